From an optimization exercise on the open Yosys and OpenROAD flow, aimed at small area, a short achievable clock period and few clock cycles; shortcuts taken in it are not production practice. Only simulation tests tie the RTL to the original design; equivalence was not proved. The runs stand in the order in which they began. Some may have run side by side, so a run need not build on the results above it, and the first need not be the original design. The series may have gaps, and a smaller design here may also do less where the tests do not look. Power and IR drop assume default switching activity.

==> flow/design.v <==
`timescale 1ns / 1ps
module Fetch_Unit (
    input clk,
    input rstn,
    output reg [32-1:0] o_mem_pc,
    input [32-1:0] i_mem_inst,
    input [32-1:0] i_mem_addr,
    output reg [32-1:0] o_du_inst,
    output reg [32-1:0] o_du_addr,
    output reg o_du_branch_taken,
    input i_du_stall,
    input i_exec_flush,
    input [32-1:0] i_exec_pc,
    output reg o_exec_sig_align_error
);
  reg flush_flag;
  reg [32-1:0] pc;
  reg [32-1:0] pc_add_4;
  reg [32-1:0] branch_pc;
  reg [32-1:0] inst_buf[1:0];
  reg [32-1:0] addr_buf[1:0];
  reg branch_taken_buf;
  always @(*) begin
    o_mem_pc = i_du_stall ? pc - 4 : pc;
    o_du_inst = inst_buf[1];
    o_du_addr = addr_buf[1];
    pc_add_4 = pc + 32'd4;
    o_du_branch_taken = branch_taken_buf;
  end
  reg [32-1:0] imm_JAL;
  reg is_JAL;
  reg [32-1:0] imm_B;
  reg is_Branch;
  reg [6:0] opcode;
  reg branch_taken;
  always @(*) begin
    opcode = inst_buf[0][6:0];
    imm_JAL = {
      {(32 - 20) {inst_buf[0][31]}},
      inst_buf[0][19:12],
      inst_buf[0][20],
      inst_buf[0][30:21],
      1'b0
    };
    is_JAL = opcode == 7'b1101111;
    imm_B = {
      {(32 - 12) {inst_buf[0][31]}}, inst_buf[0][7], inst_buf[0][30:25], inst_buf[0][11:8], 1'b0
    };
    is_Branch = opcode == 7'b1100011;
    branch_taken = is_JAL | (is_Branch & imm_B[31]);
    branch_pc = is_JAL ? addr_buf[0] + imm_JAL : is_Branch ? addr_buf[0] + imm_B : 0;
  end
  always @(posedge clk or negedge rstn) begin
    if (!rstn) begin
      pc <= 32'b0;
      addr_buf[0] <= -32'd1;
      addr_buf[1] <= -32'd1;
      o_exec_sig_align_error <= 0;
      flush_flag <= 1;
    end else begin
      if (i_exec_flush) begin
        addr_buf[0] <= -32'd1;
        addr_buf[1] <= -32'd1;
        flush_flag  <= 1;
        if (i_exec_pc[1:0] != 2'b0) begin
          pc <= 32'h0;
          o_exec_sig_align_error <= 1;
        end else begin
          pc <= i_exec_pc;
          o_exec_sig_align_error <= 0;
        end
      end else if (i_du_stall) begin
        pc <= pc;
        addr_buf[0] <= addr_buf[0];
        addr_buf[1] <= addr_buf[1];
      end else if (branch_taken) begin
        pc <= branch_pc;
        addr_buf[1] <= addr_buf[0];
        addr_buf[0] <= -32'd1;
        flush_flag <= 1;
      end else if (flush_flag) begin
        pc <= pc_add_4;
        addr_buf[1] <= addr_buf[0];
        addr_buf[0] <= -32'd1;
        flush_flag <= 0;
      end else begin
        pc <= pc_add_4;
        addr_buf[1] <= addr_buf[0];
        addr_buf[0] <= i_mem_addr;
      end
    end
  end
  always @(posedge clk or negedge rstn) begin
    if (!rstn) begin
      inst_buf[0] <= 32'h00000013;
      inst_buf[1] <= 32'h00000013;
    end else begin
      if (i_exec_flush) begin
        inst_buf[0] <= 32'h00000013;
        inst_buf[1] <= 32'h00000013;
      end else if (i_du_stall) begin
        inst_buf[0] <= inst_buf[0];
        inst_buf[1] <= inst_buf[1];
      end else if (branch_taken) begin
        inst_buf[1] <= inst_buf[0];
        inst_buf[0] <= 32'h00000013;
      end else if (flush_flag) begin
        inst_buf[1] <= inst_buf[0];
        inst_buf[0] <= 32'h00000013;
      end else begin
        inst_buf[1] <= inst_buf[0];
        inst_buf[0] <= i_mem_inst;
      end
    end
  end
  always @(posedge clk or negedge rstn) begin
    if (!rstn) begin
      branch_taken_buf <= 0;
    end else begin
      if (i_exec_flush) begin
        branch_taken_buf <= 0;
      end else if (i_du_stall) begin
        branch_taken_buf <= branch_taken_buf;
      end else begin
        branch_taken_buf <= branch_taken;
      end
    end
  end
endmodule
`timescale 1ns / 1ps
module Decode_Unit (
    input clk,
    input rstn,
    input [32-1:0] i_fu_inst,
    input [32-1:0] i_fu_addr,
    input i_fu_branch_taken,
    output reg o_fu_stall,
    output reg [4:0] o_reg_rs1,
    output reg [4:0] o_reg_rs2,
    input i_exec_stall,
    input i_exec_flush,
    output reg o_exec_branch_taken,
    output reg [4:0] o_exec_rs1,
    output reg [4:0] o_exec_rs2,
    output reg [4:0] o_exec_rd,
    output reg [1:0] o_exec_src2_type,
    output reg [4:0] o_exec_opcode,
    output reg [32-1:0] o_exec_pc,
    output reg [32-1:0] o_exec_imm,
    output reg o_exec_is_load
);
  parameter src_imm = 0, src_reg = 1, src_pc = 2, src_zero = 3;
  parameter op_add = 0, op_sub = 1,   
  op_and = 2, op_or = 3, op_xor = 4,   
  op_slt = 5, op_sltu = 6,   
  op_sll = 7, op_srl = 8, op_sra = 9,   
  op_jal = 10, op_jalr = 11,   
  op_beq = 12, op_bne = 13, op_blt = 14, op_bge = 15, op_bltu = 16, op_bgeu = 17,   
  op_lui = 18, op_auipc = 19,   
  op_lb = 20, op_lh = 21, op_lw = 22, op_lbu = 23, op_lhu = 24,   
  op_sb = 25, op_sh = 26, op_sw = 27,   
  op_nop = 31;
  reg [32-1:0] inst_buf;
  reg [32-1:0] addr_buf;
  reg branch_taken_buf;
  always @(posedge clk or negedge rstn) begin
    if (!rstn) begin
      inst_buf <= 32'h00000013;
      addr_buf <= -32'd1;
      branch_taken_buf <= 0;
    end else begin
      if (i_exec_flush) begin
        inst_buf <= 32'h00000013;
        addr_buf <= -32'd1;
        branch_taken_buf <= 0;
      end else if (i_exec_stall) begin
        inst_buf <= inst_buf;
        addr_buf <= addr_buf;
        branch_taken_buf <= branch_taken_buf;
      end else begin
        inst_buf <= i_fu_inst;
        addr_buf <= i_fu_addr;
        branch_taken_buf <= i_fu_branch_taken;
      end
    end
  end
  wire [6:0] funct7;
  wire [4:0] rs2;
  wire [4:0] rs1;
  wire [2:0] funct3;
  wire [4:0] rd;
  wire [6:0] opcode;
  assign funct7 = inst_buf[31:25];
  assign rs2 = inst_buf[24:20];
  assign rs1 = inst_buf[19:15];
  assign funct3 = inst_buf[14:12];
  assign rd = inst_buf[11:7];
  assign opcode = inst_buf[6:0];
  reg [31:0] imm_I, imm_S, imm_B, imm_U, imm_J;
  always @(*) begin
    imm_I = {{21{inst_buf[31]}}, inst_buf[30:20]};
    imm_S = {{21{inst_buf[31]}}, inst_buf[30:25], inst_buf[11:7]};
    imm_B = {{20{inst_buf[31]}}, inst_buf[7], inst_buf[30:25], inst_buf[11:8], 1'b0};
    imm_U = {inst_buf[31:12], 12'b0};
    imm_J = {{12{inst_buf[31]}}, inst_buf[19:12], inst_buf[20], inst_buf[30:21], 1'b0};
  end
  reg is_R_type, is_I_type, is_S_type, is_B_type, is_U_type, is_J_type;
  always @(*) begin
    is_R_type = opcode == 7'b0110011;
    is_I_type = opcode == 7'b0010011 | opcode == 7'b1100111 | opcode == 7'b0000011;
    is_S_type = opcode == 7'b0100011;
    is_B_type = opcode == 7'b1100011;
    is_U_type = opcode == 7'b0110111 | opcode == 7'b0010111;
    is_J_type = opcode == 7'b1101111;
  end
  always @(*) begin
    o_fu_stall = i_exec_stall;
    o_reg_rs1 = rs1;
    o_reg_rs2 = rs2;
    o_exec_branch_taken = branch_taken_buf;
    o_exec_rs1 = rs1;
    o_exec_rs2 = rs2;
    o_exec_rd = (is_B_type | is_S_type) ? 0 : rd;
    o_exec_pc = addr_buf;
    o_exec_imm = is_I_type ? imm_I : is_S_type ? imm_S : is_B_type ? imm_B : is_U_type ? imm_U : is_J_type ? imm_J : 32'b0;
    o_exec_is_load = opcode == 7'b0000011;
  end
  always @(*) begin
    if (is_R_type) begin
      o_exec_src2_type = src_reg;
    end else if (is_I_type) begin
      o_exec_src2_type = src_imm;
    end else if (is_S_type) begin
      o_exec_src2_type = src_reg;
    end else if (is_B_type) begin
      o_exec_src2_type = src_reg;
    end else if (is_U_type) begin
      o_exec_src2_type = src_imm;
    end else if (is_J_type) begin
      o_exec_src2_type = src_imm;
    end else begin   
      o_exec_src2_type = src_imm;
    end
  end
  always @(*) begin
    if (opcode == 7'b0110111) begin   
      o_exec_opcode = op_lui;
    end else if (opcode == 7'b0010111) begin   
      o_exec_opcode = op_auipc;
    end else if (opcode == 7'b1101111) begin   
      o_exec_opcode = op_jal;
    end else if (opcode == 7'b1100111) begin   
      o_exec_opcode = op_jalr;
    end else if (opcode == 7'b1100011) begin   
      case (funct3)
        3'b000:  o_exec_opcode = op_beq;
        3'b001:  o_exec_opcode = op_bne;
        3'b100:  o_exec_opcode = op_blt;
        3'b101:  o_exec_opcode = op_bge;
        3'b110:  o_exec_opcode = op_bltu;
        3'b111:  o_exec_opcode = op_bgeu;
        default: o_exec_opcode = op_nop;
      endcase
    end else if (opcode == 7'b0000011) begin   
      case (funct3)
        3'b000:  o_exec_opcode = op_lb;
        3'b001:  o_exec_opcode = op_lh;
        3'b010:  o_exec_opcode = op_lw;
        3'b100:  o_exec_opcode = op_lbu;
        3'b101:  o_exec_opcode = op_lhu;
        default: o_exec_opcode = op_nop;
      endcase
    end else if (opcode == 7'b0100011) begin   
      case (funct3)
        3'b000:  o_exec_opcode = op_sb;
        3'b001:  o_exec_opcode = op_sh;
        3'b010:  o_exec_opcode = op_sw;
        default: o_exec_opcode = op_nop;
      endcase
    end else if (opcode == 7'b0010011 | opcode == 7'b0110011) begin   
      case (funct3)
        3'b000:
        if (opcode == 7'b0110011 & funct7[5] == 1) o_exec_opcode = op_sub;
        else o_exec_opcode = op_add;
        3'b010: o_exec_opcode = op_slt;
        3'b011: o_exec_opcode = op_sltu;
        3'b100: o_exec_opcode = op_xor;
        3'b110: o_exec_opcode = op_or;
        3'b111: o_exec_opcode = op_and;
        3'b001: o_exec_opcode = op_sll;
        3'b101:
        case (funct7[5])
          0: o_exec_opcode = op_srl;
          1: o_exec_opcode = op_sra;
        endcase
      endcase
    end else begin
      o_exec_opcode = op_nop;
    end
  end
endmodule
`timescale 1ns / 1ps
module Execute_Unit (
    input clk,
    input rstn,
    input [4:0] i_du_rs1,   
    input [4:0] i_du_rs2,   
    input [4:0] i_du_rd,   
    input [1:0] i_du_src2_type,
    input [4:0] i_du_opcode,
    input [32-1:0] i_du_pc,
    input [32-1:0] i_du_imm,
    input i_du_branch_taken,
    output o_du_stall,
    output o_du_flush,
    input i_du_is_load,
    input [32-1:0] i_reg_data1,
    input [32-1:0] i_reg_data2,
    output o_fu_flush,
    output reg [32-1:0] o_fu_pc,
    input i_fu_sig_align_error,
    output reg [32-1:0] o_mau_addr_r,
    output reg [1:0] o_mau_len_r,
    output reg o_mau_is_signed,
    output o_mau_read_en,
    output reg [32-1:0] o_mau_addr_w,
    output reg [32-1:0] o_mau_data_w,
    output reg [1:0] o_mau_len_w,
    output o_mau_write_en,
    output [4:0] o_mau_rd,
    output [32-1:0] o_mau_res,
    input [4:0] i_mau_bypass_reg,
    input [32-1:0] i_mau_bypass_data,
    input [4:0] i_wb_bypass_reg,
    input [32-1:0] i_wb_bypass_data
);
  parameter src_imm = 0, src_reg = 1, src_pc = 2, src_zero = 3;
  parameter op_add = 0, op_sub = 1,   
  op_and = 2, op_or = 3, op_xor = 4,   
  op_slt = 5, op_sltu = 6,   
  op_sll = 7, op_srl = 8, op_sra = 9,   
  op_jal = 10, op_jalr = 11,   
  op_beq = 12, op_bne = 13, op_blt = 14, op_bge = 15, op_bltu = 16, op_bgeu = 17,   
  op_lui = 18, op_auipc = 19,   
  op_lb = 20, op_lh = 21, op_lw = 22, op_lbu = 23, op_lhu = 24,   
  op_sb = 25, op_sh = 26, op_sw = 27,   
  op_nop = 31;
  reg [32-1:0] rs1_data_buffer, rs2_data_buffer, pc_buffer, imm_buffer;   
  reg [4:0] rd_buffer, rs1_buffer, rs2_buffer, opcode_buffer;
  reg [1:0] src2_type;
  reg branch_taken, should_branch, flush_flag, load_flag;
  reg [32-1:0] res;
  always @(posedge clk or negedge rstn) begin
    if (!rstn) begin
      rs1_buffer <= 0;
      rs1_data_buffer <= 0;
      rs2_buffer <= 0;
      rs2_data_buffer <= 0;
      pc_buffer <= 0;
      imm_buffer <= 0;
      rd_buffer <= 0;
      branch_taken <= 0;
      load_flag <= 0;
      src2_type <= src_zero;
      opcode_buffer <= op_nop;
    end else begin
      if (flush_flag) begin   
        rs1_buffer <= 0;
        rs1_data_buffer <= 0;
        rs2_buffer <= 0;
        rs2_data_buffer <= 0;
        pc_buffer <= 0;
        imm_buffer <= 0;
        rd_buffer <= 0;
        branch_taken <= 0;
        load_flag <= 0;
        src2_type <= src_zero;
        opcode_buffer <= op_nop;
      end else begin
        rs1_data_buffer <= (i_du_rs1 == 0 | o_du_stall) ? 0 : (i_du_rs1 == rd_buffer) ? res : (i_du_rs1 == i_mau_bypass_reg) ? i_mau_bypass_data : (i_du_rs1 == i_wb_bypass_reg) ? i_wb_bypass_data : i_reg_data1;
        rs2_data_buffer <= (i_du_rs2 == 0 | o_du_stall) ? 0 : (i_du_rs2 == rd_buffer) ? res : (i_du_rs2 == i_mau_bypass_reg) ? i_mau_bypass_data : (i_du_rs2 == i_wb_bypass_reg) ? i_wb_bypass_data : i_reg_data2;
        rs1_buffer <= o_du_stall ? 0 : i_du_rs1;
        rs2_buffer <= o_du_stall ? 0 : i_du_rs2;
        pc_buffer <= o_du_stall ? 0 : i_du_pc;
        imm_buffer <= o_du_stall ? 0 : i_du_imm;
        rd_buffer <= o_du_stall ? 0 : i_du_rd;
        opcode_buffer <= o_du_stall ? op_nop : i_du_opcode;
        src2_type <= o_du_stall ? src_zero : i_du_src2_type;
        branch_taken <= o_du_stall ? 0 : i_du_branch_taken;
        load_flag <= o_du_stall ? 0 : i_du_is_load;
      end
    end
  end
  always @(*) begin
    res = 0;
    flush_flag = 0;
    should_branch = 0;
    o_fu_pc = 0;
    o_mau_addr_r = 0;
    o_mau_len_r = 0;
    o_mau_is_signed = 0;
    o_mau_addr_w = 0;
    o_mau_data_w = 0;
    o_mau_len_w = 0;
    case (opcode_buffer)
      op_add:
      if (src2_type == src_reg) res = rs1_data_buffer + rs2_data_buffer;
      else res = rs1_data_buffer + imm_buffer;
      op_sub: res = rs1_data_buffer - rs2_data_buffer;
      op_and:
      if (src2_type == src_reg) res = rs1_data_buffer & rs2_data_buffer;
      else res = rs1_data_buffer & imm_buffer;
      op_or:
      if (src2_type == src_reg) res = rs1_data_buffer | rs2_data_buffer;
      else res = rs1_data_buffer | imm_buffer;
      op_xor:
      if (src2_type == src_reg) res = rs1_data_buffer ^ rs2_data_buffer;
      else res = rs1_data_buffer ^ imm_buffer;
      op_slt:
      if (src2_type == src_reg)
        res = $signed(rs1_data_buffer) < $signed(rs2_data_buffer) ? 32'b1 : 32'b0;
      else res = $signed(rs1_data_buffer) < $signed(imm_buffer) ? 32'b1 : 32'b0;
      op_sltu:
      if (src2_type == src_reg) res = rs1_data_buffer < rs2_data_buffer ? 32'b1 : 32'b0;
      else res = rs1_data_buffer < imm_buffer ? 32'b1 : 32'b0;
      op_sll:
      if (src2_type == src_reg) res = rs1_data_buffer << (rs2_data_buffer & 32'b11111);
      else res = rs1_data_buffer << (imm_buffer & 32'b11111);
      op_srl:
      if (src2_type == src_reg) res = rs1_data_buffer >> (rs2_data_buffer & 32'b11111);
      else res = rs1_data_buffer >> (imm_buffer & 32'b11111);
      op_sra:
      if (src2_type == src_reg) res = $signed(rs1_data_buffer) >>> (rs2_data_buffer & 32'b11111);
      else res = $signed(rs1_data_buffer) >>> (imm_buffer & 32'b11111);
      op_jal: res = pc_buffer + 4;   
      op_jalr: begin
        o_fu_pc = (rs1_data_buffer + imm_buffer) & (~32'b1);
        flush_flag = 1;
        res = pc_buffer + 4;
      end
      op_beq, op_bne, op_blt, op_bge, op_bltu, op_bgeu: begin
        case (opcode_buffer)
          op_beq:  should_branch = rs1_data_buffer == rs2_data_buffer;
          op_bne:  should_branch = rs1_data_buffer != rs2_data_buffer;
          op_blt:  should_branch = $signed(rs1_data_buffer) < $signed(rs2_data_buffer);
          op_bge:  should_branch = $signed(rs1_data_buffer) >= $signed(rs2_data_buffer);
          op_bltu: should_branch = rs1_data_buffer < rs2_data_buffer;
          op_bgeu: should_branch = rs1_data_buffer >= rs2_data_buffer;
        endcase
        if (should_branch & !branch_taken) begin
          o_fu_pc = pc_buffer + imm_buffer;
          flush_flag = 1;
        end else if (!should_branch & branch_taken) begin
          o_fu_pc = pc_buffer + 4;
          flush_flag = 1;
        end
      end
      op_lui: res = imm_buffer;
      op_auipc: res = pc_buffer + imm_buffer;
      op_lb, op_lh, op_lw, op_lbu, op_lhu: begin
        o_mau_addr_r = rs1_data_buffer + imm_buffer;
        o_mau_len_r = (opcode_buffer == op_lb | opcode_buffer == op_lbu) ? 0 : (opcode_buffer == op_lh | opcode_buffer == op_lhu)? 1 : 2;
        o_mau_is_signed = (opcode_buffer == op_lb | opcode_buffer == op_lh | opcode_buffer == op_lw) ? 1 : 0;
      end
      op_sb, op_sh, op_sw: begin
        o_mau_addr_w = rs1_data_buffer + imm_buffer;
        o_mau_data_w = rs2_data_buffer;
        o_mau_len_w  = opcode_buffer == op_sb ? 0 : opcode_buffer == op_sh ? 1 : 2;
      end
      default: begin
        res = 0;
        flush_flag = 0;
      end
    endcase
  end
  assign o_fu_flush = flush_flag;
  assign o_du_flush = flush_flag;
  assign o_mau_read_en = opcode_buffer == op_lb | opcode_buffer == op_lh | opcode_buffer == op_lw | opcode_buffer == op_lbu | opcode_buffer == op_lhu;
  assign o_mau_write_en = opcode_buffer == op_sb | opcode_buffer == op_sh | opcode_buffer == op_sw;
  assign o_mau_rd = rd_buffer;
  assign o_mau_res = res;
  assign o_du_stall = i_fu_sig_align_error | (load_flag & rd_buffer != 0 & (rd_buffer == i_du_rs1 | rd_buffer == i_du_rs2));
endmodule
`timescale 1ns / 1ps
module Mem_Access_Unit (
    input clk,
    input rstn,
    input [32-1:0] i_exec_addr_r,
    input [1:0] i_exec_len_r,
    input i_exec_is_signed,
    input i_exec_read_en,
    input [32-1:0] i_exec_addr_w,
    input [32-1:0] i_exec_data_w,
    input [1:0] i_exec_len_w,
    input i_exec_write_en,
    input [4:0] i_exec_rd,
    input [32-1:0] i_exec_res,
    output [4:0] o_exec_bypass_reg,
    output [32-1:0] o_exec_bypass_data,
    output o_mem_read_en,
    output [32-1:0] o_mem_addr_r,
    input  [32-1:0] i_mem_data_r,
    output [32-1:0] o_mem_addr_w,
    output [32-1:0] o_mem_data_w,
    output [1:0] o_mem_len_w,
    output o_mem_write_en,
    output reg [4:0] o_wb_rd,
    output reg [32-1:0] o_wb_res
);
  reg [4:0] rd_buffer;
  reg [32-1:0] res_buffer;
  reg [1:0] len_r_buffer;
  reg is_signed_buffer;
  reg read_en_buffer;
  reg write_en_buffer;
  always @(posedge clk or negedge rstn) begin
    if (!rstn) begin
      rd_buffer <= 0;
      res_buffer <= 0;
      len_r_buffer <= 0;
      is_signed_buffer <= 0;
      read_en_buffer <= 0;
      write_en_buffer <= 0;
    end else begin
      rd_buffer <= i_exec_rd;
      res_buffer <= i_exec_res;
      len_r_buffer <= i_exec_len_r;
      is_signed_buffer <= i_exec_is_signed;
      read_en_buffer <= i_exec_read_en;
      write_en_buffer <= i_exec_write_en;
    end
  end
  assign o_mem_read_en = i_exec_read_en;
  assign o_mem_addr_r = i_exec_addr_r;
  assign o_mem_addr_w = i_exec_addr_w;
  assign o_mem_data_w = i_exec_data_w;
  assign o_mem_len_w = i_exec_len_w;
  assign o_mem_write_en = i_exec_write_en;
  assign o_exec_bypass_reg = o_wb_rd;
  assign o_exec_bypass_data = o_wb_res;
  always @(*) begin
    if (read_en_buffer) begin
      o_wb_rd = rd_buffer;
      case (len_r_buffer)
        0:   
        case (is_signed_buffer)
          1: o_wb_res = {{24{i_mem_data_r[7]}}, i_mem_data_r[7:0]};
          0: o_wb_res = {24'b0, i_mem_data_r[7:0]};
        endcase
        1:   
        case (is_signed_buffer)
          1: o_wb_res = {{16{i_mem_data_r[15]}}, i_mem_data_r[15:0]};
          0: o_wb_res = {16'b0, i_mem_data_r[15:0]};
        endcase
        default:   
        o_wb_res = i_mem_data_r;
      endcase
    end else if (write_en_buffer) begin
      o_wb_rd  = 0;
      o_wb_res = 0;
    end else begin
      o_wb_rd  = rd_buffer;
      o_wb_res = res_buffer;
    end
  end
endmodule
`timescale 1ns / 1ps
module Write_Back_Unit (
    input clk,
    input rstn,
    input [4:0] i_mau_rd,
    input [32-1:0] i_mau_res,
    output o_reg_write_en,
    output [4:0] o_reg_addr,
    output [32-1:0] o_reg_data,
    output [32-1:0] o_exec_bypass_data,
    output [4:0] o_exec_bypass_reg
);
  reg [4:0] addr_buffer;
  reg [32-1:0] data_buffer;
  always @(posedge clk) begin
    if (!rstn) begin
      addr_buffer <= 0;
      data_buffer <= 0;
    end else begin
      addr_buffer <= i_mau_rd;
      data_buffer <= i_mau_res;
    end
  end
  assign o_reg_write_en = addr_buffer != 0;
  assign o_reg_addr = addr_buffer;
  assign o_reg_data = data_buffer;
  assign o_exec_bypass_reg = addr_buffer;
  assign o_exec_bypass_data = data_buffer;
endmodule
`timescale 1ns / 1ps
module Register_File (
    input clk,
    input rstn,
    input [4:0] i_du_rs1,
    input [4:0] i_du_rs2,
    output [32-1:0] o_exec_data1,
    output [32-1:0] o_exec_data2,
    input i_wb_write_en,
    input [4:0] i_wb_rd,
    input [32-1:0] i_wb_data
);
  integer i;
  reg [32-1:0] GPRs[31:1];   
  assign o_exec_data1 = (i_du_rs1 == 0) ? 0 : GPRs[i_du_rs1];
  assign o_exec_data2 = (i_du_rs2 == 0) ? 0 : GPRs[i_du_rs2];
  always @(posedge clk or negedge rstn) begin
    if (!rstn) begin
      for (i = 1; i < 32; i = i + 1) begin
        GPRs[i] <= 32'b0;
      end
    end else begin
      if (i_wb_write_en) begin
        GPRs[i_wb_rd] <= i_wb_data;
      end
    end
  end
endmodule
`timescale 1ps / 1ps
module Cpu (
    input clk,
    input rstn,
    output [32-1:0] pc,
    input [32-1:0] inst,
    input [32-1:0] pc_copy,
    output read_en,
    output [32-1:0] read_addr,
    input [32-1:0] read_data,
    output write_en,
    output [32-1:0] write_addr,
    output [32-1:0] write_data,
    output [1:0] write_len
);
  wire [31:0] fu_du_inst, fu_du_addr, exec_fu_pc, du_exec_pc, du_exec_imm, reg_exec_data1, reg_exec_data2, exec_mau_addr_r, exec_mau_addr_w, exec_mau_data_w, exec_mau_res, mau_exec_bypass_data, wb_exec_res, mau_wb_res, wb_reg_data;
  wire [4:0] du_reg_rs1, du_reg_rs2, du_exec_rs1, du_exec_rs2, du_exec_rd, du_exec_opcode, exec_mau_rd, mau_exec_bypass_reg, wb_exec_bypass_reg, mau_wb_rd, wb_reg_rd;
  wire [1:0] du_exec_src2_type, exec_mau_len_r, exec_mau_len_w;
  wire fu_du_branch_taken,du_fu_stall,exec_fu_flush,fu_exec_align_error,exec_du_stall,exec_du_flush,du_exec_branch_taken,du_exec_is_load,exec_mau_is_signed,exec_mau_read_en,exec_mau_write_en,wb_reg_write_en;
  Fetch_Unit fetch_unit_inst (
      .clk(clk),
      .rstn(rstn),
      .o_mem_pc(pc),
      .i_mem_inst(inst),
      .i_mem_addr(pc_copy),
      .o_du_inst(fu_du_inst),
      .o_du_addr(fu_du_addr),
      .o_du_branch_taken(fu_du_branch_taken),
      .i_du_stall(du_fu_stall),
      .i_exec_flush(exec_fu_flush),
      .i_exec_pc(exec_fu_pc),
      .o_exec_sig_align_error(fu_exec_align_error)
  );
  Decode_Unit decode_unit_inst (
      .clk(clk),
      .rstn(rstn),
      .i_fu_inst(fu_du_inst),
      .i_fu_addr(fu_du_addr),
      .i_fu_branch_taken(fu_du_branch_taken),
      .o_fu_stall(du_fu_stall),
      .o_reg_rs1(du_reg_rs1),
      .o_reg_rs2(du_reg_rs2),
      .i_exec_stall(exec_du_stall),
      .i_exec_flush(exec_du_flush),
      .o_exec_branch_taken(du_exec_branch_taken),
      .o_exec_rs1(du_exec_rs1),
      .o_exec_rs2(du_exec_rs2),
      .o_exec_rd(du_exec_rd),
      .o_exec_src2_type(du_exec_src2_type),
      .o_exec_opcode(du_exec_opcode),
      .o_exec_pc(du_exec_pc),
      .o_exec_imm(du_exec_imm),
      .o_exec_is_load(du_exec_is_load)
  );
  Execute_Unit execute_unit_inst (
      .clk(clk),
      .rstn(rstn),
      .i_du_rs1(du_exec_rs1),
      .i_du_rs2(du_exec_rs2),
      .i_du_rd(du_exec_rd),
      .i_du_src2_type(du_exec_src2_type),
      .i_du_opcode(du_exec_opcode),
      .i_du_pc(du_exec_pc),
      .i_du_imm(du_exec_imm),
      .i_du_branch_taken(du_exec_branch_taken),
      .o_du_stall(exec_du_stall),
      .o_du_flush(exec_du_flush),
      .i_reg_data1(reg_exec_data1),
      .i_reg_data2(reg_exec_data2),
      .o_fu_flush(exec_fu_flush),
      .o_fu_pc(exec_fu_pc),
      .i_fu_sig_align_error(fu_exec_align_error),
      .o_mau_addr_r(exec_mau_addr_r),
      .o_mau_len_r(exec_mau_len_r),
      .o_mau_is_signed(exec_mau_is_signed),
      .o_mau_read_en(exec_mau_read_en),
      .o_mau_addr_w(exec_mau_addr_w),
      .o_mau_data_w(exec_mau_data_w),
      .o_mau_len_w(exec_mau_len_w),
      .o_mau_write_en(exec_mau_write_en),
      .o_mau_rd(exec_mau_rd),
      .o_mau_res(exec_mau_res),
      .i_mau_bypass_reg(mau_exec_bypass_reg),
      .i_mau_bypass_data(mau_exec_bypass_data),
      .i_wb_bypass_reg(wb_exec_bypass_reg),
      .i_wb_bypass_data(wb_exec_res),
      .i_du_is_load(du_exec_is_load)
  );
  Mem_Access_Unit mem_access_unit_inst (
      .clk(clk),
      .rstn(rstn),
      .i_exec_addr_r(exec_mau_addr_r),
      .i_exec_len_r(exec_mau_len_r),
      .i_exec_is_signed(exec_mau_is_signed),
      .i_exec_read_en(exec_mau_read_en),
      .i_exec_addr_w(exec_mau_addr_w),
      .i_exec_data_w(exec_mau_data_w),
      .i_exec_len_w(exec_mau_len_w),
      .i_exec_write_en(exec_mau_write_en),
      .i_exec_rd(exec_mau_rd),
      .i_exec_res(exec_mau_res),
      .o_exec_bypass_reg(mau_exec_bypass_reg),
      .o_exec_bypass_data(mau_exec_bypass_data),
      .o_mem_addr_r(read_addr),
      .i_mem_data_r(read_data),
      .o_mem_addr_w(write_addr),
      .o_mem_data_w(write_data),
      .o_mem_len_w(write_len),
      .o_mem_write_en(write_en),
      .o_wb_rd(mau_wb_rd),
      .o_wb_res(mau_wb_res),
      .o_mem_read_en(read_en)
  );
  Write_Back_Unit write_back_unit_inst (
      .clk(clk),
      .rstn(rstn),
      .i_mau_rd(mau_wb_rd),
      .i_mau_res(mau_wb_res),
      .o_reg_write_en(wb_reg_write_en),
      .o_reg_addr(wb_reg_rd),
      .o_reg_data(wb_reg_data),
      .o_exec_bypass_data(wb_exec_res),
      .o_exec_bypass_reg(wb_exec_bypass_reg)
  );
  Register_File register_file_inst (
      .clk(clk),
      .rstn(rstn),
      .i_du_rs1(du_reg_rs1),
      .i_du_rs2(du_reg_rs2),
      .o_exec_data1(reg_exec_data1),
      .o_exec_data2(reg_exec_data2),
      .i_wb_write_en(wb_reg_write_en),
      .i_wb_rd(wb_reg_rd),
      .i_wb_data(wb_reg_data)
  );
endmodule
==> flow/run.sh <==
#!/bin/bash
# synth_recipe.tcl (not shown) runs the flow's synth.tcl, then flattens the netlist and writes it again
# the make line also repeats each setting of config.mk as NAME=value (left out here)
make -C /OpenROAD-flow-scripts/flow DESIGN_CONFIG=/design/flow/config.mk WORK_HOME=/design/flow/orfs CLKGATE_MAP_FILE= SYNTH_SCRIPT=/design/flow/synth_recipe.tcl finish
==> flow/config.mk <==
export PLATFORM = sky130hd
export DESIGN_NAME = Cpu
export DESIGN_NICKNAME = Cpu
export VERILOG_FILES = /design/flow/design.v
export SDC_FILE = /design/flow/constraint.sdc
export NUM_CORES = 4
export LEC_CHECK = 0
export CAP_MARGIN = 20
export CORE_MARGIN = 2
export CORE_UTILIZATION = 40
export SLEW_MARGIN = 20
==> flow/constraint.sdc <==
create_clock -name core_clock -period 8.0 [get_ports {clk}]
set_input_delay 1.6000 -clock core_clock [delete_from_list [all_inputs] [get_ports {clk}]]
set_output_delay 1.6000 -clock core_clock [all_outputs]
set_load 0.01 [all_outputs]
==> results.tsv, run 1 <==
metric	value	unit
result_of_the_run	finished clean	
port-buffer-count	229	
leakagePower	44.9	nW
power.density	357	nW/um^2
endpoint_kind	primary output	
detailed_placement_hpwl	315000	um
finClkSkew	0.0884	ns
netlist-cell-type-count	99	
arrival	5.91	ns
setup-violations-final	0	
synth.avg_cell_area	9.51	sq um
cts-htree-levels	4	
crit_type	reg -> out	
startpoint_type	flip-flop	
power.ir.vdd_worst	0.000218	V
synth_async_sr_flop_share	97.4	%
pre_cts_slack	1.25	ns
ys_seq_area_share	40.9	%
ioPinCount	230	
drt_iter0_markers	17200	
post-route-cell-area	99700	sq um
first_pass_grt_wire_length	663000	um
synth-edff-count	0	
mostFrequentLayoutCells	1,291 x dfrtp_1, 1,010 x mux2_2, 886 x a22oi_1	
yosys_warnings	9	
worst-r2r-cell-count	25	
seq_power_share	30.6	%
holdCritPathClass	reg -> reg	
total_power	35.6	mW
rsz0062_at_grt	false	
dpl_cell_area	94000	sq um
die_area	224000	sq um
gpl.final_weighted_congestion	1.10	
fin_crit_sh	93.9	%
fp.coreArea	219000	sq um
cts.repair_timing.setup_buffer_count	0	
floorplan.initialDensity	40.2	%
detail_route.first_pass.iterations	14	
post_drt_wl_per_cell	39.7	um
post_route_cells_drive_above_1_share	20.4	%
layout.cells.most_common	dfrtp_1	
netlist_instances	9265	
power.share.clock	22.3	%
clock_insertion_delay_worst_skew	0.89	ns
cts_tree	yes	
r2r-start	execute_unit_inst.rs1_data_buffer[0]	
hold_buffers	0	
crit_path_start	execute_unit_inst.imm_buffer[0]	
timing_worst_slew_pin_value	1.28	ns
hold_violations	0	
cts.reportedPaths.clkPinSlew	0.07	ns
max-clock-path-buffers	3	
root_buffer	clkbuf_16	
cellInternalPower	18.1	mW
route.antenna.remaining_nets	0	
area_growth	13.2	%
chipWidth	473	um
number_of_buffers_added_by_the_clock_tree_synthesis_step	158	
regToRegEndpoint	fetch_unit_inst.pc[28]	
die_y	473	um
grt_max_degree	180	
worst-endpoint-required	6.40	ns
finalWirelength	483000	um
drv_cap	0	
max_clock_freq	133	MHz
grtUsageTotal	41.8	%
drcViolationCount	0	
power.share.combinational	47.1	%
rows	172	
syn-cell-area	88100	sq um
report.final.slew_viol_count	0	
yosys_most_used_dff	dfrtp_1	
worstSetupEndpoint	write_addr[28]	
net_switching_power	17.5	mW
ys_seq_elements	1441	
finalSetupTns	0	ns
route.vias.total	87800	
post_drt_via_cell_ratio	7.21	
grt_antenna_before_repair	38	
globalRouteOverflowTotal	0	
min_clock_period_post_route	7.51	ns
p_sw_share	49.1	%
clock_sinks	1441	
slew_headroom	13.8	%
worst-r2r-setup-slack	1.01	ns
worstPathMaxFanout	8	
num-nets-final	9533	
post_cts_resized	0	
via_count_of_the_first_global_routing_pass	82400	
nFillCells	20900	
final_critical_path_setup_slack	0.486	ns
through the flow:
stage | util (%) | cells | hold slack [ns]
2_1_floorplan | - | 9265 | 0.420
5_1_grt | 45.5 | 12200 | 0.492
4_1_cts | 45.4 | 12200 | 0.469
6_report | 45.5 | 12200 | 0.467
3_5_place_dp | 42.9 | 11900 | 0.450
3_3_place_gp | 42.8 | 11900 | 0.450
final cells by class:
type / count / area [sq um] / share of cell area (%)
multi-input combinational: 6803 / 49000 / 49.2
sequential: 1441 / 36000 / 36.1
timing repair buffer: 501 / 4510 / 4.52
clock buffer: 211 / 4500 / 4.52
tap: 2871 / 3590 / 3.60
clock inverter: 83 / 1100 / 1.10
inverter: 250 / 941 / 0.943
antenna: 19 / 47.5 / 0.0477
power groups by stage:
stage	clock (mW)	sequential [mW]	combinational, mW
after floorplan	0	9.64	9.16
after global placement	0	10.9	15.7
after detailed placement	0	10.9	15.7
after CTS	7.95	10.8	15.8
after global routing	8.27	10.9	17.1
final	7.93	10.9	16.8
worst min path at each step:
stage,cells after the start,to,slack (ns),start
after global routing,2,decode_unit_inst.addr_buf[6],0.49,decode_unit_inst.addr_buf[6]
after floorplan,0,mem_access_unit_inst.rd_buffer[4],0.42,execute_unit_inst.rd_buffer[4]
final,2,decode_unit_inst.addr_buf[10],0.47,fetch_unit_inst.addr_buf[1][10]
after global placement,0,mem_access_unit_inst.rd_buffer[1],0.45,execute_unit_inst.rd_buffer[1]
after CTS,2,decode_unit_inst.addr_buf[10],0.47,fetch_unit_inst.addr_buf[1][10]
after detailed placement,0,mem_access_unit_inst.rd_buffer[1],0.45,execute_unit_inst.rd_buffer[1]
registers in the layout, summed over array words and instances (netlist names), 2 cells and up:
signal,cells
mem_access_unit_inst.res_buffer,32
execute_unit_inst.pc_buffer,32
execute_unit_inst.src2_type,2
register_file_inst.GPRs,992
decode_unit_inst.inst_buf,32
mem_access_unit_inst.rd_buffer,5
execute_unit_inst.rs1_data_buffer,32
execute_unit_inst.imm_buffer,32
mem_access_unit_inst.len_r_buffer,2
decode_unit_inst.addr_buf,32
execute_unit_inst.rd_buffer,5
fetch_unit_inst.addr_buf,64
write_back_unit_inst.addr_buffer,5
fetch_unit_inst.inst_buf,64
execute_unit_inst.rs2_data_buffer,32
write_back_unit_inst.data_buffer,32
fetch_unit_inst.pc,32
execute_unit_inst.opcode_buffer,5
synth_stat cells, drive strengths merged (20+ instances only):
cell type | instances | area (sq um)
dfrtp | 1291 | 32300
mux2 | 1010 | 11400
a22oi | 886 | 6650
nand2 | 827 | 3100
clkbuf | 653 | 2450
nor2 | 629 | 2360
a21oi | 600 | 3040
o21ai | 362 | 1810
ha | 274 | 3430
nand3 | 257 | 1290
inv | 248 | 933
nor3 | 192 | 971
nand4 | 175 | 1090
xnor2 | 136 | 1190
buf | 118 | 513
dfstp | 113 | 2970
mux2i | 110 | 1110
o22ai | 93 | 582
and3 | 81 | 507
xor2 | 78 | 683
a211oi | 77 | 583
a21o | 74 | 556
o211ai | 71 | 538
a221oi | 61 | 541
nand2b | 59 | 372
a222oi | 55 | 551
and2 | 55 | 344
a31oi | 49 | 307
nor2b | 47 | 294
nor4 | 43 | 282
or3 | 39 | 249
dfxtp | 37 | 741
a22o | 36 | 315
o221ai | 31 | 272
o31ai | 26 | 195
o21bai | 25 | 188
mux4 | 23 | 518
a221o | 21 | 210
and4 | 21 | 184
or2 | 21 | 131
or4 | 20 | 150
critical path: stages, from the launching register on:
cell and delay (ns):
dfrtp_1 0.52, ha_1 0.34, fa_1 0.42, nor2b_1 0.17, o311a_1 0.32, o311a_1 0.40, a2111oi_4 0.49, o21ai_1 0.21
nand4_1 0.14, and4bb_2 0.39, mux2i_1 0.20, and2_1 0.21, nor2_1 0.56, clkdlybuf4s50_1 0.67
cells by family (layout without fill, tap and decap cells):
family                     Yosys count  after routing  share of synthesized area (%)
adders and majority gates          280            280                           4.03
AOI/OAI and AO/OA                 2641           2641                           20.3
muxes                             1143           1143                           14.8
buffers and inverters             1021           1045                           4.43
other                                0             19                              0
DFF                               1441           1441                           40.9
xor gates and xnor gates           214            214                           2.13
and+or+nand+nor                   2525           2525                           13.4
metal layers:
metal,wire (um),global-route usage (%)
met1,184000,54.4
met2,185000,55.5
met4,42100,28.4
met5,325,0.735
met3,71600,17.5
Testbench counts, summed over its fixed seeds: cycles 44,112.
==> inputs of run 2 (changes only) <==
==> flow/design.v (replaced) <==
`timescale 1ns / 1ps
module Register_File (
    input clk,
    input [4:0] i_rs1,
    input [4:0] i_rs2,
    output [32-1:0] o_data1,
    output [32-1:0] o_data2,
    input i_we,
    input [4:0] i_rd,
    input [32-1:0] i_wd
);
  reg [32-1:0] GPRs[31:1];
  assign o_data1 = (i_rs1 == 5'd0) ? 32'd0 : GPRs[i_rs1];
  assign o_data2 = (i_rs2 == 5'd0) ? 32'd0 : GPRs[i_rs2];
  always @(posedge clk) begin
    if (i_we) GPRs[i_rd] <= i_wd;
  end
endmodule
`timescale 1ns / 1ps
module Cpu (
    input clk,
    input rstn,
    output [32-1:0] pc,
    input [32-1:0] inst,
    input [32-1:0] pc_copy,
    output read_en,
    output [32-1:0] read_addr,
    input [32-1:0] read_data,
    output write_en,
    output [32-1:0] write_addr,
    output [32-1:0] write_data,
    output [1:0] write_len
);
  reg [31:2] pc_q;   
  reg dv;   
  reg e_valid, e_wait;
  reg [31:0] e_a, e_b, e_x;   
  reg [4:0] e_rd;
  reg e_wen, e_ld, e_st, e_br, e_jal, e_jalr, e_alt;
  reg [2:0] e_f3;
  reg e_fa, e_fb, e_fx;   
  reg m_wen, m_ld;
  reg [4:0] m_rd;
  reg [2:0] m_f3;
  reg [31:0] m_res;
  wire [31:0] sum = e_a + e_b;
  wire [32:0] dif = {1'b0, e_a} + {1'b0, ~e_b} + 33'd1;
  wire ltu = ~dif[32];
  wire lt = (e_a[31] ^ e_b[31]) ? e_a[31] : dif[31];
  wire eq = e_a == e_b;
  wire [4:0] sh = e_b[4:0];
  wire [31:0] sll = e_a << sh;
  wire [31:0] srx = $signed({e_alt & e_a[31], e_a}) >>> sh;
  reg [31:0] alu;
  always @(*) begin
    case (e_f3)
      3'b000: alu = e_alt ? dif[31:0] : sum;
      3'b001: alu = sll;
      3'b010: alu = {31'd0, lt};
      3'b011: alu = {31'd0, ltu};
      3'b100: alu = e_a ^ e_b;
      3'b101: alu = srx;
      3'b110: alu = e_a | e_b;
      default: alu = e_a & e_b;
    endcase
  end
  wire [31:0] e_res = e_jalr ? e_x : alu;
  wire e_go = e_valid & ~e_wait;
  wire cond = (e_f3[2] ? (e_f3[1] ? ltu : lt) : eq) ^ e_f3[0];
  wire taken = e_go & (e_jal | e_jalr | (e_br & cond));
  wire [31:2] target = e_jalr ? sum[31:2] : e_x[31:2];
  wire [31:2] pc_out = taken ? target : pc_q;
  assign pc = {pc_out, 2'b00};
  assign read_en = e_go & e_ld;
  assign read_addr = sum;
  assign write_en = e_go & e_st;
  assign write_addr = sum;
  assign write_data = e_x;
  assign write_len = e_f3[1:0];
  wire [31:0] ld_data = m_f3[1] ? read_data :
                        m_f3[0] ? {{16{~m_f3[2] & read_data[15]}}, read_data[15:0]} :
                                  {{24{~m_f3[2] & read_data[7]}}, read_data[7:0]};
  wire [31:0] wb_data = m_ld ? ld_data : m_res;
  wire [4:0] op = inst[6:2];
  wire d_lui = op == 5'b01101;
  wire d_auipc = op == 5'b00101;
  wire d_jal = op == 5'b11011;
  wire d_jalr = op == 5'b11001;
  wire d_br = op == 5'b11000;
  wire d_ld = op == 5'b00000;
  wire d_st = op == 5'b01000;
  wire d_opi = op == 5'b00100;
  wire d_op = op == 5'b01100;
  wire [4:0] rs1 = inst[19:15];
  wire [4:0] rs2 = inst[24:20];
  wire [4:0] rd = inst[11:7];
  wire [2:0] f3 = inst[14:12];
  wire [31:0] imm_i = {{20{inst[31]}}, inst[31:20]};
  wire [31:0] imm_s = {{20{inst[31]}}, inst[31:25], inst[11:7]};
  wire [31:0] imm_b = {{20{inst[31]}}, inst[7], inst[30:25], inst[11:8], 1'b0};
  wire [31:0] imm_u = {inst[31:12], 12'd0};
  wire [31:0] imm_j = {{12{inst[31]}}, inst[19:12], inst[20], inst[30:21], 1'b0};
  wire [31:0] pc_imm = pc_copy + (d_br ? imm_b : d_jal ? imm_j : imm_u);
  wire [31:0] pc_4 = pc_copy + 32'd4;
  wire use_rs1 = ~(d_lui | d_auipc | d_jal);
  wire use_rs2 = d_op | d_br | d_st;
  wire d_wen = (rd != 5'd0) & ~(d_br | d_st);
  wire [31:0] rf1, rf2;
  wire e_fwd = e_go & e_wen & ~e_ld;
  wire [31:0] v1 = (e_fwd && e_rd == rs1) ? e_res : (m_wen && m_rd == rs1) ? wb_data : rf1;
  wire [31:0] v2 = (e_fwd && e_rd == rs2) ? e_res : (m_wen && m_rd == rs2) ? wb_data : rf2;
  wire lu1 = use_rs1 & (rs1 == e_rd);
  wire lu2 = use_rs2 & (rs2 == e_rd);
  wire lu = e_go & e_ld & e_wen & (lu1 | lu2);
  wire [31:0] a_n = d_auipc ? pc_imm : d_jal ? pc_4 : d_lui ? 32'd0 : v1;
  wire [31:0] b_n = (d_op | d_br) ? v2 : d_st ? imm_s : d_lui ? imm_u : (d_jal | d_auipc) ? 32'd0 : imm_i;
  wire [31:0] x_n = d_st ? v2 : d_jalr ? pc_4 : pc_imm;
  wire d_take = dv & ~taken;   
  Register_File register_file_inst (
      .clk(clk),
      .i_rs1(rs1),
      .i_rs2(rs2),
      .o_data1(rf1),
      .o_data2(rf2),
      .i_we(m_wen),
      .i_rd(m_rd),
      .i_wd(wb_data)
  );
  always @(posedge clk or negedge rstn) begin
    if (!rstn) begin
      pc_q <= 30'd0;
      dv <= 1'b0;
      e_valid <= 1'b0;
      e_wait <= 1'b0;
      m_wen <= 1'b0;
    end else begin
      dv <= 1'b1;
      pc_q <= (lu & dv) ? pc_q : pc_out + 30'd1;
      if (!e_wait) begin
        e_valid <= d_take;
        e_wait <= d_take & lu;
      end else begin
        e_wait <= 1'b0;
      end
      m_wen <= e_go & e_wen;
    end
  end
  always @(posedge clk) begin
    if (e_wait) begin
      if (e_fa) e_a <= ld_data;
      if (e_fb) e_b <= ld_data;
      if (e_fx) e_x <= ld_data;
    end else begin
      e_a <= a_n;
      e_b <= b_n;
      e_x <= x_n;
      e_rd <= rd;
      e_wen <= d_wen & (d_lui | d_auipc | d_jal | d_jalr | d_ld | d_opi | d_op);
      e_ld <= d_ld;
      e_st <= d_st;
      e_br <= d_br;
      e_jal <= d_jal;
      e_jalr <= d_jalr;
      e_f3 <= (d_op | d_opi | d_br | d_ld | d_st) ? f3 : 3'b000;
      e_alt <= inst[30] & (d_op | (d_opi & f3 == 3'b101));
      e_fa <= lu1;
      e_fb <= lu2 & ~d_st;
      e_fx <= lu2 & d_st;
    end
    m_rd <= e_rd;
    m_ld <= e_ld;
    m_f3 <= e_f3;
    m_res <= e_res;
  end
endmodule
==> results.tsv, run 2 <==
metric	value	unit
worstPathMaxFanout	10	
rows	153	
drv_cap	0	
pre_cts_slack	0.468	ns
report.final.slew_viol_count	0	
synth-edff-count	1106	
worstPathBufferInverterCount	3	
crit_type	reg -> out	
yosys_warnings	2	
finalSetupTns	0	ns
post_drt_wl_per_cell	35.4	um
worst-r2r-setup-slack	1.11	ns
endpoint_kind	primary output	
route.antenna.remaining_nets	0	
result_of_the_run	finished clean	
min_delay_path_depth	0	
die_y	421	um
holdCritPathClass	reg -> reg	
via_count_of_the_first_global_routing_pass	49200	
drt_iter0_markers	6880	
max-clock-path-buffers	3	
ioPinCount	230	
crit_path_frequent_cell	nor2_1	
yosys_most_used_dff	edfxtp_1	
cp_slowest_cell	clkdlybuf4s50_1	
root_buffer	clkbuf_16	
num-nets-final	5562	
netlist_instances	5193	
power.density	247	nW/um^2
grtUsageTotal	30.5	%
regToRegEndpoint	pc_q[24]	
worst-endpoint-required	6.40	ns
route.vias.total	50800	
ys_seq_elements	1181	
r2r-start	e_b[1]	
global_route.usage.met3	6.77	%
cts.reportedPaths.clkPinSlew	0.06	ns
clock_insertion_delay_worst_skew	0.80	ns
rsz0062_at_grt	true	
endpoint_of_the_worst_hold_timing_path	m_rd[4]	
nFillCells	15300	
globalRouteOverflowTotal	0	
synth_async_sr_flop_share	2.88	%
cts-htree-levels	4	
syn-cell-area	69600	sq um
fp.coreArea	173000	sq um
arrival	6.35	ns
synth.avg_cell_area	13.4	sq um
flip_flop_count_of_the_largest_register_after_layout	992	
detailed_placement_hpwl	185000	um
synthMostInstantiatedCell	edfxtp_1	
yosys-top-cells-count	1,106 x edfxtp_1, 625 x mux4_2, 392 x nor2_1	
worst-r2r-cell-count	28	
slowest_delay	0.53	ns
finalWirelength	275000	um
hold_path_startpoint	e_rd[4]	
synth_area_leader_cell	edfxtp_1	
fin_crit_sh	99.3	%
post-route-cell-area	79400	sq um
synth_top_cell_area_share	47.7	%
mostFrequentLayoutCells	1,106 x edfxtp_1, 625 x mux4_2, 360 x nor2_1	
die_area	177000	sq um
hold_violations	0	
grt_max_degree	113	
floorplan.initialDensity	40.1	%
drcViolationCount	0	
power.ir.vdd_worst	0.000241	V
cts_tree	yes	
gpl.final_weighted_congestion	1.08	
cell_family_contributing_the_most_delay_on_the_critical_path	compound AO/OA/AOI/OAI gates	
first_pass_grt_wire_length	383000	um
grt.met2_usage	48.1	%
timing_worst_slew_pin_value	1.23	ns
path_depth	20	
total_power	19.6	mW
setup-violations-final	0	
netlist-cell-type-count	106	
largest_register_by_flop_count	register_file_inst.GPRs	
post_route_cells_drive_above_1_share	21.9	%
detail_route.first_pass.iterations	8	
hold_buffers	0	
ys_seq_area_share	50.1	%
leakagePower	27.2	nW
synth.top_cells.by_area	edfxtp_1 48%, mux4_2 20%, mux2i_1 3.2%	
port-buffer-count	225	
number_of_buffers_added_by_the_clock_tree_synthesis_step	133	
startpoint_type	flip-flop	
finClkSkew	0.0354	ns
groute.layer.met1.usage	37.2	%
final_critical_path_setup_slack	0.0539	ns
dpl_cell_area	74800	sq um
min_clock_period_post_route	7.95	ns
area_growth	14.2	%
slew_headroom	17.7	%
layout.cells.most_common	edfxtp_1	
max_clock_freq	126	MHz
post_drt_via_cell_ratio	6.54	
grt_antenna_before_repair	10	
cp_cell_sequence	inv_2 -> ha_1 -> o21ba_2 -> or4_4 -> a21oi_2 -> o311a_1 -> or3_1 -> nand4_1 -> a31oi_2 -> a21oi_1 -> nor2_1 -> nor2_1 -> fa_2 -> nand3b_1 -> o21ai_4 -> a211oi_4 -> buf_4 -> a21o_2 -> mux2_2 -> clkdlybuf4s50_1	
global_route.peak_usage_layer	met2	
clock_sinks	1181	
crit_path_start	e_b[1]	
chipWidth	421	um
run 2: what timing repair did:
| action | 4_1_cts | 5_1_grt |
|---|---|---|
| gates cloned | 2 | 1 |
| pin swaps | 1 | 4 |
| buffers inserted | 2 | 3 |
| endpoints found under the setup margin | 29 | 19 |
| gates resized for setup | 5 | 10 |
run 2: worst max-delay path by stage:
stage	endpoint	slack [ns]
2_1_floorplan	pc_q[24]	0.75
3_3_place_gp	pc[8]	0.40
3_5_place_dp	pc[8]	0.47
4_1_cts	pc[21]	0.02
5_1_grt	pc[30]	-0.02
6_report	pc[11]	0.05
run 2: stage by stage:
stage	hold slack, ns	instances	utilization [%]
after floorplan	0.407	5194	-
after global placement	0.422	7512	43.1
after detailed placement	0.426	7512	43.1
after CTS	0.423	7756	45.7
after global routing	0.451	7762	45.8
final	0.423	7765	45.8
run 2: power by group:
part / internal (mW) / leakage [nW] / switching [mW] / total (mW)
logic: 1.96 / 14.1 / 3.54 / 5.50
registers: 7.65 / 10.9 / 0.277 / 7.92
clock network: 3.59 / 2.11 / 2.64 / 6.23
total: 13.2 / 27.2 / 6.45 / 19.6
run 2: area by class of cell:
cell class                 count  area [sq um]  area share, %
multi-input combinational   3426         32800           41.2
clock inverter                66           772          0.972
tap                         2325          2910           3.66
clock buffer                 174          3600           4.53
timing repair buffer         424          3900           4.91
sequential                  1181         34900           43.9
inverter                     165           619          0.780
antenna                        4          10.0         0.0126
run 2: kinds of logic (layout without fill, tap and decap cells):
| group | after synthesis | count (layout) | share of synthesized area, % |
|---|---|---|---|
| buffers and inverters | 590 | 829 | 3.55 |
| flip-flops | 1181 | 1181 | 50.1 |
| AND/OR/NAND/NOR | 1107 | 1107 | 7.31 |
| adder cells (fa/ha/maj) | 133 | 133 | 2.43 |
| multiplexers | 875 | 875 | 23.9 |
| AO/OA/AOI/OAI | 1169 | 1172 | 10.9 |
| XOR/XNOR | 136 | 136 | 1.71 |
| other | 2 | 7 | 0.0108 |
run 2: routing by layer:
layer	wire length [um]	vias to the layer above
met2	128000	3110
met3	26000	683
li1	-	21000
met1	97500	26000
met5	39	-
met4	23200	8
Testbench counts for the RTL of run 2, summed over its fixed seeds: cycles 32,254.
==> inputs of run 3 (changes only) <==
==> flow/design.v (replaced) <==
`timescale 1ns / 1ps
module Register_File (
    input clk,
    input [4:0] i_rs1,
    input [4:0] i_rs2,
    output [32-1:0] o_data1,
    output [32-1:0] o_data2,
    input i_we,
    input [4:0] i_rd,
    input [32-1:0] i_wd
);
  reg [32-1:0] GPRs[31:1];
  assign o_data1 = (i_rs1 == 5'd0) ? 32'd0 : GPRs[i_rs1];
  assign o_data2 = (i_rs2 == 5'd0) ? 32'd0 : GPRs[i_rs2];
  always @(posedge clk) begin
    if (i_we) GPRs[i_rd] <= i_wd;
  end
endmodule
`timescale 1ns / 1ps
module Cpu (
    input clk,
    input rstn,
    output [32-1:0] pc,
    input [32-1:0] inst,
    input [32-1:0] pc_copy,
    output read_en,
    output [32-1:0] read_addr,
    input [32-1:0] read_data,
    output write_en,
    output [32-1:0] write_addr,
    output [32-1:0] write_data,
    output [1:0] write_len
);
  reg [31:2] pc_q;   
  reg dv;   
  reg e_valid;
  reg [31:0] e_a, e_b, e_x;   
  reg [4:0] e_rd;
  reg e_wen, e_ld, e_st, e_br, e_jalr, e_fx;
  reg e_isa;   
  reg e_bf;   
  reg e_jr;   
  reg ft;   
  reg [2:0] e_f3;
  reg [4:0] e_sh;   
  reg e_sgn;   
  reg e_beq;   
  reg e_binv;   
  reg e_sra;
  reg r_add, r_sub, r_sll, r_srl, r_slt, r_xor, r_or, r_and, r_link;
  reg ren_q, wen_q;
  reg [31:0] addr_q, wdata_q;
  reg [1:0] wlen_q;
  reg m_wen, m_ld;
  reg [4:0] m_rd;
  reg [2:0] m_f3;
  reg [31:0] m_res;
  reg w_wen, w_ld;
  reg [4:0] w_rd;
  reg [2:0] w_f3;
  reg [31:0] w_res;
  assign pc = {pc_q, 2'b00};
  assign read_en = ren_q;
  assign read_addr = addr_q;
  assign write_en = wen_q;
  assign write_addr = addr_q;
  assign write_data = wdata_q;
  assign write_len = wlen_q;
  wire [31:0] ld_data = w_f3[1] ? read_data :
                        w_f3[0] ? {{16{~w_f3[2] & read_data[15]}}, read_data[15:0]} :
                                  {{24{~w_f3[2] & read_data[7]}}, read_data[7:0]};
  wire [31:0] wb_data = w_ld ? ld_data : w_res;
  wire [31:0] sum = e_a + e_b;
  wire [31:0] dif = e_a - e_b;
  wire [31:0] ca = {e_a[31] ^ e_sgn, e_a[30:0]};
  wire [31:0] cb = {e_b[31] ^ e_sgn, e_b[30:0]};
  wire [31:0] g0 = ~ca & cb;
  wire [31:0] e0 = ~(ca ^ cb);
  wire [15:0] g1, e1;
  wire [7:0] g2, e2;
  wire [3:0] g3, e3;
  wire [1:0] g4, e4;
  genvar gi;
  generate
    for (gi = 0; gi < 16; gi = gi + 1) begin : cmp1
      assign g1[gi] = g0[2*gi+1] | (e0[2*gi+1] & g0[2*gi]);
      assign e1[gi] = e0[2*gi+1] & e0[2*gi];
    end
    for (gi = 0; gi < 8; gi = gi + 1) begin : cmp2
      assign g2[gi] = g1[2*gi+1] | (e1[2*gi+1] & g1[2*gi]);
      assign e2[gi] = e1[2*gi+1] & e1[2*gi];
    end
    for (gi = 0; gi < 4; gi = gi + 1) begin : cmp3
      assign g3[gi] = g2[2*gi+1] | (e2[2*gi+1] & g2[2*gi]);
      assign e3[gi] = e2[2*gi+1] & e2[2*gi];
    end
    for (gi = 0; gi < 2; gi = gi + 1) begin : cmp4
      assign g4[gi] = g3[2*gi+1] | (e3[2*gi+1] & g3[2*gi]);
      assign e4[gi] = e3[2*gi+1] & e3[2*gi];
    end
  endgenerate
  wire lt = g4[1] | (e4[1] & g4[0]);
  wire eq = e4[1] & e4[0];
  wire [31:0] sll = e_a << e_sh;
  wire [31:0] srx = $signed({e_sra & e_a[31], e_a}) >>> e_sh;
  wire [31:0] e_res = ({32{r_add}} & sum) | ({32{r_sub}} & dif) | ({32{r_sll}} & sll) |
                      ({32{r_srl}} & srx) | {31'd0, r_slt & lt} | ({32{r_xor}} & (e_a ^ e_b)) |
                      ({32{r_or}} & (e_a | e_b)) | ({32{r_and}} & (e_a & e_b)) | ({32{r_link}} & e_x);
  wire cond = e_beq ? eq : lt;
  wire taken = cond ^ e_binv;   
  wire redir = e_valid & (e_jr | (e_bf & taken));
  wire bt = ft & taken;   
  wire bn = ft & ~taken;   
  wire [31:2] redir_pc = e_jr ? sum[31:2] : e_x[31:2];
  wire [4:0] op = inst[6:2];
  wire d_lui = op == 5'b01101;
  wire d_auipc = op == 5'b00101;
  wire d_jal = op == 5'b11011;
  wire d_jalr = op == 5'b11001;
  wire d_br = op == 5'b11000;
  wire d_ld = op == 5'b00000;
  wire d_st = op == 5'b01000;
  wire d_opi = op == 5'b00100;
  wire d_op = op == 5'b01100;
  wire [4:0] rs1 = inst[19:15];
  wire [4:0] rs2 = inst[24:20];
  wire [4:0] rd = inst[11:7];
  wire [2:0] f3 = inst[14:12];
  wire [31:0] imm_i = {{20{inst[31]}}, inst[31:20]};
  wire [31:0] imm_s = {{20{inst[31]}}, inst[31:25], inst[11:7]};
  wire [31:0] imm_b = {{20{inst[31]}}, inst[7], inst[30:25], inst[11:8], 1'b0};
  wire [31:0] imm_u = {inst[31:12], 12'd0};
  wire [31:0] imm_j = {{12{inst[31]}}, inst[19:12], inst[20], inst[30:21], 1'b0};
  wire [31:0] pc_b = pc_copy + imm_b;
  wire [31:0] pc_j = pc_copy + imm_j;
  wire [31:0] pc_u = {pc_copy[31:12] + inst[31:12], pc_copy[11:0]};
  wire [31:0] pc_4 = pc_copy + 32'd4;
  wire use_rs1 = ~(d_lui | d_auipc | d_jal);
  wire use_rs2 = d_op | d_br;   
  wire d_wen = (rd != 5'd0) & ~(d_br | d_st);
  wire d_pred = d_jal | (d_br & inst[31]);   
  wire [31:0] rf1, rf2;
  wire e_fwd = e_valid & e_wen & ~e_ld;
  wire m_fwd = m_wen & ~m_ld;
  wire [31:0] v1 = (e_fwd && e_rd == rs1) ? e_res : (m_fwd && m_rd == rs1) ? m_res :
                   (w_wen && w_rd == rs1) ? wb_data : rf1;
  wire [31:0] v2 = (e_fwd && e_rd == rs2) ? e_res : (m_fwd && m_rd == rs2) ? m_res :
                   (w_wen && w_rd == rs2) ? wb_data : rf2;
  wire e_ldw = e_valid & e_ld & e_wen;
  wire m_ldw = m_wen & m_ld;
  wire hz_e = e_ldw & ((use_rs1 & rs1 == e_rd) | ((use_rs2 | d_st) & rs2 == e_rd));
  wire hz_m = m_ldw & ((use_rs1 & rs1 == m_rd & ~(e_fwd & rs1 == e_rd)) | (use_rs2 & rs2 == m_rd & ~(e_fwd & rs2 == e_rd)));
  wire fx_m = m_ldw & d_st & (rs2 == m_rd) & ~(e_fwd & rs2 == e_rd);   
  wire d_jf = d_jalr & e_valid & e_isa & e_wen & (rs1 == e_rd);
  wire [31:0] jf_t = e_a + imm_i;
  wire d_ok = dv & ~redir & ~bt;
  wire hz = hz_e | hz_m | (bn & (d_pred | d_jalr));
  wire replay = d_ok & hz;
  wire d_go = d_ok & ~hz;
  wire predict = d_go & (d_pred | d_jf);
  wire pbb = d_go & d_br & inst[31];   
  wire [31:0] a_n = d_auipc ? pc_u : d_jal ? pc_4 : d_lui ? imm_u : v1;
  wire [31:0] b_n = (d_op | d_br) ? v2 : d_st ? imm_s : (d_jal | d_auipc | d_lui) ? 32'd0 : imm_i;
  wire [31:0] x_n = d_st ? v2 : (d_jalr | (d_br & inst[31])) ? pc_4 : pc_b;
  Register_File register_file_inst (
      .clk(clk),
      .i_rs1(rs1),
      .i_rs2(rs2),
      .o_data1(rf1),
      .o_data2(rf2),
      .i_we(w_wen),
      .i_rd(w_rd),
      .i_wd(wb_data)
  );
  always @(posedge clk or negedge rstn) begin
    if (!rstn) begin
      pc_q <= 30'd0;
      dv <= 1'b0;
      ft <= 1'b0;
      e_valid <= 1'b0;
      ren_q <= 1'b0;
      wen_q <= 1'b0;
      m_wen <= 1'b0;
      w_wen <= 1'b0;
    end else begin
      pc_q <= redir ? redir_pc : replay ? pc_copy[31:2] :
              predict ? (d_jal ? pc_j[31:2] : d_jalr ? jf_t[31:2] : pc_b[31:2]) :
              bn ? pc_4[31:2] : pc_q + 30'd1;
      dv <= ~(redir | replay | (predict & ~pbb) | bn);
      ft <= pbb;
      e_valid <= d_go;
      ren_q <= e_valid & e_ld;
      wen_q <= e_valid & e_st;
      m_wen <= e_valid & e_wen;
      w_wen <= m_wen;
    end
  end
  always @(posedge clk) begin
    e_a <= a_n;
    e_b <= b_n;
    e_x <= x_n;
    e_rd <= rd;
    e_wen <= d_wen & (d_lui | d_auipc | d_jal | d_jalr | d_ld | d_opi | d_op);
    e_ld <= d_ld;
    e_st <= d_st;
    e_br <= d_br;
    e_jalr <= d_jalr;
    e_jr <= d_jalr & ~d_jf;
    e_isa <= d_lui | d_auipc | d_jal;
    e_bf <= d_br & ~inst[31];
    e_fx <= fx_m;
    e_f3 <= f3;
    e_sh <= (d_op | d_opi) & f3[1:0] == 2'b01 ? b_n[4:0] : 5'd0;
    e_sgn <= d_br ? ~f3[1] : ~f3[0];
    e_beq <= ~f3[2];
    e_binv <= f3[0];
    e_sra <= inst[30];
    r_add <= ~(d_op | d_opi | d_jalr) | ((d_op | d_opi) & f3 == 3'b000 & ~(d_op & inst[30]));
    r_sub <= d_op & f3 == 3'b000 & inst[30];
    r_sll <= (d_op | d_opi) & f3 == 3'b001;
    r_srl <= (d_op | d_opi) & f3 == 3'b101;
    r_slt <= (d_op | d_opi) & f3[2:1] == 2'b01;
    r_xor <= (d_op | d_opi) & f3 == 3'b100;
    r_or <= (d_op | d_opi) & f3 == 3'b110;
    r_and <= (d_op | d_opi) & f3 == 3'b111;
    r_link <= d_jalr;
    addr_q <= sum;
    wdata_q <= e_fx ? ld_data : e_x;
    wlen_q <= e_f3[1:0];
    m_rd <= e_rd;
    m_ld <= e_ld;
    m_f3 <= e_f3;
    m_res <= e_res;
    w_rd <= m_rd;
    w_ld <= m_ld;
    w_f3 <= m_f3;
    w_res <= m_res;
  end
endmodule
--- a/flow/config.mk
+++ b/flow/config.mk
@@ -7,2 +7,3 @@
 export LEC_CHECK = 0
+export ABC_AREA = 1
 export CAP_MARGIN = 20
@@ -10,2 +11,3 @@
 export CORE_UTILIZATION = 40
+export SETUP_SLACK_MARGIN = 4.5
 export SLEW_MARGIN = 20
==> results.tsv, run 3 <==
metric	value	unit
ioPinCount	230	
root_buffer	clkbuf_16	
num-nets-final	10400	
power.density	244	nW/um^2
synth_simple_gate_area_share	18.2	%
power.share.combinational	32.8	%
cellInternalPower	14.7	mW
synth-compound-area-share	22.4	%
route.vias.total	81400	
finalSetupTns	0	ns
hold_path_startpoint	e_f3[2]	
max_clock_freq	277	MHz
place.detailed.instances	12300	
fin_crit_sh	45.2	%
area_growth	22.7	%
leakagePower	37.2	nW
die_y	448	um
flip_flop_count_of_the_largest_register_after_layout	992	
synth-edff-count	992	
detail_route.first_pass.iterations	9	
post_drt_via_cell_ratio	6.34	
hold_violations	0	
cts.reportedPaths.clkPinSlew	0.06	ns
drv_cap	0	
slew_headroom	24.4	%
ys_seq_area_share	45.8	%
clock_insertion_delay_worst_skew	0.85	ns
drt_iter0_markers	12500	
timing_worst_slew_pin_value	1.13	ns
largest_register_by_flop_count	register_file_inst.GPRs	
clock_sinks	1303	
setup-violations-final	0	
mostFrequentLayoutCells	1,663 x nand2_1, 1,355 x o21ai_0, 992 x edfxtp_1	
post_drt_wl_per_cell	34.1	um
arrival	4.32	ns
synth_fa_ha_area_share	3.61	%
holdCritPathClass	reg -> reg	
endpoint_kind	flip-flop	
layout.cells.most_common	nand2_1	
floorplan.initialDensity	40.1	%
rows	163	
netlist_instances	9889	
synth.top_cells.by_area	edfxtp_1 38%, o21ai_0 9.4%, nand2_1 8.4%	
grtUsageTotal	41.3	%
first_pass_grt_wire_length	581000	um
route.antenna.remaining_nets	0	
yosys_most_used_dff	edfxtp_1	
ys_seq_elements	1303	
via_count_of_the_first_global_routing_pass	73900	
synth.avg_cell_area	7.99	sq um
post_layout_nonfiller_instances	12800	
finClkSkew	0.0522	ns
p_sw_share	38.1	%
net_switching_power	9.00	mW
finalWirelength	439000	um
yosys_warnings	2	
startpoint_type	input port	
min_delay_path_depth	0	
hold_buffers	0	
worstPathMaxFanout	20	
grt_max_degree	119	
globalRouteOverflowTotal	0	
synth_async_sr_flop_share	2.84	%
synth_top_cell_area_share	37.7	%
fp.coreArea	197000	sq um
regToRegEndpoint	pc_q[28]	
r2r-start	e_a[8]	
worst-r2r-setup-slack	4.42	ns
yosys-top-cells-count	1,771 x nand2_1, 1,484 x o21ai_0, 1,029 x a21oi_1	
result_of_the_run	finished clean	
power.ir.vdd_worst	0.000205	V
detailed_placement_hpwl	281000	um
min_clock_period_post_route	3.61	ns
post_route_cells_drive_above_1_share	15.3	%
netlist-cell-type-count	65	
chipWidth	448	um
crit_type	in -> reg	
port-buffer-count	225	
syn-cell-area	79000	sq um
gpl.final_weighted_congestion	1.04	
worst-r2r-cell-count	15	
endpoint_of_the_worst_hold_timing_path	m_f3[2]	
drcViolationCount	0	
synth.area.mux_share	0.253	%
synthMostInstantiatedCell	nand2_1	
cts_tree	yes	
number_of_buffers_added_by_the_clock_tree_synthesis_step	149	
power.share.clock	29.3	%
cts-htree-levels	4	
synth_area_leader_cell	edfxtp_1	
report.final.slew_viol_count	0	
synth_top_family_by_area	compound AO/OA/AOI/OAI gates	
seq_power_share	37.9	%
grt_antenna_before_repair	28	
die_area	201000	sq um
max-clock-path-buffers	3	
rsz0062_at_grt	true	
post_synth_xor_area_fraction	1.35	%
worst-endpoint-required	8.71	ns
## run 3: kinds of logic (layout without fill, tap and decap cells)
kind of cell	after synthesis	count (layout)
buffers and inverters	1598	1895
and+or+nand+nor	3407	3409
other	1	21
adders and majority gates	225	225
muxes	20	20
DFF	1303	1303
AOI/OAI and AO/OA	3213	3213
xor gates and xnor gates	122	122
## run 3: worst max path at each step
| stage | cells past startpoint | end | slack [ns] | start |
|---|---|---|---|---|
| global route | 17 | pc_q[27] | 4.20 | pc_copy[12] |
| global placement | 13 | pc_q[14] | 2.14 | inst[29] |
| floorplan | 13 | e_a[22] | 4.15 | read_data[7] |
| detailed placement | 13 | e_a[1] | 2.15 | inst[17] |
| finish | 13 | e_b[6] | 4.39 | inst[24] |
| CTS | 13 | e_b[13] | 4.40 | e_a[11] |
## run 3: cell type report
cell class	instances	area, sq um
Antenna cell	19	47.5
Sequential cell	1303	36300
Multi-Input combinational cell	6991	40300
Inverter	911	3730
Timing Repair inverter	11	90.1
Tap cell	2640	3300
Clock buffer	190	4020
Clock inverter	82	803
Timing Repair Buffer	701	8380
Fill cell	18900	99900
## run 3: critical path: stages
cell,delay [ns]
buf_16,0.19
inv_1,0.15
buf_8,0.21
a221oi_2,0.32
nand3_2,0.19
o21ai_4,0.19
clkinv_2,0.31
buf_4,0.23
o211ai_1,0.08
nand2_1,0.11
o21ai_0,0.09
o21ai_1,0.23
a22o_1,0.32
## run 3: routing by layer
metal / up-vias / track usage (%) / part of all wire, %
li1: 34900 / - / -
met5: - / 0 / 0.017
met2: 5775 / 62.2 / 43
met3: 1421 / 9.04 / 11
met4: 12 / 30.7 / 9.2
met1: 39300 / 52.1 / 37
## run 3: power by group through the flow
stage | registers, mW | clock network (mW) | logic (mW)
after floorplan | 8.91 | 0 | 3.17
after global placement | 9.06 | 0 | 6.35
after detailed placement | 9.07 | 0 | 6.36
after CTS | 8.93 | 6.94 | 7.08
after global routing | 8.97 | 7.20 | 8.04
final | 8.96 | 6.93 | 7.76
## run 3: metrics by stage
stage	area [sq um]	util [%]	hold WS, ns	total power, mW	setup WS (ns)
after floorplan	79100	-	0.310	12.1	4.15
after global placement	83500	42.5	0.312	15.4	2.14
after detailed placement	83600	42.5	0.315	15.4	2.15
after CTS	93700	47.6	0.329	23.0	4.40
after global routing	96900	49.2	0.338	24.2	4.20
final	96900	49.3	0.331	23.7	4.39
## run 3: repair_timing
item	in CTS	in global routing
resized for setup	1012	484
buffers inserted	89	120
setup endpoints to repair	815	226
gates cloned	39	33
pin swaps	56	98
Testbench counts for the RTL of run 3, summed over its fixed seeds: cycles 34,491.
==> inputs of run 4 (changes only) <==
--- a/flow/design.v
+++ b/flow/design.v
@@ -39,6 +39,2 @@
   reg e_wen, e_ld, e_st, e_br, e_jalr, e_fx;
-  reg e_isa;   
-  reg e_bf;   
-  reg e_jr;   
-  reg ft;   
   reg [2:0] e_f3;
@@ -109,7 +105,4 @@
   wire cond = e_beq ? eq : lt;
-  wire taken = cond ^ e_binv;   
-  wire redir = e_valid & (e_jr | (e_bf & taken));
-  wire bt = ft & taken;   
-  wire bn = ft & ~taken;   
-  wire [31:2] redir_pc = e_jr ? sum[31:2] : e_x[31:2];
+  wire redir = e_valid & (e_jalr | (e_br & (cond ^ e_binv)));
+  wire [31:2] redir_pc = e_jalr ? sum[31:2] : e_x[31:2];
   wire [4:0] op = inst[6:2];
@@ -153,12 +146,8 @@
   wire fx_m = m_ldw & d_st & (rs2 == m_rd) & ~(e_fwd & rs2 == e_rd);   
-  wire d_jf = d_jalr & e_valid & e_isa & e_wen & (rs1 == e_rd);
-  wire [31:0] jf_t = e_a + imm_i;
-  wire d_ok = dv & ~redir & ~bt;
-  wire hz = hz_e | hz_m | (bn & (d_pred | d_jalr));
-  wire replay = d_ok & hz;
-  wire d_go = d_ok & ~hz;
-  wire predict = d_go & (d_pred | d_jf);
-  wire pbb = d_go & d_br & inst[31];   
-  wire [31:0] a_n = d_auipc ? pc_u : d_jal ? pc_4 : d_lui ? imm_u : v1;
-  wire [31:0] b_n = (d_op | d_br) ? v2 : d_st ? imm_s : (d_jal | d_auipc | d_lui) ? 32'd0 : imm_i;
+  wire d_ok = dv & ~redir;
+  wire replay = d_ok & (hz_e | hz_m);
+  wire d_go = d_ok & ~(hz_e | hz_m);
+  wire predict = d_go & d_pred;
+  wire [31:0] a_n = d_auipc ? pc_u : d_jal ? pc_4 : d_lui ? 32'd0 : v1;
+  wire [31:0] b_n = (d_op | d_br) ? v2 : d_st ? imm_s : d_lui ? imm_u : (d_jal | d_auipc) ? 32'd0 : imm_i;
   wire [31:0] x_n = d_st ? v2 : (d_jalr | (d_br & inst[31])) ? pc_4 : pc_b;
@@ -178,3 +167,2 @@
       dv <= 1'b0;
-      ft <= 1'b0;
       e_valid <= 1'b0;
@@ -185,7 +173,4 @@
     end else begin
-      pc_q <= redir ? redir_pc : replay ? pc_copy[31:2] :
-              predict ? (d_jal ? pc_j[31:2] : d_jalr ? jf_t[31:2] : pc_b[31:2]) :
-              bn ? pc_4[31:2] : pc_q + 30'd1;
-      dv <= ~(redir | replay | (predict & ~pbb) | bn);
-      ft <= pbb;
+      pc_q <= redir ? redir_pc : replay ? pc_copy[31:2] : predict ? (d_jal ? pc_j[31:2] : pc_b[31:2]) : pc_q + 30'd1;
+      dv <= ~(redir | replay | predict);
       e_valid <= d_go;
@@ -207,5 +192,2 @@
     e_jalr <= d_jalr;
-    e_jr <= d_jalr & ~d_jf;
-    e_isa <= d_lui | d_auipc | d_jal;
-    e_bf <= d_br & ~inst[31];
     e_fx <= fx_m;
@@ -215,3 +197,3 @@
     e_beq <= ~f3[2];
-    e_binv <= f3[0];
+    e_binv <= f3[0] ^ inst[31];
     e_sra <= inst[30];
==> results.tsv, run 4 <==
metric	value	unit
result_of_the_run	finished clean	
slew_headroom	24.6	%
syn-cell-area	74900	sq um
leakagePower	33.9	nW
num-nets-final	9292	
hold_buffers	0	
grt_max_degree	170	
min_clock_period_post_route	3.64	ns
worstPathMaxFanout	19	
fin_crit_sh	45.5	%
detailed_placement_hpwl	239000	um
netlist_instances	8938	
cts_tree	yes	
drv_cap	0	
fp.coreArea	186000	sq um
synth_top_cell_area_share	39.8	%
hold_violations	0	
rsz0062_at_grt	true	
post_drt_via_cell_ratio	6.47	
route.vias.total	75100	
synth_async_sr_flop_share	2.77	%
finClkSkew	0.0398	ns
synth.avg_cell_area	8.38	sq um
finalWirelength	380000	um
max-clock-path-buffers	3	
clock_insertion_delay_worst_skew	0.84	ns
max_clock_freq	275	MHz
port-buffer-count	225	
grtUsageTotal	37.5	%
rows	158	
floorplan.initialDensity	40.3	%
die_y	437	um
yosys_most_used_dff	edfxtp_1	
number_of_buffers_added_by_the_clock_tree_synthesis_step	149	
ys_seq_area_share	48.3	%
dpl_cell_area	79000	sq um
route.antenna.remaining_nets	0	
crit_type	reg -> reg	
post_drt_wl_per_cell	32.7	um
cts.reportedPaths.clkPinSlew	0.06	ns
synth.top_cells.by_area	edfxtp_1 40%, o21ai_0 7.5%, dfxtp_1 7.3%	
report.final.slew_viol_count	0	
yosys_warnings	2	
synth-edff-count	992	
fin_worst_hold_slack	0.326	ns
holdCritPathClass	reg -> reg	
mostFrequentLayoutCells	1,277 x nand2_1, 1,072 x o21ai_0, 992 x edfxtp_1	
die_area	191000	sq um
drcViolationCount	0	
via_count_of_the_first_global_routing_pass	68400	
synthMostInstantiatedCell	nand2_1	
layout.core_utilization	48.4	%
layout.cells.most_common	nand2_1	
flip_flop_count_of_the_largest_register_after_layout	992	
ioPinCount	230	
drt_iter0_markers	12600	
detail_route.first_pass.iterations	9	
startpoint_type	flip-flop	
netlist-cell-type-count	72	
clock_sinks	1301	
root_buffer	clkbuf_16	
endpoint_kind	flip-flop	
post-route-cell-area	89900	sq um
largest_register_by_flop_count	register_file_inst.GPRs	
finalSetupTns	0	ns
synth_area_leader_cell	edfxtp_1	
arrival	4.33	ns
grt_antenna_before_repair	27	
ys_seq_elements	1301	
globalRouteOverflowTotal	0	
timing_worst_slew_pin_value	1.13	ns
gpl.final_weighted_congestion	1.06	
cts-htree-levels	4	
first_pass_grt_wire_length	515000	um
setup-violations-final	0	
power.ir.vdd_worst	0.000286	V
yosys-top-cells-count	1,326 x nand2_1, 1,122 x o21ai_0, 992 x edfxtp_1	
post_route_cells_drive_above_1_share	13.3	%
worst-endpoint-required	8.70	ns
area_growth	20.1	%
total_power	22.5	mW
power.density	251	nW/um^2
chipWidth	437	um
[run 4: cell types whose count changed in the layout (fill, tap and decap cells not counted), moves of 98 or more]
cell,delta
o2111ai_1,+122
inv_1,-122
o22ai_1,+100
o211ai_1,-200
buf_4,-98
nand2_1,-386
nand3_1,+122
o21ai_0,-283
[run 4: area by class of cell]
cell class | count | area, sq um
fillers | 17400 | 95700
multi-input cells | 6205 | 35900
repair inverters | 17 | 150
diodes | 14 | 35.0
flip-flops and latches | 1301 | 36300
well taps | 2480 | 3100
inverters | 789 | 3260
clock inverters | 77 | 857
repair buffers | 539 | 6240
clock buffers | 196 | 4040
[run 4: path summary, 6_finish.rpt]
kind / slack (ns) / depth (start not counted) / from / end
worst min register to register: 0.33 / 0 / e_f3[0] / m_f3[0]
worst min-delay path: 0.33 / 0 / e_f3[0] / m_f3[0]
max in group asynchronous: 6.25 / 1 / rstn / ren_q
worst max-delay path: 4.36 / 11 / r_or / e_a[30]
worst max register to register: 4.36 / 11 / r_or / e_a[30]
min in group asynchronous: 0.99 / 1 / rstn / pc_q[4]
[run 4: metal layers]
layer	vias up	global-route usage, %	wire (um)
met5	-	0	46
met4	6	22.6	27200
met3	1164	8.61	49000
met2	5930	54.7	160000
met1	36200	50.5	144000
li1	31900	-	-
[run 4: per-stage QoR]
step / cells / setup WS, ns
6_report: 11600 / 4.36
5_1_grt: 11600 / 4.36
4_1_cts: 11500 / 4.40
3_5_place_dp: 11100 / 2.08
3_3_place_gp: 11100 / 2.16
2_1_floorplan: 8939 / 4.16
[run 4: what timing repair did]
item | 4_1_cts | 5_1_grt
gates cloned | 48 | 18
gates resized for setup | 667 | 338
setup buffers | 46 | 82
setup endpoints to repair | 731 | 270
pin swaps | 39 | 40
[run 4: report_power, final]
part           leakage, nW  switching, mW  total, mW  internal (mW)
registers             11.6          0.548       9.02           8.47
logic                 19.9           4.60       6.61           2.00
clock network         2.37           3.02       6.91           3.90
[run 4: worst max-delay path, stage by stage (launching register included)]
cell and delay (ns):
dfxtp_1 0.30, inv_1 0.51, buf_4 0.43, o22ai_1 0.12, a221oi_1 0.58, nand2_1 0.12
a211oi_1 0.55, nand4_1 0.50, nand2_1 0.22, nand2_1 0.07, nand2_1 0.06, nand2_1 0.05
[run 4: logic make-up (layout without fill, tap and decap cells)]
family,after synthesis,after routing,share of synthesized area (%)
AO/OA/AOI/OAI,2943,2943,22.2
multiplexers,13,13,0.180
AND/OR/NAND/NOR,2911,2929,16.7
XOR/XNOR,126,126,1.47
buffers and inverters,1451,1618,7.92
other,1,16,0.00501
adder cells (fa/ha/maj),192,192,3.26
flip-flops,1301,1301,48.3
Testbench counts for the RTL of run 4, summed over its fixed seeds: cycles 35,437.
==> inputs of run 5 (changes only) <==
--- a/flow/design.v
+++ b/flow/design.v
@@ -99,4 +99,9 @@
   wire eq = e4[1] & e4[0];
-  wire [31:0] sll = e_a << e_sh;
-  wire [31:0] srx = $signed({e_sra & e_a[31], e_a}) >>> e_sh;
+  function [31:0] rev32(input [31:0] v);
+    integer k;
+    for (k = 0; k < 32; k = k + 1) rev32[k] = v[31-k];
+  endfunction
+  wire [31:0] sh_in = r_sll ? rev32(e_a) : e_a;
+  wire [31:0] srx = $signed({e_sra & sh_in[31], sh_in}) >>> e_sh;
+  wire [31:0] sll = rev32(srx);
   wire [31:0] e_res = ({32{r_add}} & sum) | ({32{r_sub}} & dif) | ({32{r_sll}} & sll) |
@@ -198,3 +203,3 @@
     e_binv <= f3[0] ^ inst[31];
-    e_sra <= inst[30];
+    e_sra <= inst[30] & f3[2];
     r_add <= ~(d_op | d_opi | d_jalr) | ((d_op | d_opi) & f3 == 3'b000 & ~(d_op & inst[30]));
--- a/flow/config.mk
+++ b/flow/config.mk
@@ -10,3 +10,3 @@
 export CORE_MARGIN = 2
-export CORE_UTILIZATION = 40
+export CORE_UTILIZATION = 55
 export SETUP_SLACK_MARGIN = 4.5
==> results.tsv, run 5 <==
metric	value	unit
result_of_the_run	finished clean	
endpoint_kind	flip-flop	
synthMostInstantiatedCell	nand2_1	
report.final.slew_viol_count	0	
first_pass_grt_wire_length	479000	um
fin_crit_sh	45.6	%
clock_insertion_delay_worst_skew	0.84	ns
via_count_of_the_first_global_routing_pass	67600	
power.share.combinational	28.9	%
synth-edff-count	992	
worstPathMaxFanout	27	
post_route_cells_drive_above_1_share	12.9	%
area_growth	18.2	%
layout.cells.most_common	nand2_1	
yosys_most_used_dff	edfxtp_1	
number_of_buffers_added_by_the_clock_tree_synthesis_step	142	
power.ir.vdd_worst	0.000283	V
largest_register_by_flop_count	register_file_inst.GPRs	
timing_worst_slew_pin_value	1.21	ns
hold_buffers	0	
cellInternalPower	14.0	mW
slowest_delay	0.45	ns
root_buffer	clkbuf_16	
detailed_placement_hpwl	223000	um
cts-htree-levels	4	
flip_flop_count_of_the_largest_register_after_layout	992	
cp_slowest_cell	a21oi_2	
grt_max_degree	131	
gpl.final_weighted_congestion	1.09	
cp_cell_sequence	buf_12 -> clkinvlp_4 -> buf_4 -> nand2_1 -> a221oi_1 -> nand3_1 -> nand2_2 -> inv_1 -> buf_12 -> nand3_1 -> nand2_1 -> nand2_1 -> nand3_1 -> o211ai_1 -> a21oi_2	
yosys-top-cells-count	1,472 x nand2_1, 1,094 x o21ai_0, 992 x edfxtp_1	
synth.top_cells.by_area	edfxtp_1 40%, nand2_1 7.5%, o21ai_0 7.4%	
num-nets-final	9173	
post_drt_via_cell_ratio	7.00	
drv_cap	0	
grt_antenna_before_repair	17	
die_area	138000	sq um
chipWidth	371	um
path_depth	15	
cts.reportedPaths.clkPinSlew	0.06	ns
post_drt_wl_per_cell	32.9	um
syn-cell-area	74100	sq um
setup-violations-final	0	
cell_family_contributing_the_most_delay_on_the_critical_path	buffers and inverters	
pre_cts_slack	1.44	ns
netlist-cell-type-count	71	
ys_seq_elements	1301	
ioPinCount	230	
min_clock_period_post_route	3.65	ns
fp.coreArea	134000	sq um
leakagePower	33.3	nW
seq_power_share	40.8	%
startpoint_type	input port	
p_sw_share	35.7	%
final_critical_path_setup_slack	4.35	ns
synth_area_leader_cell	edfxtp_1	
arrival	4.32	ns
globalRouteOverflowTotal	0	
ys_seq_area_share	48.8	%
finClkSkew	0.0586	ns
finalWirelength	354000	um
hold_violations	0	
rows	134	
route.antenna.remaining_nets	0	
finalSetupTns	0	ns
drcViolationCount	0	
worst-endpoint-required	8.67	ns
drt_iter0_markers	15500	
synth_top_cell_area_share	40.2	%
power.density	249	nW/um^2
max_clock_freq	274	MHz
floorplan.initialDensity	55.5	%
route.vias.total	75400	
cts_tree	yes	
max-clock-path-buffers	3	
synth.avg_cell_area	8.40	sq um
synth_async_sr_flop_share	2.77	%
slew_headroom	18.6	%
min_delay_path_depth	0	
yosys_warnings	2	
clock_sinks	1301	
rsz0062_at_grt	true	
detail_route.first_pass.iterations	13	
net_switching_power	7.78	mW
worst-r2r-cell-count	10	
port-buffer-count	225	
power.share.clock	30.3	%
holdCritPathClass	reg -> reg	
worstPathBufferInverterCount	5	
crit_type	in -> reg	
grtUsageTotal	48.7	%
netlist_instances	8825	
die_y	371	um
mostFrequentLayoutCells	1,421 x nand2_1, 1,010 x o21ai_0, 992 x edfxtp_1	
==> run 5: cell types whose count changed after synthesis, sizes merged, moves of 20 or more <==
cell	before	now
nand2	1334	1477
nand3	758	738
o2111ai	129	102
o21ai	1280	1146
clkbuf	324	368
o221ai	121	168
a21oi	964	843
nor2	648	692
or2	24	44
inv	781	743
buf	338	272
==> run 5: final timing paths <==
path                          start       end  slack (ns)
max                        inst[18]    e_a[8]        4.35
min                         e_f3[1]   m_f3[1]        0.32
max reg2reg                  e_a[1]    e_a[3]        4.38
min reg2reg                 e_f3[1]   m_f3[1]        0.32
max in group asynchronous      rstn  pc_q[23]        6.33
min in group asynchronous      rstn   pc_q[7]        0.97
==> run 5: kinds of logic after synthesis <==
logic type	share of synthesized area, %
flip-flops	48.8
other	0.00506
AO/OA/AOI/OAI	20.9
AND/OR/NAND/NOR	17.8
buffers and inverters	7.66
XOR/XNOR	1.56
adder cells (fa/ha/maj)	3.29
multiplexers	0.0270
==> run 5: power by group through the flow <==
stage / sequential (mW) / combinational (mW) / clock [mW]
after floorplan: 8.89 / 2.84 / 0
after global placement: 8.95 / 5.24 / 0
after detailed placement: 8.97 / 5.28 / 0
after CTS: 8.84 / 5.71 / 6.55
after global routing: 8.90 / 6.50 / 6.82
final: 8.88 / 6.30 / 6.60
==> run 5: cell type report <==
| class | instances | area (sq um) |
|---|---|---|
| Fill cell | 10700 | 46000 |
| Sequential cell | 1301 | 36300 |
| Multi-Input combinational cell | 6143 | 35000 |
| Timing Repair Buffer | 530 | 6210 |
| Clock buffer | 181 | 3800 |
| Inverter | 751 | 3150 |
| Tap cell | 1768 | 2210 |
| Clock inverter | 78 | 813 |
| Timing Repair inverter | 14 | 126 |
| Antenna cell | 5 | 12.5 |
==> run 5: metal layers <==
metal	GRT usage (%)	up-vias	share of wire, %	routed length [um]
li1	-	31300	-	-
met1	65.4	35300	35	125000
met2	66.6	7207	39	140000
met3	17.7	1595	17	62000
met4	29.9	16	7.9	28000
met5	0	-	0.050	177
==> run 5: repair_timing <==
item,CTS,global route
buffers inserted,46,55
pin swaps,30,39
endpoints found under the hold margin,0,0
gates resized for setup,628,402
cloned,37,21
setup endpoints to repair,491,226
==> run 5: through the flow <==
stage	total power, mW	cell area, sq um	hold WS, ns	std cells	util [%]
finish	21.8	87600	0.325	10800	65.5
global route	22.2	87600	0.327	10800	65.5
CTS	21.1	85400	0.326	10700	63.9
detailed placement	14.2	77500	0.314	10300	58.0
global placement	14.2	77500	0.312	10300	58.0
floorplan	11.7	74200	0.310	8826	-
==> run 5: worst reg2reg max path, cell delays in order (launching register included) <==
cell	delay, ns
dfxtp_4	0.46
inv_1	0.11
ha_1	0.36
nand2_1	0.08
nand2_1	0.05
o21ai_1	0.16
xor2_1	0.37
a2111oi_2	0.60
nand3_1	0.35
o211ai_1	0.77
a22oi_1	0.13
Testbench counts for the RTL of run 5, summed over its fixed seeds: cycles 35,437.
==> inputs of run 6 (changes only) <==
--- a/flow/design.v
+++ b/flow/design.v
@@ -39,2 +39,4 @@
   reg e_wen, e_ld, e_st, e_br, e_jalr, e_fx;
+  reg e_bf;   
+  reg ft;   
   reg [2:0] e_f3;
@@ -110,3 +112,6 @@
   wire cond = e_beq ? eq : lt;
-  wire redir = e_valid & (e_jalr | (e_br & (cond ^ e_binv)));
+  wire taken = cond ^ e_binv;   
+  wire redir = e_valid & (e_jalr | (e_bf & taken));
+  wire bt = ft & taken;   
+  wire bn = ft & ~taken;   
   wire [31:2] redir_pc = e_jalr ? sum[31:2] : e_x[31:2];
@@ -151,6 +156,8 @@
   wire fx_m = m_ldw & d_st & (rs2 == m_rd) & ~(e_fwd & rs2 == e_rd);   
-  wire d_ok = dv & ~redir;
-  wire replay = d_ok & (hz_e | hz_m);
-  wire d_go = d_ok & ~(hz_e | hz_m);
+  wire d_ok = dv & ~redir & ~bt;
+  wire hz = hz_e | hz_m | (bn & d_pred);
+  wire replay = d_ok & hz;
+  wire d_go = d_ok & ~hz;
   wire predict = d_go & d_pred;
+  wire pbb = d_go & d_br & inst[31];   
   wire [31:0] a_n = d_auipc ? pc_u : d_jal ? pc_4 : d_lui ? 32'd0 : v1;
@@ -172,2 +179,3 @@
       dv <= 1'b0;
+      ft <= 1'b0;
       e_valid <= 1'b0;
@@ -178,4 +186,6 @@
     end else begin
-      pc_q <= redir ? redir_pc : replay ? pc_copy[31:2] : predict ? (d_jal ? pc_j[31:2] : pc_b[31:2]) : pc_q + 30'd1;
-      dv <= ~(redir | replay | predict);
+      pc_q <= redir ? redir_pc : replay ? pc_copy[31:2] : predict ? (d_jal ? pc_j[31:2] : pc_b[31:2]) :
+              bn ? pc_4[31:2] : pc_q + 30'd1;
+      dv <= ~(redir | replay | (predict & ~pbb) | bn);
+      ft <= pbb;
       e_valid <= d_go;
@@ -197,2 +207,3 @@
     e_jalr <= d_jalr;
+    e_bf <= d_br & ~inst[31];
     e_fx <= fx_m;
@@ -202,3 +213,3 @@
     e_beq <= ~f3[2];
-    e_binv <= f3[0] ^ inst[31];
+    e_binv <= f3[0];
     e_sra <= inst[30] & f3[2];
==> results.tsv, run 6 <==
metric	value	unit
post_drt_via_cell_ratio	7.23	
routed-wl-met3	66500	um
cts-htree-levels	4	
synth-edff-count	992	
grtUsageTotal	50.7	%
min_clock_period_post_route	3.72	ns
route.antenna.remaining_nets	0	
number_of_buffers_added_by_the_clock_tree_synthesis_step	139	
grt_antenna_before_repair	16	
worstPathMaxFanout	8	
rows	135	
ys_seq_area_share	48.5	%
p_sw_share	36.6	%
synth_async_sr_flop_share	2.84	%
power.share.combinational	30.6	%
cell_family_contributing_the_most_delay_on_the_critical_path	simple AND/OR/NAND/NOR gates	
max_clock_freq	269	MHz
clock_sinks	1301	
root_buffer	clkbuf_16	
yosys_most_used_dff	edfxtp_1	
hold_violations	0	
slew_headroom	19.1	%
netlist_instances	8844	
yosys-top-cells-count	1,329 x nand2_1, 1,130 x o21ai_0, 992 x edfxtp_1	
post-route-cell-area	89000	sq um
grt_max_degree	113	
worstPathBufferInverterCount	4	
finClkSkew	0.0619	ns
maxUsedRoutingLayer	met5	
finalWirelength	372000	um
die_area	138000	sq um
num-nets-final	9247	
rsz0062_at_grt	true	
post_drt_wl_per_cell	34.2	um
flip_flop_count_of_the_largest_register_after_layout	992	
power.share.clock	28.8	%
route.vias.total	78500	
crit_type	reg -> reg	
detailed_placement_hpwl	222000	um
ioPinCount	230	
leakagePower	33.6	nW
synth_top_cell_area_share	40.0	%
finalSetupTns	0	ns
arrival	4.35	ns
die_y	372	um
max-clock-path-buffers	3	
power.ir.vdd_worst	0.000288	V
drt_iter0_markers	16400	
fin_crit_sh	46.5	%
gpl.final_weighted_congestion	1.09	
via_count_of_the_first_global_routing_pass	70300	
synth.top_cells.by_area	edfxtp_1 40%, o21ai_0 7.6%, dfxtp_1 7.3%	
startpoint_type	flip-flop	
synth.avg_cell_area	8.42	sq um
post_route_cells_drive_above_1_share	14.4	%
met2RoutedLength	148000	um
cp_cell_sequence	inv_1 -> ha_4 -> a21oi_1 -> nand2_1 -> a21oi_1 -> buf_4 -> buf_4 -> xor2_1 -> inv_1 -> nor2_1 -> nor4_2 -> nand3_1 -> o211ai_1 -> a21oi_1	
final_critical_path_setup_slack	4.28	ns
port-buffer-count	225	
chipWidth	372	um
layout.cells.most_common	nand2_1	
synthMostInstantiatedCell	nand2_1	
detail_route.first_pass.iterations	10	
cellInternalPower	14.0	mW
synth_area_leader_cell	edfxtp_1	
pre_cts_slack	2.34	ns
yosys_warnings	2	
netlist-cell-type-count	73	
ys_seq_elements	1301	
clock_insertion_delay_worst_skew	0.82	ns
crit_path_frequent_cell	a21oi_1	
detail_route.wirelength.met1	127000	um
largest_register_by_flop_count	register_file_inst.GPRs	
drv_cap	0	
result_of_the_run	finished clean	
layout.core_utilization	66.0	%
slowest_delay	0.50	ns
mostFrequentLayoutCells	1,275 x nand2_1, 1,038 x o21ai_0, 992 x edfxtp_1	
first_pass_grt_wire_length	501000	um
timing_worst_slew_pin_value	1.21	ns
total_power	22.0	mW
area_growth	19.5	%
hold_buffers	0	
setup-violations-final	0	
worst-endpoint-required	8.63	ns
holdCritPathClass	reg -> reg	
syn-cell-area	74500	sq um
drcViolationCount	0	
report.final.slew_viol_count	0	
cts_tree	yes	
power.density	248	nW/um^2
globalRouteOverflowTotal	0	
cts.reportedPaths.clkPinSlew	0.07	ns
net_switching_power	8.07	mW
fp.coreArea	135000	sq um
endpoint_kind	flip-flop	
floorplan.initialDensity	55.2	%
seq_power_share	40.6	%
cp_slowest_cell	o211ai_1	
dpl_cell_area	77900	sq um
## run 6: cell count changes after synthesis, sizes merged, moves of 18 or more
cell,previous run,this run
nor3,59,41
nand2,1477,1335
a21oi,843,889
o21ai,1146,1169
nand3,738,847
inv,743,716
## run 6: power groups by stage
| stage | Combinational (mW) | Clock, mW | Sequential (mW) |
|---|---|---|---|
| after CTS | 6.03 | 6.27 | 8.91 |
| after global routing | 6.92 | 6.56 | 8.97 |
| after floorplan | 2.92 | 0 | 8.94 |
| final | 6.75 | 6.35 | 8.95 |
| after global placement | 5.43 | 0 | 9.03 |
| after detailed placement | 5.48 | 0 | 9.04 |
## run 6: kinds of logic (layout without fill, tap and decap cells)
family	Yosys count	after routing	share of synthesized area [%]
other	1	23	0.00503
buffers and inverters	1379	1585	7.50
and+or+nand+nor	3033	3044	17.5
adders and majority gates	195	195	3.33
muxes	9	9	0.124
AOI/OAI and AO/OA	2796	2796	21.5
xor gates and xnor gates	130	130	1.54
DFF	1301	1301	48.5
## run 6: final timing paths
kind / from / endpoint / slack (ns) / cells past startpoint
max: e_a[2] / e_a[5] / 4.28 / 14
min in group asynchronous: rstn / wen_q / 0.99 / 1
min reg2reg: e_f3[1] / m_f3[1] / 0.33 / 0
max reg2reg: e_a[2] / e_a[5] / 4.28 / 14
min: e_f3[1] / m_f3[1] / 0.33 / 0
max in group asynchronous: rstn / pc_q[20] / 6.27 / 1
## run 6: cell type report
type | instances | area (sq um)
Timing Repair inverter | 14 | 124
Multi-Input combinational cell | 6176 | 35900
Tap cell | 1781 | 2230
Clock inverter | 64 | 647
Sequential cell | 1301 | 36300
Antenna cell | 21 | 52.6
Clock buffer | 185 | 3720
Timing Repair Buffer | 599 | 7060
Inverter | 723 | 3010
Fill cell | 10800 | 45900
## run 6: routing by layer
| layer | GRT usage (%) | up-vias |
|---|---|---|
| met3 | 17.8 | 1894 |
| met4 | 32.3 | 14 |
| li1 | - | 31700 |
| met1 | 67.1 | 36700 |
| met2 | 70.3 | 8217 |
| met5 | 0 | - |
## run 6: stage by stage
step | hold slack, ns | instances
floorplan | 0.310 | 8845
global placement | 0.313 | 10400
detailed placement | 0.314 | 10400
CTS | 0.327 | 10700
global route | 0.330 | 10800
finish | 0.327 | 10900
## run 6: worst reg2reg max path, stage by stage, from the launching register on
cell      delay [ns]
dfxtp_4         0.41
inv_1           0.11
ha_4            0.30
a21oi_1         0.13
nand2_1         0.13
a21oi_1         0.19
buf_4           0.21
buf_4           0.14
xor2_1          0.19
inv_1           0.18
nor2_1          0.07
nor4_2          0.40
nand3_1         0.43
o211ai_1        0.50
a21oi_1         0.14
## run 6: timing repair
action,in CTS,in global routing
cloned,48,26
buffers inserted,72,97
pin swaps,47,80
gates resized for setup,719,388
setup endpoints to repair,548,252
Testbench counts for the RTL of run 6, summed over its fixed seeds: cycles 34,997.
==> inputs of run 7 (changes only) <==
--- a/flow/design.v
+++ b/flow/design.v
@@ -70,4 +70,3 @@
   wire [31:0] wb_data = w_ld ? ld_data : w_res;
-  wire [31:0] sum = e_a + e_b;
-  wire [31:0] dif = e_a - e_b;
+  wire [31:0] sum = e_a + e_b + {31'd0, r_sub};
   wire [31:0] ca = {e_a[31] ^ e_sgn, e_a[30:0]};
@@ -108,3 +107,3 @@
   wire [31:0] sll = rev32(srx);
-  wire [31:0] e_res = ({32{r_add}} & sum) | ({32{r_sub}} & dif) | ({32{r_sll}} & sll) |
+  wire [31:0] e_res = ({32{r_add | r_sub}} & sum) | ({32{r_sll}} & sll) |
                       ({32{r_srl}} & srx) | {31'd0, r_slt & lt} | ({32{r_xor}} & (e_a ^ e_b)) |
@@ -163,3 +162,4 @@
   wire [31:0] a_n = d_auipc ? pc_u : d_jal ? pc_4 : d_lui ? 32'd0 : v1;
-  wire [31:0] b_n = (d_op | d_br) ? v2 : d_st ? imm_s : d_lui ? imm_u : (d_jal | d_auipc) ? 32'd0 : imm_i;
+  wire d_sub = d_op & f3 == 3'b000 & inst[30];
+  wire [31:0] b_n = d_sub ? ~v2 : (d_op | d_br) ? v2 : d_st ? imm_s : d_lui ? imm_u : (d_jal | d_auipc) ? 32'd0 : imm_i;
   wire [31:0] x_n = d_st ? v2 : (d_jalr | (d_br & inst[31])) ? pc_4 : pc_b;
@@ -216,3 +216,3 @@
     r_add <= ~(d_op | d_opi | d_jalr) | ((d_op | d_opi) & f3 == 3'b000 & ~(d_op & inst[30]));
-    r_sub <= d_op & f3 == 3'b000 & inst[30];
+    r_sub <= d_sub;
     r_sll <= (d_op | d_opi) & f3 == 3'b001;
==> results.tsv, run 7 <==
metric	value	unit
result_of_the_run	finished clean	
ioPinCount	230	
detailed_placement_hpwl	209000	um
root_buffer	clkbuf_16	
mostFrequentLayoutCells	1,241 x nand2_1, 992 x edfxtp_1, 982 x o21ai_0	
endpoint_of_the_worst_hold_timing_path	m_f3[2]	
power.density	247	nW/um^2
timing_worst_slew_pin_value	1.21	ns
fp.coreArea	131000	sq um
slew_headroom	18.3	%
cts-htree-levels	4	
detail_route.first_pass.iterations	9	
clock_insertion_delay_worst_skew	0.85	ns
crit_path_start	inst[15]	
route.antenna.remaining_nets	0	
ys_seq_area_share	49.7	%
globalRouteOverflowTotal	0	
power.ir.vdd_worst	0.000252	V
synth_async_sr_flop_share	2.84	%
drv_cap	0	
grt_max_degree	124	
grt_antenna_before_repair	14	
min_delay_path_depth	0	
number_of_buffers_added_by_the_clock_tree_synthesis_step	139	
post_drt_wl_per_cell	32.4	um
first_pass_grt_wire_length	464000	um
min_clock_period_post_route	3.70	ns
yosys_warnings	2	
r2r-start	e_a[19]	
fin_worst_hold_slack	0.326	ns
cts_tree	yes	
nFillCells	10500	
synth.avg_cell_area	8.53	sq um
finClkSkew	0.0658	ns
hold_buffers	0	
netlist_instances	8526	
max-clock-path-buffers	3	
area_growth	18.5	%
arrival	4.45	ns
floorplan.initialDensity	55.4	%
yosys_most_used_dff	edfxtp_1	
fin_crit_sh	46.2	%
worst-r2r-cell-count	15	
max_clock_freq	271	MHz
finalSetupTns	0	ns
netlist-cell-type-count	64	
worstPathMaxFanout	58	
synthMostInstantiatedCell	nand2_1	
synth_area_leader_cell	edfxtp_1	
setup-violations-final	0	
die_y	368	um
pre_cts_slack	2.15	ns
hold_path_startpoint	e_f3[2]	
layout.cells.most_common	nand2_1	
regToRegEndpoint	pc_q[28]	
ys_seq_elements	1301	
synth.top_cells.by_area	edfxtp_1 41%, dfxtp_1 7.5%, o21ai_0 7.3%	
num-nets-final	8836	
rows	133	
worst-endpoint-required	8.76	ns
synth_top_cell_area_share	41.0	%
total_power	21.3	mW
synth-edff-count	992	
endpoint_kind	flip-flop	
hold_violations	0	
chipWidth	368	um
finalWirelength	339000	um
drcViolationCount	0	
holdCritPathClass	reg -> reg	
crit_type	in -> reg	
grtUsageTotal	47.4	%
leakagePower	32.2	nW
rsz0062_at_grt	true	
gpl.final_weighted_congestion	1.08	
route.vias.total	73200	
worst-r2r-setup-slack	4.46	ns
report.final.slew_viol_count	0	
cts.reportedPaths.clkPinSlew	0.07	ns
clock_sinks	1301	
post_route_cells_drive_above_1_share	12.8	%
syn-cell-area	72700	sq um
die_area	135000	sq um
largest_register_by_flop_count	register_file_inst.GPRs	
yosys-top-cells-count	1,274 x nand2_1, 1,055 x o21ai_0, 992 x edfxtp_1	
startpoint_type	input port	
final_critical_path_setup_slack	4.30	ns
flip_flop_count_of_the_largest_register_after_layout	992	
post_drt_via_cell_ratio	7.00	
port-buffer-count	225	
layout.core_utilization	65.6	%
via_count_of_the_first_global_routing_pass	66000	
drt_iter0_markers	15400	
==> run 7: cell types whose count changed in the layout (fill, tap and decap cells not counted), moves of 20 or more <==
| cell | change |
|---|---|
| buf_4 | -46 |
| nand2_2 | -20 |
| a21oi_1 | -47 |
| nand2_1 | -34 |
| nor2_1 | -53 |
| o21ai_0 | -56 |
| nand4_1 | +32 |
| nand3_1 | -40 |
| ha_1 | -32 |
| o211ai_1 | +38 |
| inv_1 | -30 |
==> run 7: how the worst max path moves through the flow <==
stage | end | slack, ns | cells after the start
global route | e_a[30] | 4.34 | 16
finish | e_a[27] | 4.30 | 16
CTS | pc_q[30] | 4.42 | 14
detailed placement | e_b[20] | 2.15 | 14
global placement | e_b[3] | 2.20 | 17
floorplan | e_b[17] | 4.22 | 10
==> run 7: area by class of cell <==
type	instances	area [sq um]	share of cell area, %
Clock inverter	75	851	0.988
Clock buffer	184	3710	4.30
Inverter	686	2870	3.33
Timing Repair inverter	20	170	0.198
Sequential cell	1301	36200	42.0
Timing Repair Buffer	537	6170	7.16
Antenna cell	6	15.0	0.0174
Multi-Input combinational cell	5898	33900	39.4
Tap cell	1755	2200	2.55
==> run 7: layer usage <==
layer	vias to the layer above	global-route usage (%)	part of all wire [%]
li1	30500	-	-
met2	6757	66.7	40
met4	12	24.9	7.1
met5	-	0.0712	0.027
met3	1375	15.9	17
met1	34600	64.7	36
==> run 7: cells by family after synthesis <==
group	synth area share (%)
fa+ha+maj	2.72
xor+xnor	1.61
compound gates	21.4
simple gates	17.0
flops	49.7
mux	0.138
buf+inv	7.39
other cells	0.00516
==> run 7: report_power, final <==
group / internal (mW) / switching (mW)
registers: 8.45 / 0.408
clock network: 3.61 / 2.92
logic: 1.85 / 4.04
==> run 7: repair_timing <==
item | 4_1_cts | 5_1_grt
resized for setup | 599 | 356
pin swaps | 45 | 49
setup endpoints to repair | 449 | 177
setup buffers | 65 | 59
gates cloned | 38 | 21
==> run 7: per-stage QoR <==
step	instance area [sq um]	instances
floorplan	72900	8527
global placement	76100	10000
detailed placement	76100	10000
CTS	83900	10400
global route	86100	10500
finish	86100	10500
==> run 7: worst max-delay path, stage by stage <==
cell and delay (ns):
buf_16 0.23, inv_16 0.16, nand2_8 0.28, buf_16 0.31
o2111ai_1 0.17, nand3_1 0.15, o221ai_1 0.23, nand2_1 0.13
nand3_1 0.21, nand2_1 0.18, nand2_1 0.08, nand3_1 0.08
nand2_1 0.09, o21ai_1 0.19, nand2_1 0.09, nand2_1 0.08
Testbench counts for the RTL of run 7, summed over its fixed seeds: cycles 34,997.
==> inputs of run 8 (changes only) <==
--- a/flow/design.v
+++ b/flow/design.v
@@ -39,4 +39,2 @@
   reg e_wen, e_ld, e_st, e_br, e_jalr, e_fx;
-  reg e_bf;   
-  reg ft;   
   reg [2:0] e_f3;
@@ -111,6 +109,3 @@
   wire cond = e_beq ? eq : lt;
-  wire taken = cond ^ e_binv;   
-  wire redir = e_valid & (e_jalr | (e_bf & taken));
-  wire bt = ft & taken;   
-  wire bn = ft & ~taken;   
+  wire redir = e_valid & (e_jalr | (e_br & (cond ^ e_binv)));
   wire [31:2] redir_pc = e_jalr ? sum[31:2] : e_x[31:2];
@@ -155,8 +150,6 @@
   wire fx_m = m_ldw & d_st & (rs2 == m_rd) & ~(e_fwd & rs2 == e_rd);   
-  wire d_ok = dv & ~redir & ~bt;
-  wire hz = hz_e | hz_m | (bn & d_pred);
-  wire replay = d_ok & hz;
-  wire d_go = d_ok & ~hz;
+  wire d_ok = dv & ~redir;
+  wire replay = d_ok & (hz_e | hz_m);
+  wire d_go = d_ok & ~(hz_e | hz_m);
   wire predict = d_go & d_pred;
-  wire pbb = d_go & d_br & inst[31];   
   wire [31:0] a_n = d_auipc ? pc_u : d_jal ? pc_4 : d_lui ? 32'd0 : v1;
@@ -179,3 +172,2 @@
       dv <= 1'b0;
-      ft <= 1'b0;
       e_valid <= 1'b0;
@@ -186,6 +178,4 @@
     end else begin
-      pc_q <= redir ? redir_pc : replay ? pc_copy[31:2] : predict ? (d_jal ? pc_j[31:2] : pc_b[31:2]) :
-              bn ? pc_4[31:2] : pc_q + 30'd1;
-      dv <= ~(redir | replay | (predict & ~pbb) | bn);
-      ft <= pbb;
+      pc_q <= redir ? redir_pc : replay ? pc_copy[31:2] : predict ? (d_jal ? pc_j[31:2] : pc_b[31:2]) : pc_q + 30'd1;
+      dv <= ~(redir | replay | predict);
       e_valid <= d_go;
@@ -207,3 +197,2 @@
     e_jalr <= d_jalr;
-    e_bf <= d_br & ~inst[31];
     e_fx <= fx_m;
@@ -213,3 +202,3 @@
     e_beq <= ~f3[2];
-    e_binv <= f3[0];
+    e_binv <= f3[0] ^ inst[31];
     e_sra <= inst[30] & f3[2];
==> results.tsv, run 8 <==
metric	value	unit
result_of_the_run	finished clean	
post_drt_via_cell_ratio	7.06	
num-nets-final	8814	
drcViolationCount	0	
holdCritPathClass	reg -> reg	
syn-cell-area	72400	sq um
rsz0062_at_grt	true	
netlist-cell-type-count	68	
slew_headroom	26.2	%
synth_async_sr_flop_share	2.77	%
yosys_warnings	2	
port-buffer-count	225	
min_delay_path_depth	0	
hold_path_startpoint	m_f3[2]	
flip_flop_count_of_the_largest_register_after_layout	992	
grtUsageTotal	48.3	%
post_route_cells_drive_above_1_share	12.9	%
synth_area_leader_cell	edfxtp_1	
first_pass_grt_wire_length	469000	um
cts_tree	yes	
global_route.peak_usage_layer	met2	
netlist_instances	8441	
clock_sinks	1301	
yosys-top-cells-count	1,268 x nand2_1, 1,067 x o21ai_0, 992 x edfxtp_1	
hold_violations	0	
area_growth	19.2	%
grt_antenna_before_repair	23	
synth_top_cell_area_share	41.1	%
worstPathMaxFanout	21	
place.detailed.instances	9938	
finalSetupTns	0	ns
rows	133	
grt_max_degree	145	
synthMostInstantiatedCell	nand2_1	
arrival	4.38	ns
yosys_most_used_dff	edfxtp_1	
cts-htree-levels	4	
root_buffer	clkbuf_16	
power.ir.vdd_worst	0.000245	V
synth-edff-count	992	
regToRegEndpoint	pc_q[27]	
ys_seq_area_share	49.9	%
detail_route.first_pass.iterations	9	
mostFrequentLayoutCells	1,232 x nand2_1, 999 x o21ai_0, 992 x edfxtp_1	
drv_cap	0	
drt_iter0_markers	14800	
worst-endpoint-required	8.73	ns
largest_register_by_flop_count	register_file_inst.GPRs	
endpoint_kind	flip-flop	
startpoint_type	input port	
die_y	367	um
setup-violations-final	0	
worst-r2r-cell-count	17	
timing_worst_slew_pin_value	1.09	ns
via_count_of_the_first_global_routing_pass	66100	
globalRouteOverflowTotal	0	
gpl.final_weighted_congestion	1.14	
pre_cts_slack	2.06	ns
worst-r2r-setup-slack	4.36	ns
crit_type	in -> reg	
global_route.usage.met3	17.1	%
cts.reportedPaths.clkPinSlew	0.06	ns
min_clock_period_post_route	3.64	ns
nFillCells	10600	
post_drt_wl_per_cell	33.1	um
route.vias.total	73700	
report.final.slew_viol_count	0	
hold_buffers	0	
final_critical_path_setup_slack	4.36	ns
detailed_placement_hpwl	204000	um
synth.avg_cell_area	8.58	sq um
groute.layer.met1.usage	64.7	%
floorplan.initialDensity	55.2	%
synth.top_cells.by_area	edfxtp_1 41%, dfxtp_1 7.5%, o21ai_0 7.4%	
finalWirelength	346000	um
number_of_buffers_added_by_the_clock_tree_synthesis_step	143	
layout.cells.most_common	nand2_1	
r2r-start	e_a[31]	
finClkSkew	0.0511	ns
ys_seq_elements	1301	
power.density	248	nW/um^2
total_power	21.4	mW
chipWidth	367	um
ioPinCount	230	
fin_crit_sh	45.6	%
clock_insertion_delay_worst_skew	0.83	ns
leakagePower	32.6	nW
route.antenna.remaining_nets	0	
die_area	135000	sq um
max_clock_freq	274	MHz
post_layout_nonfiller_instances	10400	
grt.met2_usage	66.7	%
fp.coreArea	131000	sq um
endpoint_of_the_worst_hold_timing_path	w_f3[2]	
max-clock-path-buffers	3	
## run 8: changes by cell type after synthesis, moves of 19 or more
cell      delta
o221ai_1    +26
a21oi_1     -26
o21ai_1     -19
o211ai_1    -34
nand4_1     -23
clkbuf_1    -34
## run 8: final cells by class
type                            count  area [sq um]  share of cell area (%)
Sequential cell                  1301         36200                    42.0
Multi-Input combinational cell   5825         33300                    38.6
Timing Repair Buffer              590          6890                    7.98
Clock buffer                      185          3860                    4.47
Inverter                          682          2870                    3.33
Tap cell                         1755          2200                    2.54
Clock inverter                     76           815                   0.944
Timing Repair inverter             18           150                   0.174
Antenna cell                        8          20.0                  0.0232
## run 8: worst max path at each step
| stage | startpoint | to | slack, ns | cells after the start |
|---|---|---|---|---|
| 2_1_floorplan | read_data[15] | e_b[31] | 4.14 | 11 |
| 3_3_place_gp | inst[5] | pc_q[21] | 2.15 | 20 |
| 3_5_place_dp | inst[5] | e_sh[1] | 2.06 | 15 |
| 4_1_cts | inst[31] | pc_q[20] | 4.45 | 17 |
| 5_1_grt | inst[15] | e_a[6] | 4.38 | 13 |
| 6_report | inst[24] | e_b[18] | 4.36 | 15 |
## run 8: power breakdown
group	internal (mW)	switching (mW)
sequential	8.44	0.410
combinational	1.83	4.04
clock	3.69	2.97
## run 8: cells by family after synthesis
group	Yosys count	synth area share, %
adders and majority gates	155	2.73
buffers and inverters	1322	7.40
and+or+nand+nor	2855	17.0
AOI/OAI and AO/OA	2668	21.3
DFF	1301	49.9
other	1	0.00518
muxes	10	0.140
xor gates and xnor gates	129	1.56
## run 8: worst max-delay path: stages
cell and delay, ns:
buf_4 0.19, inv_2 0.13, buf_16 0.15, o22ai_1 0.15, nor2_1 0.09, o2111ai_1 0.16, buf_6 0.16, nand2_1 0.07
bufinv_16 0.29, nand3_1 0.40, nand2_1 0.20, o21ai_0 0.10, o21ai_1 0.33, o21ai_0 0.17, o21ai_0 0.11
## run 8: timing repair
action | 4_1_cts | 5_1_grt
resized for setup | 582 | 286
pin swaps | 44 | 75
cloned | 38 | 31
endpoints found under the hold margin | 0 | 0
buffers inserted | 72 | 92
endpoints found under the setup margin | 294 | 149
## run 8: routing by layer
| layer | vias to the layer above | wire length (um) |
|---|---|---|
| li1 | 30400 | - |
| met3 | 1438 | 59900 |
| met4 | 18 | 25900 |
| met1 | 34900 | 122000 |
| met5 | - | 356 |
| met2 | 6959 | 138000 |
## run 8: stage by stage
stage | utilization (%) | hold WS [ns] | area, sq um
2_1_floorplan | - | 0.310 | 72500
3_3_place_gp | 57.8 | 0.311 | 75800
3_5_place_dp | 57.8 | 0.315 | 75800
4_1_cts | 64.0 | 0.327 | 83900
5_1_grt | 65.8 | 0.345 | 86300
6_report | 65.8 | 0.325 | 86300
Testbench counts for the RTL of run 8, summed over its fixed seeds: cycles 35,437.

==> separate check: timing with driven ports <==
In the flow no input, the clock included, has a driving cell. The finished layouts below were timed again as built, in two steps.
Step 1, drivers: a clkbuf_16 drives clk and a buf_2 each remaining input, both assumed.
Step 2 times the ports against the registers' clock, not the clock port: input delays grow and output delays shrink by t, the midpoint of the rising clock arrivals with the driver on.
Slacks: ideal / step 1 / step 2; pairs: ideal / step 1.
| run | shift t [ns] | setup slack, ns | worst setup path at the end | slew at the worst register clock pin (ns) |
|---|---|---|---|---|
| run 1 | 0.935 | 0.486 / 0.399 / 1.008 | register to register | 0.08 / 0.08 |
| run 2 | 0.865 | 0.054 / -0.028 / 0.642 | input to register | 0.07 / 0.07 |
| run 3 | 0.916 | 4.386 / 4.174 / 3.257 | input to register | 0.07 / 0.07 |
| run 4 | 0.912 | 4.362 / 4.143 / 3.231 | input to register | 0.07 / 0.07 |
| run 5 | 0.887 | 4.350 / 4.224 / 3.338 | input to register | 0.07 / 0.07 |
| run 6 | 0.870 | 4.279 / 4.076 / 3.206 | input to register | 0.07 / 0.07 |
| run 7 | 0.890 | 4.304 / 4.033 / 3.143 | input to register | 0.07 / 0.07 |
| run 8 | 0.887 | 4.355 / 4.049 / 3.162 | input to register | 0.08 / 0.08 |
After both steps every run listed still meets setup and hold. The setup slack of run 8, which loses most, moves by -0.306 ns with the drivers and by -1.193 ns with both steps.
